This is an optimization exercise on Yosys and OpenROAD, whose aim is small area, not a production implementation.
In this exercise RTL edits were held to simulation tests only and were not proved equivalent to the original.
The runs stand in the order in which they began. Some may have run side by side, so a run need not build on the results above it, and the first need not be the original design.
The series may have gaps, and a smaller design here may also do less where the tests do not look.
Power is estimated from default activity; no workload was simulated.

<file path="flow/run.sh">
#!/bin/bash
# synth_recipe.tcl (not shown) runs the flow's synth.tcl, then flattens the netlist and writes it again
# the make line also repeats each setting of config.mk as NAME=value (left out here)
make -C /OpenROAD-flow-scripts/flow DESIGN_CONFIG=/design/flow/config.mk WORK_HOME=/design/flow/orfs CLKGATE_MAP_FILE= SYNTH_SCRIPT=/design/flow/synth_recipe.tcl finish
</file>
<file path="flow/design.v">
module cpu (
    input           clk,
    input           rst,
    output          imem_en,
    output          imem_wen,
    output  [31:0]  imem_addr,
    output  [31:0]  imem_wdata,
    input   [31:0]  imem_rdata,
    output          dmem_en,
    output          dmem_wen,
    output  [31:0]  dmem_addr,
    output  [31:0]  dmem_wdata,
    input   [31:0]  dmem_rdata
);
    wire    [31:0]  pc;
    wire    [31:0]  inst;
    wire            branch_en;
    wire    [31:0]  branch_addr;
    wire    [31:0]  imm;
    wire            mem_read;
    wire            mem_write;
    wire            mem2reg;
    wire    [ 3:0]  aluop;
    wire    [ 1:0]  alu_src_a;
    wire    [ 1:0]  alu_src_b;
    wire    [31:0]  rf_qa;
    wire    [31:0]  rf_qb;
    wire    [31:0]  rf_di;
    wire    [31:0]  alu_do;
    wire    [31:0]  mem_do;
    PC u_PC (clk, rst, 32'h00001000, branch_en, branch_addr, pc);
    IF u_IF (pc, inst, imem_en, imem_wen, imem_addr, imem_wdata, imem_rdata);
    ID u_ID (clk, rst, pc, inst, imm, branch_en, branch_addr, mem_read, mem_write, mem2reg, aluop, alu_src_a, alu_src_b, rf_qa, rf_qb, rf_di);
    EX u_EX (pc, imm, rf_qa, rf_qb, aluop, alu_src_a, alu_src_b, alu_do);
    MA u_MA (alu_do, mem_read, mem_do, mem_write, rf_qb, dmem_en, dmem_wen, dmem_addr, dmem_wdata, dmem_rdata);
    WB u_WB (alu_do, mem_do, mem2reg, rf_di);
endmodule
module regfile (
    input           clk,
    input           rst,
    input   [ 4:0]  ra,
    input   [ 4:0]  rb,
    input           we,
    input   [ 4:0]  rd,
    input   [31:0]  di,
    output  [31:0]  qa,
    output  [31:0]  qb
);
    reg [31:0] rf [0:31];
    assign qa = ra == 0 ? 'h0 : rf[ra];
    assign qb = rb == 0 ? 'h0 : rf[rb];
    always @(posedge clk) begin
        if (!rst && we && rd != 0)
            rf[rd] <= di;
    end
endmodule
module PC (
    input           clk,
    input           rst_en,
    input   [31:0]  rst_addr,
    input           branch_en,
    input   [31:0]  branch_addr,
    output  [31:0]  pc
);
    reg [31:0] pcr;
    always @(posedge clk) begin
        if (rst_en)
            pcr <= rst_addr;
        else if (branch_en)
            pcr <= branch_addr;
        else
            pcr <= pcr + 'h4;
    end
    assign pc = pcr;
endmodule
module IF (
    input   [31:0]  pc,
    output  [31:0]  inst,
    output          imem_en,
    output          imem_wen,
    output  [31:0]  imem_addr,
    output  [31:0]  imem_wdata,
    input   [31:0]  imem_rdata
);
    assign  imem_en     = 1;
    assign  imem_wen    = 0;
    assign  imem_addr   = pc;
    assign  imem_wdata  = 'h0;
    assign  inst = { imem_rdata[7:0], imem_rdata[15:8], imem_rdata[23:16], imem_rdata[31:24] };
endmodule
module ID (
    input           clk,
    input           rst,
    input   [31:0]  pc,
    input   [31:0]  inst,
    output  [31:0]  imm,
    output          branch_en,
    output  [31:0]  branch_addr,
    output          mem_read,
    output          mem_write,
    output          mem2reg,
    output  [ 3:0]  aluop,
    output  [ 1:0]  alu_src_a,
    output  [ 1:0]  alu_src_b,
    output  [31:0]  rf_qa,
    output  [31:0]  rf_qb,
    input   [31:0]  rf_di
);
    wire [6:0] opcode = inst[6:0];
    wire [2:0] funct3 = inst[14:12];
    wire [6:0] funct7 = inst[31:25];
    wire lui    = opcode == 7'b0110111;
    wire auipc  = opcode == 7'b0010111;
    wire jal    = opcode == 7'b1101111;
    wire jalr   = opcode == 7'b1100111;
    wire beq    = opcode == 7'b1100011 && funct3 == 3'b000;
    wire bne    = opcode == 7'b1100011 && funct3 == 3'b001;
    wire blt    = opcode == 7'b1100011 && funct3 == 3'b100;
    wire bge    = opcode == 7'b1100011 && funct3 == 3'b101;
    wire bltu   = opcode == 7'b1100011 && funct3 == 3'b110;
    wire bgeu   = opcode == 7'b1100011 && funct3 == 3'b111;
    wire lw     = opcode == 7'b0000011 && funct3 == 3'b010;
    wire sw     = opcode == 7'b0100011 && funct3 == 3'b010;
    wire i_type = opcode == 7'b0010011;
    wire r_type = opcode == 7'b0110011;
    wire       rf_we = lui | auipc | jal | jalr | lw | i_type | r_type;
    wire [4:0] rf_ra = inst[19:15];
    wire [4:0] rf_rb = inst[24:20];
    wire [4:0] rf_rd = inst[11:7];
    regfile u_regfile (clk, rst, rf_ra, rf_rb, rf_we, rf_rd, rf_di, rf_qa, rf_qb);
    assign imm          =   lui | auipc                            ? { inst[31:12], 12'b0 }                                             :
                            jal                                    ? { {12{inst[31]}}, inst[31], inst[19:12], inst[20], inst[30:21] }   :
                            jalr | lw | i_type                     ? { {20{inst[31]}}, inst[31:20] }                                    :
                            beq | bne | blt | bge | bltu | bgeu    ? { {20{inst[31]}}, inst[31], inst[7], inst[30:25], inst[11:8] }     :
                            sw                                     ? { {20{inst[31]}}, inst[31:25], inst[11:7] }                        :
                            'h0;
    assign branch_en    =   jal | jalr |
                            (beq && rf_qa == rf_qb) |
                            (bne && rf_qa != rf_qb) |
                            (blt && $signed(rf_qa) <  $signed(rf_qb)) |
                            (bge && $signed(rf_qa) >= $signed(rf_qb)) |
                            (bltu && $unsigned(rf_qa) <  $unsigned(rf_qb)) |
                            (bgeu && $unsigned(rf_qa) >= $unsigned(rf_qb)) ;
    assign branch_addr  =   jal | beq | bne | blt | bge | bltu | bgeu   ? pc + (imm << 1)               :
                            jalr                                        ? (rf_qa + imm) & 32'hfffffffe  :
                            'h0;
    assign mem_read     =   lw;
    assign mem_write    =   sw;
    assign mem2reg      =   mem_read;
    assign aluop        =   lui | auipc | jal | jalr | lw | sw  ? 4'b0000                                   :
                            i_type                              ? { funct3 == 3'b101 & funct7[5] , funct3 } :
                            r_type                              ? { funct7[5], funct3 }                     :
                            4'b1111;
    assign alu_src_a    =   lw | sw | i_type | r_type        ? 2'b00 :    
                            lui                              ? 2'b10 :    
                            auipc | jal | jalr               ? 2'b01 :    
                            2'b11;
    assign alu_src_b    =   r_type                           ? 2'b00 :    
                            lui | auipc | lw | sw | i_type   ? 2'b01 :    
                            jal | jalr                       ? 2'b10 :    
                            2'b11;
endmodule
module EX (
    input   [31:0]  pc,
    input   [31:0]  imm,
    input   [31:0]  rf_qa,
    input   [31:0]  rf_qb,
    input   [ 3:0]  aluop,
    input   [ 1:0]  alu_src_a,
    input   [ 1:0]  alu_src_b,
    output  [31:0]  alu_do
);
    reg [31:0] at;
    reg [31:0] bt;
    reg [31:0] rt;
    always @(alu_src_a, pc, rf_qa) begin
        case (alu_src_a)
            2'b00: at = rf_qa; 
            2'b01: at = pc; 
            2'b10: at = 'h0; 
            default: at = 'h0;
        endcase
    end
    always @(alu_src_b, imm, rf_qb) begin
        case (alu_src_b)
            2'b00: bt = rf_qb;
            2'b01: bt = imm;
            2'b10: bt = 'h4; 
            default: bt = 'h0;
        endcase
    end
    always @(aluop, at, bt) begin
        case (aluop)
            4'b0000: rt = at + bt;
            4'b1000: rt = at - bt;
            4'b0001: rt = at << bt[4:0];
            4'b0010: rt = $signed(at) < $signed(bt) ? 'h1 : 'h0;
            4'b0011: rt = $unsigned(at) < $unsigned(bt) ? 'h1 : 'h0;
            4'b0100: rt = at ^ bt;
            4'b0101: rt = at >> bt[4:0];
            4'b1101: rt = $signed(at) >>> bt[4:0];
            4'b0110: rt = at | bt;
            4'b0111: rt = at & bt;
            default: rt = 'h0;
        endcase
    end
    assign alu_do = rt;
endmodule
module MA (
    input   [31:0]  alu_do,
    input           mem_read,
    output  [31:0]  mem_do,
    input           mem_write,
    input   [31:0]  rf_qb,
    output          dmem_en,
    output          dmem_wen,
    output  [31:0]  dmem_addr,
    output  [31:0]  dmem_wdata,
    input   [31:0]  dmem_rdata
);
    assign  dmem_en     = mem_read | mem_write;
    assign  dmem_wen    = mem_write;
    assign  dmem_addr   = dmem_en ? alu_do : 'h0;
    assign  dmem_wdata  = dmem_wen ? { rf_qb[7:0], rf_qb[15:8], rf_qb[23:16], rf_qb[31:24] } : 'h0;
    assign  mem_do = { dmem_rdata[7:0], dmem_rdata[15:8], dmem_rdata[23:16], dmem_rdata[31:24] };
endmodule
module WB (
    input   [31:0]  alu_do,
    input   [31:0]  mem_do,
    input           mem2reg,
    output  [31:0]  rf_di
);
    assign rf_di = mem2reg ? mem_do : alu_do;
endmodule
</file>
<file path="flow/constraint.sdc">
create_clock -name core_clock -period 13.0 [get_ports {clk}]
set_input_delay 2.6000 -clock core_clock [delete_from_list [all_inputs] [get_ports {clk}]]
set_output_delay 2.6000 -clock core_clock [all_outputs]
set_load 0.01 [all_outputs]
</file>
<file path="flow/config.mk">
export PLATFORM = sky130hd
export DESIGN_NAME = cpu
export DESIGN_NICKNAME = cpu
export VERILOG_FILES = /design/flow/design.v
export SDC_FILE = /design/flow/constraint.sdc
export NUM_CORES = 4
export LEC_CHECK = 0
export CAP_MARGIN = 20
export CORE_MARGIN = 2
export CORE_UTILIZATION = 40
export SLEW_MARGIN = 20
</file>
==> impl_metrics.yaml, run 1 <==
pwr:
  p_comb_frac: 0.109
  power.switching_mw: 1.96
  pwr-share-clk: 0.414
  cellLeakagePower_nw: 27.1
  seq_power_share: 0.476
  post-layout-total-power_mw: 7.77
  cell_internal_pwr_mw: 5.81
  power.density_cell_area_nw_per_um2: 106
  netSwitchingFraction: 0.252
  power.ir.vdd_worst_uv: 114
floorplanning:
  initial_utilization: 0.403
  ios: 198
  die-area_sq_um: 165000
  number_of_placement_rows: 147
  placeableCoreArea_sq_um: 160000
  die_x_um: 406
  floorplan.die.height_um: 406
hold_path:
  holdCritPathClass: "reg2reg"
  timing.hold.worst.start: "u_PC.pcr[1]$_SDFFE_PP0N_"
  holdPathStages: 2
  whs_endpoint: "u_PC.pcr[1]$_SDFFE_PP0N_"
worst_setup_path:
  critical_path_peak_fanout: 12
  worstSetupStartpointType: "input pin"
  timing.reg2reg.worst_path_depth: 17
  arrival_ns: 10.14
  r2r_start: "u_ID.u_regfile.rf[6][10]$_DFFE_PP_"
  r2r_slack_ns: 6.09
  timing_worst_setup_path_type: "in2out"
  crit-reg2reg-capture: "u_ID.u_regfile.rf[23][19]$_DFFE_PP_"
  cp-end-kind: "primary output"
  timing.critical_path.required_ns: 10.40
clock_tree:
  clock_sink_count: 1055
  postCtsHoldBufs: 0
  postCtsResizedCells: 0
  cts_tree: "built"
  clock_tree.root_cell: "sky130_fd_sc_hd__clkbuf_16"
  clock_insertion_delay_worst_skew_ns: 0.78
  cts_post_setup_buffers_inserted: 0
  ctsHtreeMaxLevel: 3
  clk_path_buf_depth: 3
  number_of_buffers_inserted_during_clock_tree_synthesis: 111
  worst_setup_hold_path_clk_slew_ns: 0.07
placed_design:
  dp_hpwl_mm: 176
  gpl_wtd_cong: 1.02
  number_of_port_buffers: 162
  placedCellCount: 7149
  post-place-ws_ns: 0.329
  placement.cell_area_sq_um: 69700
final_layout:
  post_route_cells_drive_above_1_share: 0.205
  non_filler_cells_in_the_finished_layout: 7361
  final_design_area_no_fill_sq_um: 73400
  area.growth.synth_to_final_pct: 13.6
  num-nets-final: 5365
  post-route-util: 0.457
synthesis:
  postSynth.asyncResetShare: 0
  dominantRegCellSynth: "sky130_fd_sc_hd__edfxtp_1"
  yosys_warnings: 3
  synth.top_cells.by_count: "1,024 x sky130_fd_sc_hd__edfxtp_1, 434 x sky130_fd_sc_hd__mux4_2, 411 x sky130_fd_sc_hd__mux2i_1"
  library_cell_occupying_the_most_area_in_the_post_synthesis_netlist: "sky130_fd_sc_hd__edfxtp_1"
  synth.avg_cell_area_sq_um: 13.2
  synthTopCellsByArea: "sky130_fd_sc_hd__edfxtp_1 48%, sky130_fd_sc_hd__mux4_2 15%, sky130_fd_sc_hd__mux2i_1 6.4%, sky130_fd_sc_hd__ha_1 3.7%, sky130_fd_sc_hd__a22oi_1 2.5%"
  most_frequently_used_cell_type_in_the_post_synthesis_netlist: "sky130_fd_sc_hd__edfxtp_1"
  post_synth_instance_area_sq_um: 64600
  netlist-cell-type-count: 117
  post-synth-top-area-fraction: 0.476
  syn_inst: 4887
  seq_area_frac_synth: 0.486
  synth_enable_flop_cells: 1024
  ys_ff_latch: 1055
global_route:
  number_of_antenna_violations_at_the_first_check_in_global_routing: 5
  first_pass_grt_wire_length_mm: 364
  grt_max_degree: 67
  groute.usage.overall: 0.314
  first_global_vias: 47100
  grt_overflow_total: 0
timing:
  max_slew_margin: 0.189
  finalSetupViolations: 0
  timing.final.ws_setup_ns: 0.256
  post-route-min-period_ns: 12.74
  drv_slew: 0
  timing.final.crit_share: 0.980
  hold_slack_ns: 0.692
  rsz0062_at_grt: "false"
  finalHoldViolations: 0
  achievable-frequency_mhz: 78.5
  setup_tns_ns: 0
  worst_slew_pin_slew_ns: 1.21
  fin_skew_ns: 0.0779
drt:
  dr.first_iter.drc_count: 6981
  post-route-drc-count: 0
  drt_wl_total_mm: 263
  detailroute.via_count: 48900
  detail_route.first_pass.iterations: 6
  drt.antenna.violating_nets: 0
  routedWlPerCell_um: 35.7
  vias_per_cell: 6.65
outcome:
  status: "no timing/DRC/antenna violations"
job:
  timing.max_cap.violations: 0
==> per-layer routing <==
metal | vias up | track usage | routed length, um
met2 | 3170 | 0.477 | 117000
met4 | 2 | 0.153 | 14900
met5 | - | 0 | 18
li1 | 20100 | - | -
met1 | 25100 | 0.432 | 104000
met3 | 619 | 0.0608 | 27000
==> final cells by class <==
cell class                      instances  area, sq um
Antenna cell                            1         2.50
Clock buffer                          126         2830
Clock inverter                         84          820
Fill cell                           14200        87000
Inverter                              138          526
Multi-Input combinational cell       3378        31400
Sequential cell                      1055        31400
Tap cell                             2160         2700
Timing Repair Buffer                  419         3730
==> critical path, cell delays in order <==
cell                              delay [ns]
sky130_fd_sc_hd__clkdlybuf4s50_1        0.65
sky130_fd_sc_hd__or2_2                  0.63
sky130_fd_sc_hd__buf_4                  0.34
sky130_fd_sc_hd__nor4_2                 0.12
sky130_fd_sc_hd__or3_1                  0.49
sky130_fd_sc_hd__nor3_1                 0.80
sky130_fd_sc_hd__inv_1                  0.17
sky130_fd_sc_hd__ha_1                   0.31
sky130_fd_sc_hd__fa_1                   0.49
sky130_fd_sc_hd__o21bai_1               0.17
sky130_fd_sc_hd__a21oi_1                0.17
sky130_fd_sc_hd__o211ai_1               0.38
sky130_fd_sc_hd__a31oi_1                0.29
sky130_fd_sc_hd__o31ai_1                0.40
sky130_fd_sc_hd__xnor2_1                0.20
sky130_fd_sc_hd__o221ai_1               0.17
sky130_fd_sc_hd__a211oi_1               0.31
sky130_fd_sc_hd__buf_4                  0.25
sky130_fd_sc_hd__o211ai_1               0.11
sky130_fd_sc_hd__o32ai_1                0.46
sky130_fd_sc_hd__nor2_1                 0.08
sky130_fd_sc_hd__clkdlybuf4s50_1        0.50
==> flip-flops by register name, indices dropped and copies added (netlist names) <==
| register | flops |
|---|---|
| u_PC.pcr | 31 |
| u_ID.u_regfile.rf | 1024 |
==> cell usage in the layout (no fill, tap or decap), types with 38 or more instances in the layout <==
cell	Yosys	layout
sky130_fd_sc_hd__a211oi_1	49	48
sky130_fd_sc_hd__a21o_1	73	73
sky130_fd_sc_hd__a21oi_1	219	207
sky130_fd_sc_hd__a22oi_1	219	219
sky130_fd_sc_hd__and2_1	47	45
sky130_fd_sc_hd__buf_4	62	244
sky130_fd_sc_hd__clkbuf_16	0	111
sky130_fd_sc_hd__clkdlybuf4s50_1	0	156
sky130_fd_sc_hd__conb_1	2	67
sky130_fd_sc_hd__edfxtp_1	1024	1024
sky130_fd_sc_hd__ha_1	192	192
sky130_fd_sc_hd__inv_1	130	130
sky130_fd_sc_hd__mux2_2	60	60
sky130_fd_sc_hd__mux2i_1	411	411
sky130_fd_sc_hd__mux4_2	434	434
sky130_fd_sc_hd__nand2_1	210	209
sky130_fd_sc_hd__nand3_1	85	85
sky130_fd_sc_hd__nor2_1	340	304
sky130_fd_sc_hd__nor3_1	63	62
sky130_fd_sc_hd__o21a_1	39	38
sky130_fd_sc_hd__o21ai_0	118	117
sky130_fd_sc_hd__o22ai_1	40	40
sky130_fd_sc_hd__xnor2_1	59	59
==> worst max path at each step <==
stage                               from       endpoint  slack [ns]  cells past startpoint
final                     imem_rdata[11]  dmem_addr[10]        0.26                     22
after global routing      imem_rdata[23]  dmem_addr[31]        0.06                     19
after CTS                 imem_rdata[11]  dmem_addr[10]        0.32                     22
after detailed placement  imem_rdata[11]  dmem_addr[10]        0.33                     22
after global placement    imem_rdata[11]  dmem_addr[10]        0.30                     22
after floorplan           imem_rdata[12]  dmem_addr[27]        1.79                     25
==> power by group through the flow <==
stage / Clock, mW / Combinational [mW] / Sequential [mW]
after floorplan: 0 / 0.524 / 3.77
after CTS: 3.25 / 0.829 / 3.70
after global placement: 0 / 0.824 / 3.77
after global routing: 3.38 / 0.886 / 3.70
after detailed placement: 0 / 0.826 / 3.77
final: 3.22 / 0.850 / 3.70
==> cells by family (layout without fill, tap and decap cells) <==
logic type | count (synthesis) | in the layout | share of synthesized area
AO/OA/AOI/OAI | 1136 | 1136 | 0.125
multiplexers | 911 | 911 | 0.227
buffers and inverters | 519 | 767 | 0.0394
AND/OR/NAND/NOR | 978 | 978 | 0.0729
XOR/XNOR | 90 | 90 | 0.0122
other | 2 | 68 | 0.000116
adder cells (fa/ha/maj) | 196 | 196 | 0.0384
flip-flops | 1055 | 1055 | 0.486
==> run 2, diff against run 1 <==
==> flow/design.v (replaced) <==
module cpu (
    input           clk,
    input           rst,
    output          imem_en,
    output          imem_wen,
    output  [31:0]  imem_addr,
    output  [31:0]  imem_wdata,
    input   [31:0]  imem_rdata,
    output          dmem_en,
    output          dmem_wen,
    output  [31:0]  dmem_addr,
    output  [31:0]  dmem_wdata,
    input   [31:0]  dmem_rdata
);
    reg  [2:0]  ph;          
    reg         r2;          
    reg  [31:2] pc;
    reg  [31:0] T;           
    reg  [31:0] D;           
    reg         c;           
    reg         ic;          
    reg         nz;          
    reg         flag;        
    reg  [4:0]  s;           
    reg         sgn;         
    wire [31:0] inst = { imem_rdata[7:0], imem_rdata[15:8], imem_rdata[23:16], imem_rdata[31:24] };
    wire [4:0]  opc  = inst[6:2];
    wire [2:0]  f3   = inst[14:12];
    wire i_lui   = opc == 5'b01101;
    wire i_auipc = opc == 5'b00101;
    wire i_jal   = opc == 5'b11011;
    wire i_jalr  = opc == 5'b11001;
    wire i_br    = opc == 5'b11000;
    wire i_ld    = opc == 5'b00000;
    wire i_st    = opc == 5'b01000;
    wire i_opi   = opc == 5'b00100;
    wire i_op    = opc == 5'b01100;
    wire i_alu   = i_op | i_opi;
    wire i_sh    = i_alu & (f3[1:0] == 2'b01);
    wire i_slt   = i_alu & (f3[2:1] == 2'b01);
    wire [4:0] rs1 = inst[19:15];
    wire [4:0] rs2 = inst[24:20];
    wire [4:0] rd  = inst[11:7];
    wire [31:0] immI = { {20{inst[31]}}, inst[31:20] };
    wire [31:0] immS = { {20{inst[31]}}, inst[31:25], inst[11:7] };
    wire [31:0] immB = { {19{inst[31]}}, inst[31], inst[7], inst[30:25], inst[11:8], 1'b0 };
    wire [31:0] immU = { inst[31:12], 12'b0 };
    wire [31:0] immJ = { {11{inst[31]}}, inst[31], inst[19:12], inst[20], inst[30:21], 1'b0 };
    wire [31:0] imm  = (i_lui | i_auipc) ? immU :
                       i_jal             ? immJ :
                       i_br              ? immB :
                       i_st              ? immS : immI;
    wire [3:0]  imm_n = imm[4*ph +: 4];
    wire [31:0] pcw  = { pc, 2'b00 };
    wire [3:0]  pc_n = pcw[4*ph +: 4];
    wire [3:0] tail [0:31];
    wire [3:0] wd;
    wire       rf_we;
    assign tail[0] = 4'b0;
    genvar g;
    generate
        for (g = 1; g < 32; g = g + 1) begin : R
            reg [31:0] q;
            always @(posedge clk)
                q <= { (rf_we && rd == g) ? wd : q[3:0], q[31:4] };
            assign tail[g] = q[3:0];
        end
    endgenerate
    reg [3:0] ra, rb;
    integer i;
    always @* begin
        ra = 4'b0;
        rb = 4'b0;
        for (i = 1; i < 32; i = i + 1) begin
            ra = ra | (tail[i] & {4{rs1 == i}});
            rb = rb | (tail[i] & {4{rs2 == i}});
        end
    end
    wire first = ph == 3'd0;
    wire last  = ph == 3'd7;
    wire       use_pc = i_auipc | i_jal | (i_br & r2);
    wire [3:0] a      = i_lui ? 4'b0 : use_pc ? pc_n : ra;
    wire [3:0] b      = (i_op | (i_br & ~r2)) ? rb : imm_n;
    wire       sub    = (i_op & inst[30] & (f3 == 3'b000)) | i_slt | (i_br & ~r2);
    wire       cin    = first ? sub : c;
    wire [4:0] sum    = {1'b0, a} + {1'b0, b ^ {4{sub}}} + {4'b0, cin};
    wire [3:0] res    = ~i_alu          ? sum[3:0] :
                        f3 == 3'b100    ? a ^ b :
                        f3 == 3'b110    ? a | b :
                        f3 == 3'b111    ? a & b : sum[3:0];
    wire ltu = ~sum[4];
    wire lt  = (a[3] ^ b[3]) ? a[3] : ltu;
    wire eq  = ~nz & (a == b);
    wire taken = (f3[2] ? (f3[1] ? ltu : lt) : eq) ^ f3[0];
    wire [4:0] inc = {1'b0, pc_n} + {2'b0, first, 2'b0} + {4'b0, ~first & ic};
    wire       left = ~f3[2];
    wire [4:0] t    = left ? (~s + 5'd1) : s;
    wire [63:0] DD  = { D, D };
    wire [7:0] win  = DD[4*t[4:2] +: 8];
    wire [3:0] rot  = win[t[1:0] +: 4];
    wire       fill = ~left & inst[30] & sgn;
    reg  [3:0] sh_n;
    integer j;
    always @* begin
        for (j = 0; j < 4; j = j + 1) begin
            if ((left ? {ph, j[1:0]} : ~{ph, j[1:0]}) < s)
                sh_n[j] = left ? 1'b0 : fill;
            else
                sh_n[j] = rot[j];
        end
    end
    wire [31:0] ldv = { dmem_rdata[7:0], dmem_rdata[15:8], dmem_rdata[23:16], dmem_rdata[31:24] };
    assign wd = ~r2             ? ((i_jal | i_jalr) ? inc[3:0] : res) :
                i_ld            ? (first ? ldv[3:0] : D[3:0]) :
                i_slt           ? {3'b0, first & flag} :
                                  sh_n;
    assign rf_we = r2 ? (i_ld | i_sh | i_slt)
                      : ((i_alu & ~i_sh & ~i_slt) | i_lui | i_auipc | i_jal | i_jalr);
    wire t_main = r2 ? i_br : (i_jal | i_jalr | i_ld | i_st);
    wire [3:0] t_in = t_main ? sum[3:0] : inc[3:0];
    wire [31:0] tn = { t_in, T[31:4] };
    wire done = r2 | ~(i_ld | i_st | i_sh | i_slt | (i_br & taken));
    always @(posedge clk) begin
        T  <= tn;
        c  <= sum[4];
        ic <= inc[4];
        nz <= (~first & nz) | (a != b);
        if (last & ~r2) flag <= f3[0] ? ltu : lt;
        if (~r2 & first) s[3:0] <= b;
        if (~r2 & (ph == 3'd1)) s[4] <= b[0];
        if (~r2 & last) sgn <= ra[3];
        if (r2 & i_ld & first)
            D <= { ldv[3:0], ldv[31:4] };
        else
            D <= { r2 ? D[3:0] : i_st ? rb : ra, D[31:4] };
        if (rst) begin
            ph <= 3'd0;
            r2 <= 1'b0;
            pc <= 30'h400;
        end else begin
            ph <= ph + 3'd1;
            if (last) begin
                r2 <= ~done;
                if (done) pc <= tn[31:2];
            end
        end
    end
    assign imem_en    = 1'b1;
    assign imem_wen   = 1'b0;
    assign imem_addr  = pcw;
    assign imem_wdata = 32'h0;
    wire mem = r2 & first & (i_ld | i_st);
    assign dmem_en    = mem;
    assign dmem_wen   = mem & i_st;
    assign dmem_addr  = { T[31:2], 2'b00 };
    assign dmem_wdata = { D[7:0], D[15:8], D[23:16], D[31:24] };
endmodule
--- a/flow/config.mk
+++ b/flow/config.mk
@@ -5,7 +5,8 @@
 export SDC_FILE = /design/flow/constraint.sdc
 export NUM_CORES = 4
 export LEC_CHECK = 0
+export ABC_AREA = 1
 export CAP_MARGIN = 20
 export CORE_MARGIN = 2
-export CORE_UTILIZATION = 40
+export CORE_UTILIZATION = 65
 export SLEW_MARGIN = 20
==> impl_metrics.yaml, run 2 <==
outcome:
  status: "no timing/DRC/antenna violations"
placed_design:
  placement.cell_area_sq_um: 33000
  placedCellCount: 3748
  dp_hpwl_mm: 66.6
  gpl_wtd_cong: 1.01
  number_of_port_buffers: 157
drt:
  detailroute.via_count: 23000
  routedWlPerCell_um: 26.3
  drt.antenna.violating_nets: 0
  drt_wl_total_mm: 103
  dr.first_iter.drc_count: 3210
  post-route-drc-count: 0
  vias_per_cell: 5.85
  detail_route.first_pass.iterations: 8
floorplanning:
  number_of_placement_rows: 80
  ios: 198
  initial_utilization: 0.655
  die_x_um: 223
  die-area_sq_um: 49700
  placeableCoreArea_sq_um: 47500
  floorplan.die.height_um: 223
timing:
  worst_slew_pin_slew_ns: 1.16
  drv_slew: 0
  post-route-min-period_ns: 8.73
  max_slew_margin: 0.225
  timing.final.crit_share: 0.671
  rsz0062_at_grt: "false"
  fin_skew_ns: 0.0337
  finalSetupViolations: 0
  finalHoldViolations: 0
  setup_tns_ns: 0
  achievable-frequency_mhz: 115
clock_tree:
  cts_post_setup_buffers_inserted: 0
  number_of_buffers_inserted_during_clock_tree_synthesis: 94
  ctsHtreeMaxLevel: 3
  cts_tree: "built"
  clock_insertion_delay_worst_skew_ns: 0.68
  worst_setup_hold_path_clk_slew_ns: 0.07
  clock_tree.root_cell: "sky130_fd_sc_hd__clkbuf_16"
  postCtsResizedCells: 0
  clock_sink_count: 1098
  clk_path_buf_depth: 3
  postCtsHoldBufs: 0
final_layout:
  largest_register: "R.q"
  top_flop_regs: "R.q x992, D x32"
  multi_input_area_sq_um: 7420
  non_filler_cells_in_the_finished_layout: 3925
  area.growth.synth_to_final_pct: 16.4
  num-nets-final: 3321
  post_route_cells_drive_above_1_share: 0.0695
  final-seq-area_sq_um: 22100
  final_design_area_no_fill_sq_um: 36300
  layout.cells.most_common: "sky130_fd_sc_hd__dfxtp_1"
  largest_register_ffs: 992
  most_frequent_cells_in_the_layout: "1,091 x sky130_fd_sc_hd__dfxtp_1, 689 x sky130_fd_sc_hd__nand2_1, 285 x sky130_fd_sc_hd__inv_1"
  fillerInstances: 2722
synthesis:
  netlist-cell-type-count: 56
  synth.avg_cell_area_sq_um: 10.2
  library_cell_occupying_the_most_area_in_the_post_synthesis_netlist: "sky130_fd_sc_hd__dfxtp_1"
  postSynth.asyncResetShare: 0
  ys_ff_latch: 1098
  synthTopCellsByArea: "sky130_fd_sc_hd__dfxtp_1 70%, sky130_fd_sc_hd__nand2_1 8.4%, sky130_fd_sc_hd__inv_1 3.4%, sky130_fd_sc_hd__nand3_1 3.3%, sky130_fd_sc_hd__nor2_1 2.6%"
  dominantRegCellSynth: "sky130_fd_sc_hd__dfxtp_1"
  most_frequently_used_cell_type_in_the_post_synthesis_netlist: "sky130_fd_sc_hd__dfxtp_1"
  post_synth_instance_area_sq_um: 31100
  synth.top_cells.by_count: "1,091 x sky130_fd_sc_hd__dfxtp_1, 695 x sky130_fd_sc_hd__nand2_1, 285 x sky130_fd_sc_hd__inv_1"
  post-synth-top-area-fraction: 0.701
  syn_inst: 3042
  seq_area_frac_synth: 0.708
  yosys_warnings: 1
  synth_enable_flop_cells: 7
pwr:
  seq_power_share: 0.508
  p_comb_frac: 0.070
  post-layout-total-power_mw: 7.00
  power.density_cell_area_nw_per_um2: 193
  power.switching_mw: 1.74
  power.ir.vdd_worst_uv: 193
  cell_internal_pwr_mw: 5.26
  cellLeakagePower_nw: 15.3
  netSwitchingFraction: 0.249
  pwr-share-clk: 0.422
worst_setup_path:
  timing_worst_setup_path_type: "in2reg"
  slowest_cell_on_crit_path: "sky130_fd_sc_hd__clkdlybuf4s50_1"
  worstSetupStartpointType: "input pin"
  critical-path-top-cell-by-count: "sky130_fd_sc_hd__nand2_1"
  critical_path_peak_fanout: 61
  worst_path_largest_cell_delay_ns: 1.14
  arrival_ns: 9.26
  timing.critical_path.required_ns: 13.53
  cp-end-kind: "flip-flop"
global_route:
  grt_overflow_total: 0
  first_pass_grt_wire_length_mm: 149
  groute.usage.overall: 0.412
  grt_max_degree: 62
  number_of_antenna_violations_at_the_first_check_in_global_routing: 3
  grt_use_met3: 0.104
  top_usage_layer: "met2"
  first_global_vias: 23400
  groute.layer.met1.usage: 0.481
  gr-usage-met2: 0.669
job:
  timing.max_cap.violations: 0
hold_path:
  holdCritPathClass: "reg2reg"
==> run 2: power groups by stage <==
stage	sequential [mW]	clock, mW	combinational (mW)
final	3.55	2.95	0.492
after global routing	3.56	3.05	0.518
after CTS	3.55	2.93	0.475
after detailed placement	3.62	0	0.468
after global placement	3.61	0	0.458
after floorplan	3.60	0	0.270
==> run 2: final timing paths <==
kind	startpoint	slack [ns]	cells after the start	endpoint
worst min-delay path	R[5].q[27]$_DFF_P_	0.31	0	R[5].q[23]$_DFF_P_
worst max register to register	ph[0]$_SDFF_PP0_	7.51	22	pc[13]$_SDFFE_PP0P_
worst max-delay path	imem_rdata[0]	4.27	26	pc[13]$_SDFFE_PP0P_
worst min register to register	R[5].q[27]$_DFF_P_	0.31	0	R[5].q[23]$_DFF_P_
==> run 2: kinds of logic after synthesis <==
logic type,synth area share
and+or+nand+nor,0.163
DFF,0.708
buffers and inverters,0.0587
AOI/OAI and AO/OA,0.0548
adders and majority gates,0.0109
xor gates and xnor gates,0.00362
other,0.000241
muxes,0.000321
==> run 2: per-layer routing <==
metal | up-vias | part of all wire
li1 | 9921 | -
met1 | 10800 | 0.35
met2 | 1707 | 0.46
met3 | 567 | 0.10
met4 | 2 | 0.083
met5 | - | 0.00014
==> run 2: final cells by class <==
class | count | area share
flip-flops and latches | 1098 | 0.608
clock buffers | 137 | 0.0760
well taps | 615 | 0.0212
clock inverters | 37 | 0.0129
multi-input cells | 1565 | 0.205
diodes | 3 | 0.000207
inverters | 302 | 0.0313
repair buffers | 168 | 0.0456
==> run 2: critical path: cells and delay by family <==
kind | cells | cell delay [ns]
adders and majority gates | 2 | 0.65
and+or+nand+nor | 13 | 2.57
buffers and inverters | 5 | 1.92
xor gates and xnor gates | 1 | 0.12
AOI/OAI and AO/OA | 5 | 1.32
==> run 2: stage by stage <==
stage,setup WS (ns),utilization,hold WS [ns]
after floorplan,6.85,-,0.310
after global placement,4.30,0.695,0.310
after detailed placement,4.09,0.695,0.312
after CTS,4.66,0.762,0.319
after global routing,4.15,0.763,0.320
final,4.27,0.763,0.310
==> run 3, diff against run 2 <==
--- a/flow/design.v
+++ b/flow/design.v
@@ -23,18 +23,19 @@
     reg         flag;        
     reg  [4:0]  s;           
     reg         sgn;         
+    reg  [3:0]  pv1, pv2;    
     wire [31:0] inst = { imem_rdata[7:0], imem_rdata[15:8], imem_rdata[23:16], imem_rdata[31:24] };
-    wire [4:0]  opc  = inst[6:2];
     wire [2:0]  f3   = inst[14:12];
-    wire i_lui   = opc == 5'b01101;
-    wire i_auipc = opc == 5'b00101;
-    wire i_jal   = opc == 5'b11011;
-    wire i_jalr  = opc == 5'b11001;
-    wire i_br    = opc == 5'b11000;
-    wire i_ld    = opc == 5'b00000;
-    wire i_st    = opc == 5'b01000;
-    wire i_opi   = opc == 5'b00100;
-    wire i_op    = opc == 5'b01100;
+    wire o6 = inst[6], o5 = inst[5], o4 = inst[4], o3 = inst[3], o2 = inst[2];
+    wire i_br    =  o6 & ~o2;
+    wire i_jalr  =  o6 &  o2 & ~o3;
+    wire i_jal   =  o6 &  o3;
+    wire i_ld    = ~o6 & ~o5 & ~o4;
+    wire i_st    = ~o6 &  o5 & ~o4;
+    wire i_opi   = ~o6 & ~o5 &  o4 & ~o2;
+    wire i_auipc = ~o6 & ~o5 &  o4 &  o2;
+    wire i_op    = ~o6 &  o5 &  o4 & ~o2;
+    wire i_lui   = ~o6 &  o5 &  o4 &  o2;
     wire i_alu   = i_op | i_opi;
     wire i_sh    = i_alu & (f3[1:0] == 2'b01);
     wire i_slt   = i_alu & (f3[2:1] == 2'b01);
@@ -93,33 +94,39 @@
     wire eq  = ~nz & (a == b);
     wire taken = (f3[2] ? (f3[1] ? ltu : lt) : eq) ^ f3[0];
     wire [4:0] inc = {1'b0, pc_n} + {2'b0, first, 2'b0} + {4'b0, ~first & ic};
-    wire       left = ~f3[2];
-    wire [4:0] t    = left ? (~s + 5'd1) : s;
-    wire [63:0] DD  = { D, D };
-    wire [7:0] win  = DD[4*t[4:2] +: 8];
-    wire [3:0] rot  = win[t[1:0] +: 4];
-    wire       fill = ~left & inst[30] & sgn;
+    wire       left    = ~f3[2];
+    wire       fill    = inst[30] & sgn;
+    wire       big     = |s[4:3];
+    wire       sh_last = ~big | (s == 5'd8);
+    wire [11:0] win    = left ? { D[3:0], first ? 4'b0 : pv1, (ph[2:1] == 2'b00) ? 4'b0 : pv2 }
+                              : { (ph[2:1] == 2'b11) ? {4{fill}} : D[11:8], last ? {4{fill}} : D[7:4], D[3:0] };
+    wire [3:0] o       = left ? (big ? 4'd0 : 4'd8 - {1'b0, s[2:0]})
+                              : (big ? 4'd8 : {1'b0, s[2:0]});
     reg  [3:0] sh_n;
-    integer j;
     always @* begin
-        for (j = 0; j < 4; j = j + 1) begin
-            if ((left ? {ph, j[1:0]} : ~{ph, j[1:0]}) < s)
-                sh_n[j] = left ? 1'b0 : fill;
-            else
-                sh_n[j] = rot[j];
-        end
+        case (o)
+            4'd0: sh_n = win[3:0];
+            4'd1: sh_n = win[4:1];
+            4'd2: sh_n = win[5:2];
+            4'd3: sh_n = win[6:3];
+            4'd4: sh_n = win[7:4];
+            4'd5: sh_n = win[8:5];
+            4'd6: sh_n = win[9:6];
+            4'd7: sh_n = win[10:7];
+            default: sh_n = win[11:8];
+        endcase
     end
     wire [31:0] ldv = { dmem_rdata[7:0], dmem_rdata[15:8], dmem_rdata[23:16], dmem_rdata[31:24] };
     assign wd = ~r2             ? ((i_jal | i_jalr) ? inc[3:0] : res) :
                 i_ld            ? (first ? ldv[3:0] : D[3:0]) :
                 i_slt           ? {3'b0, first & flag} :
                                   sh_n;
-    assign rf_we = r2 ? (i_ld | i_sh | i_slt)
+    assign rf_we = r2 ? (i_ld | (i_sh & sh_last) | i_slt)
                       : ((i_alu & ~i_sh & ~i_slt) | i_lui | i_auipc | i_jal | i_jalr);
     wire t_main = r2 ? i_br : (i_jal | i_jalr | i_ld | i_st);
     wire [3:0] t_in = t_main ? sum[3:0] : inc[3:0];
     wire [31:0] tn = { t_in, T[31:4] };
-    wire done = r2 | ~(i_ld | i_st | i_sh | i_slt | (i_br & taken));
+    wire done = r2 ? ~(i_sh & ~sh_last) : ~(i_ld | i_st | i_sh | i_slt | (i_br & taken));
     always @(posedge clk) begin
         T  <= tn;
         c  <= sum[4];
@@ -129,10 +136,13 @@
         if (~r2 & first) s[3:0] <= b;
         if (~r2 & (ph == 3'd1)) s[4] <= b[0];
         if (~r2 & last) sgn <= ra[3];
+        if (r2 & last & ~sh_last) s[4:3] <= s[4:3] - 2'd1;
+        pv1 <= D[3:0];
+        pv2 <= pv1;
         if (r2 & i_ld & first)
             D <= { ldv[3:0], ldv[31:4] };
         else
-            D <= { r2 ? D[3:0] : i_st ? rb : ra, D[31:4] };
+            D <= { r2 ? sh_n : i_st ? rb : ra, D[31:4] };
         if (rst) begin
             ph <= 3'd0;
             r2 <= 1'b0;
==> flow/flow/run.sh (new file) <==
#!/bin/bash
# The standard layout (standard.sh: ORFS with the standard synthesis),
# with two changes:
#  - ports are buffered with buf_1 instead of the default buffer cell;
#  - clock tree: sink clusters of up to 30 flops within 60 um, no dummy loads.
set -euo pipefail
cd "$(dirname "$0")/.."
export BUFFER_PORTS_ARGS="-buffer_cell sky130_fd_sc_hd__buf_1"
export CTS_ARGS="-sink_clustering_enable -repair_clock_nets -sink_clustering_size 30 -sink_clustering_max_diameter 60 -dont_use_dummy_load"
bash standard.sh finish > flow_standard.log 2>&1
==> flow/standard.sh (new file) <==
#!/bin/bash
# synth_recipe.tcl (not shown) runs the flow's synth.tcl, then flattens the netlist and writes it again
# the make line also repeats each setting of config.mk as NAME=value (left out here)
make -C /OpenROAD-flow-scripts/flow DESIGN_CONFIG=/design/flow/config.mk WORK_HOME=/design/flow/orfs CLKGATE_MAP_FILE= SYNTH_SCRIPT=/design/flow/synth_recipe.tcl "${@:-finish}"
removed: flow/run.sh
==> impl_metrics.yaml, run 3 <==
synthesis:
  seq_area_frac_synth: 0.728
  ys_ff_latch: 1106
  synth.top_cells.by_count: "1,099 x sky130_fd_sc_hd__dfxtp_1, 536 x sky130_fd_sc_hd__nand2_1, 263 x sky130_fd_sc_hd__inv_1"
  netlist-cell-type-count: 55
  syn_inst: 2859
  postSynth.asyncResetShare: 0
  post_synth_instance_area_sq_um: 30500
  library_cell_occupying_the_most_area_in_the_post_synthesis_netlist: "sky130_fd_sc_hd__dfxtp_1"
  dominantRegCellSynth: "sky130_fd_sc_hd__dfxtp_1"
  post-synth-top-area-fraction: 0.722
  most_frequently_used_cell_type_in_the_post_synthesis_netlist: "sky130_fd_sc_hd__dfxtp_1"
  synthTopCellsByArea: "sky130_fd_sc_hd__dfxtp_1 72%, sky130_fd_sc_hd__nand2_1 6.6%, sky130_fd_sc_hd__inv_1 3.2%, sky130_fd_sc_hd__nor2_1 2.7%, sky130_fd_sc_hd__nand3_1 2.5%"
  yosys_warnings: 1
  synth_enable_flop_cells: 7
  synth.avg_cell_area_sq_um: 10.7
global_route:
  grt_use_met3: 0.0625
  grt_max_degree: 62
  number_of_antenna_violations_at_the_first_check_in_global_routing: 4
  first_pass_grt_wire_length_mm: 125
  groute.usage.overall: 0.354
  gr-usage-met2: 0.573
  groute.layer.met1.usage: 0.467
  grt_overflow_total: 0
  first_global_vias: 20200
  top_usage_layer: "met2"
drt:
  post-route-drc-count: 0
  dr.first_iter.drc_count: 2403
  routedWlPerCell_um: 24.1
  drt_wl_total_mm: 87.1
  drt.antenna.violating_nets: 0
  vias_per_cell: 5.72
  detail_route.first_pass.iterations: 8
  detailroute.via_count: 20700
pwr:
  cellLeakagePower_nw: 14.3
  power.ir.vdd_worst_uv: 264
  power.density_cell_area_nw_per_um2: 186
final_layout:
  most_frequent_cells_in_the_layout: "1,099 x sky130_fd_sc_hd__dfxtp_1, 534 x sky130_fd_sc_hd__nand2_1, 263 x sky130_fd_sc_hd__inv_1"
  largest_register: "R.q"
  top_flop_regs: "R.q x992, D x32"
  post_route_cells_drive_above_1_share: 0.0372
  fillerInstances: 3054
  largest_register_ffs: 992
  area.growth.synth_to_final_pct: 7.18
  layout.cells.most_common: "sky130_fd_sc_hd__dfxtp_1"
  non_filler_cells_in_the_finished_layout: 3619
  num-nets-final: 3098
  final_design_area_no_fill_sq_um: 32700
worst_setup_path:
  worstSetupStartpointType: "input pin"
  critical_path_peak_fanout: 61
  setup.worst_path.start: "imem_rdata[11]"
  r2r_start: "ph[0]$_SDFF_PP0_"
  cp-end-kind: "flip-flop"
  arrival_ns: 8.53
  timing.critical_path.required_ns: 13.52
  timing_worst_setup_path_type: "in2reg"
timing:
  post-route-min-period_ns: 8.01
  timing.final.crit_share: 0.616
  achievable-frequency_mhz: 125
  drv_slew: 0
  max_slew_margin: 0.295
  setup_tns_ns: 0
  rsz0062_at_grt: "false"
  worst_slew_pin_slew_ns: 1.05
  finalHoldViolations: 0
  fin_skew_ns: 0.0971
  finalSetupViolations: 0
clock_tree:
  number_of_buffers_inserted_during_clock_tree_synthesis: 49
  clock_sink_count: 1106
  postCtsResizedCells: 0
  clock_tree.root_cell: "sky130_fd_sc_hd__clkbuf_16"
  clock_insertion_delay_worst_skew_ns: 0.64
  postCtsHoldBufs: 0
  ctsHtreeMaxLevel: 2
  worst_setup_hold_path_clk_slew_ns: 0.10
  clk_path_buf_depth: 3
  cts_post_setup_buffers_inserted: 0
  cts_tree: "built"
outcome:
  status: "no timing/DRC/antenna violations"
floorplanning:
  floorplan.die.height_um: 221
  number_of_placement_rows: 79
  die_x_um: 221
  ios: 198
  die-area_sq_um: 48700
  placeableCoreArea_sq_um: 46500
  initial_utilization: 0.656
placed_design:
  dp_hpwl_mm: 61.3
  placement.cell_area_sq_um: 31400
  number_of_port_buffers: 157
  gpl_wtd_cong: 1.00
  placedCellCount: 3566
hold_path:
  holdCritPathClass: "reg2reg"
  timing.hold.worst.start: "R[1].q[26]$_DFF_P_"
job:
  timing.max_cap.violations: 0
## run 3: cell count changes after synthesis, moves of 8 or more
| cell | change |
|---|---|
| sky130_fd_sc_hd__a21oi_1 | -22 |
| sky130_fd_sc_hd__o22ai_1 | +18 |
| sky130_fd_sc_hd__o21ai_1 | +14 |
| sky130_fd_sc_hd__nand2_1 | -159 |
| sky130_fd_sc_hd__o21ai_0 | +48 |
| sky130_fd_sc_hd__dfxtp_1 | +8 |
| sky130_fd_sc_hd__buf_2 | +8 |
| sky130_fd_sc_hd__nor3_2 | -9 |
| sky130_fd_sc_hd__nor2_2 | +10 |
| sky130_fd_sc_hd__nand3_1 | -57 |
| sky130_fd_sc_hd__inv_1 | -22 |
## run 3: path summary, 6_finish.rpt
| kind | cells past startpoint | end | slack (ns) |
|---|---|---|---|
| worst min-delay path | 0 | R[1].q[22]$_DFF_P_ | 0.25 |
| worst max-delay path | 28 | pc[4]$_SDFFE_PP0P_ | 4.99 |
| worst min register to register | 0 | R[1].q[22]$_DFF_P_ | 0.25 |
| worst max register to register | 20 | pc[4]$_SDFFE_PP0P_ | 7.23 |
## run 3: kinds of logic after synthesis
| logic type | Yosys count | share of synthesized area |
|---|---|---|
| buf+inv | 378 | 0.0544 |
| other cells | 2 | 0.000246 |
| fa+ha+maj | 22 | 0.00952 |
| xor+xnor | 8 | 0.00230 |
| simple gates | 982 | 0.135 |
| flops | 1106 | 0.728 |
| compound gates | 361 | 0.0701 |
## run 3: layout make-up
cell class / count / area (sq um) / share of cell area
tap: 607 / 759 / 0.0232
clock buffer: 49 / 1230 / 0.0375
multi-input combinational: 1411 / 6770 / 0.207
antenna: 4 / 10.0 / 0.000306
timing repair buffer: 168 / 672 / 0.0206
inverter: 274 / 1030 / 0.0315
sequential: 1106 / 22200 / 0.680
## run 3: report_power, final
group	switching, mW	internal [mW]
clock network	0.963	0.676
logic	0.451	0.148
registers	0.144	3.69
## run 3: routing by layer
layer / wire length, um / up-vias / part of all wire
met5: 0 / - / 0
met4: 4420 / 0 / 0.051
met3: 7100 / 313 / 0.082
met2: 40200 / 1163 / 0.46
met1: 35400 / 9906 / 0.41
li1: - / 9309 / -
## run 3: critical path, stage by stage
cell and delay, ns:
sky130_fd_sc_hd__buf_1 0.07, sky130_fd_sc_hd__buf_4 0.25, sky130_fd_sc_hd__inv_2 0.52, sky130_fd_sc_hd__nor2_2 0.26, sky130_fd_sc_hd__nand2_1 0.12, sky130_fd_sc_hd__inv_1 0.07, sky130_fd_sc_hd__nand2_1 0.10, sky130_fd_sc_hd__o21ai_0 0.09
sky130_fd_sc_hd__nor2_1 0.21, sky130_fd_sc_hd__nand2_1 0.15, sky130_fd_sc_hd__nor4_1 0.66, sky130_fd_sc_hd__nand3_1 0.15, sky130_fd_sc_hd__nand2_1 0.15, sky130_fd_sc_hd__inv_1 0.08, sky130_fd_sc_hd__fa_1 0.42, sky130_fd_sc_hd__fa_1 0.47
sky130_fd_sc_hd__nand2_1 0.08, sky130_fd_sc_hd__nand2_1 0.06, sky130_fd_sc_hd__a21oi_1 0.26, sky130_fd_sc_hd__inv_1 0.10, sky130_fd_sc_hd__or2_2 0.30, sky130_fd_sc_hd__nand3_2 0.09, sky130_fd_sc_hd__nand2_1 0.06, sky130_fd_sc_hd__nand2_1 0.09
sky130_fd_sc_hd__nand3_4 0.52, sky130_fd_sc_hd__nand3_1 0.34, sky130_fd_sc_hd__nand2_1 0.09, sky130_fd_sc_hd__nor2_1 0.12
## run 3: through the flow
step	hold slack, ns	power, mW	setup slack (ns)	utilization
after floorplan	0.310	4.19	6.68	-
after global placement	0.310	4.43	4.63	0.677
after detailed placement	0.312	4.47	4.50	0.677
after CTS	0.253	6.06	5.08	0.703
after global routing	0.251	6.25	4.71	0.703
final	0.254	6.07	4.99	0.703
==> run 4, diff against run 3 <==
--- a/flow/design.v
+++ b/flow/design.v
@@ -20,7 +20,6 @@
     reg         c;           
     reg         ic;          
     reg         nz;          
-    reg         flag;        
     reg  [4:0]  s;           
     reg         sgn;         
     reg  [3:0]  pv1, pv2;    
@@ -84,15 +83,17 @@
     wire [3:0] b      = (i_op | (i_br & ~r2)) ? rb : imm_n;
     wire       sub    = (i_op & inst[30] & (f3 == 3'b000)) | i_slt | (i_br & ~r2);
     wire       cin    = first ? sub : c;
-    wire [4:0] sum    = {1'b0, a} + {1'b0, b ^ {4{sub}}} + {4'b0, cin};
+    wire       sgnd   = (i_slt | (i_br & ~r2)) & (f3[2] ? ~f3[1] : ~f3[0]) & last;
+    wire [3:0] ac     = { a[3] ^ sgnd, a[2:0] };
+    wire [3:0] bc     = { b[3] ^ sgnd, b[2:0] } ^ {4{sub}};
+    wire [4:0] sum    = {1'b0, ac} + {1'b0, bc} + {4'b0, cin};
     wire [3:0] res    = ~i_alu          ? sum[3:0] :
                         f3 == 3'b100    ? a ^ b :
                         f3 == 3'b110    ? a | b :
                         f3 == 3'b111    ? a & b : sum[3:0];
-    wire ltu = ~sum[4];
-    wire lt  = (a[3] ^ b[3]) ? a[3] : ltu;
+    wire lt  = ~sum[4];
     wire eq  = ~nz & (a == b);
-    wire taken = (f3[2] ? (f3[1] ? ltu : lt) : eq) ^ f3[0];
+    wire taken = (f3[2] ? lt : eq) ^ f3[0];
     wire [4:0] inc = {1'b0, pc_n} + {2'b0, first, 2'b0} + {4'b0, ~first & ic};
     wire       left    = ~f3[2];
     wire       fill    = inst[30] & sgn;
@@ -119,7 +120,7 @@
     wire [31:0] ldv = { dmem_rdata[7:0], dmem_rdata[15:8], dmem_rdata[23:16], dmem_rdata[31:24] };
     assign wd = ~r2             ? ((i_jal | i_jalr) ? inc[3:0] : res) :
                 i_ld            ? (first ? ldv[3:0] : D[3:0]) :
-                i_slt           ? {3'b0, first & flag} :
+                i_slt           ? {3'b0, first & ~c} :
                                   sh_n;
     assign rf_we = r2 ? (i_ld | (i_sh & sh_last) | i_slt)
                       : ((i_alu & ~i_sh & ~i_slt) | i_lui | i_auipc | i_jal | i_jalr);
@@ -132,7 +133,6 @@
         c  <= sum[4];
         ic <= inc[4];
         nz <= (~first & nz) | (a != b);
-        if (last & ~r2) flag <= f3[0] ? ltu : lt;
         if (~r2 & first) s[3:0] <= b;
         if (~r2 & (ph == 3'd1)) s[4] <= b[0];
         if (~r2 & last) sgn <= ra[3];
==> flow/flow/run.sh (replaced) <==
#!/bin/bash
# The standard layout (standard.sh) with these changes:
#  - after the standard synthesis, its combinational logic is mapped again
#    by ABC with an area-oriented script (flow/resyn.ys.in); flip-flops keep
#    their cells and names;
#  - ports are buffered with buf_1 instead of the default buffer cell;
#  - clock tree: sink clusters of up to 30 flops within 60 um, no dummy loads.
set -euo pipefail
cd "$(dirname "$0")/.."
W=$(pwd)
R=$W/orfs/results/sky130hd/cpu/base
LIB=$FLOW_HOME/platforms/sky130hd/lib/sky130_fd_sc_hd__tt_025C_1v80.lib
YOSYS=$FLOW_HOME/../tools/install/yosys/bin/yosys
[ -x "$YOSYS" ] || YOSYS=yosys
export BUFFER_PORTS_ARGS="-buffer_cell sky130_fd_sc_hd__buf_1"
export CTS_ARGS="-sink_clustering_enable -repair_clock_nets -sink_clustering_size 30 -sink_clustering_max_diameter 60 -dont_use_dummy_load"

bash standard.sh synth > flow_synth.log 2>&1
cp $R/1_2_yosys.v $W/std_synth.v
sed -e "s#@LIB@#$LIB#g" -e "s#@IN@#$W/std_synth.v#g" -e "s#@OUT@#$W/resyn.v#g" flow/resyn.ys.in > resyn.ys
$YOSYS -l resyn.log -s resyn.ys > /dev/null 2>&1
# same flip-flops, same names
diff <(grep -E '^ *sky130_fd_sc_hd__[a-z]*df[a-z]*_[0-9] ' std_synth.v | sort) \
     <(grep -E '^ *sky130_fd_sc_hd__[a-z]*df[a-z]*_[0-9] ' resyn.v | sort) > resyn_flops.diff
sleep 1
cp resyn.v $R/1_2_yosys.v
bash standard.sh finish > flow_standard.log 2>&1
==> flow/flow/resyn.ys.in (new file) <==
# Re-map the combinational logic of the standard synthesis netlist with a
# stronger ABC script. Flip-flops (and their instance names) are kept as
# they are: their cell modules are kept as hierarchy while the rest is
# flattened into logic and mapped again.
read_liberty -ignore_miss_func @LIB@
read_verilog @IN@
hierarchy -top cpu
setattr -mod -set keep_hierarchy 1 sky130_fd_sc_hd__dfxtp_1 sky130_fd_sc_hd__edfxtp_1 sky130_fd_sc_hd__dfrtp_1 sky130_fd_sc_hd__dfstp_1 sky130_fd_sc_hd__dfxtp_2 sky130_fd_sc_hd__dfxtp_4
flatten
opt_clean
abc -liberty @LIB@ -dont_use sky130_fd_sc_hd__lpflow_bleeder_1 -dont_use sky130_fd_sc_hd__lpflow_clkbufkapwr_1 -dont_use sky130_fd_sc_hd__lpflow_clkbufkapwr_16 -dont_use sky130_fd_sc_hd__lpflow_clkbufkapwr_2 -dont_use sky130_fd_sc_hd__lpflow_clkbufkapwr_4 -dont_use sky130_fd_sc_hd__lpflow_clkbufkapwr_8 -dont_use sky130_fd_sc_hd__lpflow_clkinvkapwr_1 -dont_use sky130_fd_sc_hd__lpflow_clkinvkapwr_16 -dont_use sky130_fd_sc_hd__lpflow_clkinvkapwr_2 -dont_use sky130_fd_sc_hd__lpflow_clkinvkapwr_4 -dont_use sky130_fd_sc_hd__lpflow_clkinvkapwr_8 -dont_use sky130_fd_sc_hd__lpflow_decapkapwr_12 -dont_use sky130_fd_sc_hd__lpflow_decapkapwr_3 -dont_use sky130_fd_sc_hd__lpflow_decapkapwr_4 -dont_use sky130_fd_sc_hd__lpflow_decapkapwr_6 -dont_use sky130_fd_sc_hd__lpflow_decapkapwr_8 -dont_use sky130_fd_sc_hd__lpflow_inputiso0n_1 -dont_use sky130_fd_sc_hd__lpflow_inputiso0p_1 -dont_use sky130_fd_sc_hd__lpflow_inputiso1n_1 -dont_use sky130_fd_sc_hd__lpflow_inputiso1p_1 -dont_use sky130_fd_sc_hd__lpflow_inputisolatch_1 -dont_use sky130_fd_sc_hd__lpflow_isobufsrc_1 -dont_use sky130_fd_sc_hd__lpflow_isobufsrc_16 -dont_use sky130_fd_sc_hd__lpflow_isobufsrc_2 -dont_use sky130_fd_sc_hd__lpflow_isobufsrc_4 -dont_use sky130_fd_sc_hd__lpflow_isobufsrc_8 -dont_use sky130_fd_sc_hd__lpflow_isobufsrckapwr_16 -dont_use sky130_fd_sc_hd__lpflow_lsbuf_lh_hl_isowell_tap_1 -dont_use sky130_fd_sc_hd__lpflow_lsbuf_lh_hl_isowell_tap_2 -dont_use sky130_fd_sc_hd__lpflow_lsbuf_lh_hl_isowell_tap_4 -dont_use sky130_fd_sc_hd__lpflow_lsbuf_lh_isowell_4 -dont_use sky130_fd_sc_hd__lpflow_lsbuf_lh_isowell_tap_1 -dont_use sky130_fd_sc_hd__lpflow_lsbuf_lh_isowell_tap_2 -dont_use sky130_fd_sc_hd__lpflow_lsbuf_lh_isowell_tap_4 -dont_use sky130_fd_sc_hd__probe_p_8 -dont_use sky130_fd_sc_hd__probec_p_8  -script "+strash; &get -n; &dch -f; &nf -R 1000; &put"
opt_clean -purge
hilomap -singleton -hicell sky130_fd_sc_hd__conb_1 HI -locell sky130_fd_sc_hd__conb_1 LO
insbuf -buf sky130_fd_sc_hd__buf_4 A X
splitnets
opt_clean -purge
stat -liberty @LIB@
select cpu
write_verilog -noattr -noexpr -nohex -nodec -selected @OUT@
==> impl_metrics.yaml, run 4 <==
global_route:
  first_pass_grt_wire_length_mm: 111
  grt_use_met3: 0.0493
  grt_overflow_total: 0
  groute.layer.met1.usage: 0.418
  groute.usage.overall: 0.326
  gr-usage-met2: 0.544
  grt_max_degree: 35
  number_of_antenna_violations_at_the_first_check_in_global_routing: 3
  top_usage_layer: "met2"
  first_global_vias: 17400
worst_setup_path:
  cell_family_with_most_cp_delay: "compound AO/OA/AOI/OAI gates"
  worst_path_largest_cell_delay_ns: 0.90
  worstSetupStartpointType: "input pin"
  cp-end-kind: "flip-flop"
  slowest_cell_on_crit_path: "sky130_fd_sc_hd__o221a_2"
  critical_path_peak_fanout: 32
  crit_chain: "buf_1 > buf_4 > clkinv_1 > nand2_1 > nor2_1 > a222oi_1 > nand4_1 > or3_1 > a32oi_1 > xnor2_1 > maj3_1 > o22ai_1 > a221oi_1 > nor2_1 > a21o_1 > xnor2_1 > a21oi_1 > o221a_2 > mux2i_1 > nor2_1"
  arrival_ns: 8.88
  timing_worst_setup_path_type: "in2reg"
  timing.critical_path.required_ns: 13.48
  critPathBufInv: 3
  critical-path-top-cell-by-count: "sky130_fd_sc_hd__nor2_1"
synthesis:
  post_synth_instance_area_sq_um: 29200
  synth.avg_cell_area_sq_um: 12.7
  syn_inst: 2306
  yosys_warnings: 1
drt:
  detail_route.first_pass.iterations: 8
  routedWlPerCell_um: 25.3
  detailroute.via_count: 17800
  drt_wl_total_mm: 76.7
  drt.antenna.violating_nets: 0
  vias_per_cell: 5.88
  post-route-drc-count: 0
  dr.first_iter.drc_count: 2257
timing:
  timing.final.ws_setup_ns: 4.60
  fin_skew_ns: 0.0746
  finalHoldViolations: 0
  drv_slew: 0
  setup_tns_ns: 0
  hold_slack_ns: 0.289
  rsz0062_at_grt: "false"
  timing.final.crit_share: 0.646
  worst_slew_pin_slew_ns: 1.20
  post-route-min-period_ns: 8.40
  finalSetupViolations: 0
  max_slew_margin: 0.200
  achievable-frequency_mhz: 119
final_layout:
  antenna-diode-count: 0
  largest_register: "R.q"
  most_frequent_cells_in_the_layout: "1,099 x sky130_fd_sc_hd__dfxtp_1, 228 x sky130_fd_sc_hd__nor2_1, 160 x sky130_fd_sc_hd__nand2_1"
  post_route_cells_drive_above_1_share: 0.0295
  layout.cells.most_common: "sky130_fd_sc_hd__dfxtp_1"
  area.growth.synth_to_final_pct: 6.30
  non_filler_cells_in_the_finished_layout: 3029
  num-nets-final: 2505
  largest_register_ffs: 992
  top_flop_regs: "R.q x992, D x32"
placed_design:
  post-place-ws_ns: 4.31
  dp_hpwl_mm: 53.9
  placedCellCount: 2983
  gpl_wtd_cong: 0.993
  number_of_port_buffers: 157
clock_tree:
  postCtsHoldBufs: 0
  clock_tree.root_cell: "sky130_fd_sc_hd__clkbuf_16"
  cts_tree: "built"
  ctsHtreeMaxLevel: 2
  cts_post_setup_buffers_inserted: 0
  clock_sink_count: 1105
  clock_insertion_delay_worst_skew_ns: 0.62
  worst_setup_hold_path_clk_slew_ns: 0.10
  postCtsResizedCells: 0
  number_of_buffers_inserted_during_clock_tree_synthesis: 46
  clk_path_buf_depth: 3
hold_path:
  holdCritPathClass: "reg2reg"
floorplanning:
  number_of_placement_rows: 77
  ios: 198
  floorplan.die.height_um: 216
  die_x_um: 216
  die-area_sq_um: 46600
  initial_utilization: 0.659
  placeableCoreArea_sq_um: 44300
job:
  timing.max_cap.violations: 0
outcome:
  status: "no timing/DRC/antenna violations"
pwr:
  post-layout-total-power_mw: 5.78
  cellLeakagePower_nw: 12.0
  power.density_cell_area_nw_per_um2: 186
  power.ir.vdd_worst_uv: 174
==> run 4: routing by layer <==
layer	routed length [um]	vias up
met1	30700	8676
met4	4090	2
met5	14	-
li1	-	7959
met2	36300	948
met3	5510	238
==> run 4: final timing paths <==
kind / slack (ns) / start / to / cells after the start
min: 0.29 / R[24].q[8]$_DFF_P_ / R[24].q[4]$_DFF_P_ / 0
max reg2reg: 7.29 / ph[0]$_SDFF_PP0_ / pc[9]$_SDFFE_PP0P_ / 16
max: 4.60 / imem_rdata[0] / pc[9]$_SDFFE_PP0P_ / 20
min reg2reg: 0.29 / R[24].q[8]$_DFF_P_ / R[24].q[4]$_DFF_P_ / 0
==> run 4: worst register-to-register path: stages (launching register included) <==
cell and delay, ns:
sky130_fd_sc_hd__dfxtp_1 1.02, sky130_fd_sc_hd__and2_0 0.58, sky130_fd_sc_hd__a222oi_1 0.21, sky130_fd_sc_hd__nand3_1 0.12
sky130_fd_sc_hd__nand2_1 0.17, sky130_fd_sc_hd__a22oi_1 0.21, sky130_fd_sc_hd__o21ai_0 0.38, sky130_fd_sc_hd__maj3_1 0.55
sky130_fd_sc_hd__o22ai_1 0.31, sky130_fd_sc_hd__a221oi_1 0.14, sky130_fd_sc_hd__nor2_1 0.19, sky130_fd_sc_hd__a21o_1 0.17
sky130_fd_sc_hd__xnor2_1 0.07, sky130_fd_sc_hd__a21oi_1 0.16, sky130_fd_sc_hd__o221a_2 0.90, sky130_fd_sc_hd__mux2i_1 0.34
sky130_fd_sc_hd__nor2_1 0.07
==> run 4: area by class of cell <==
type	instances	area (sq um)
Clock buffer	46	1150
Multi-Input combinational cell	1099	6190
Inverter	12	45.0
Timing Repair Buffer	175	722
Sequential cell	1105	22200
Tap cell	592	741
Fill cell	2863	13300
==> run 4: through the flow <==
stage,util,instance area [sq um]
2_1_floorplan,-,29300
5_1_grt,0.700,31000
3_5_place_dp,0.674,29900
3_3_place_gp,0.674,29900
4_1_cts,0.700,31000
6_report,0.700,31000
==> run 4: where the power goes <==
| group | internal (mW) | switching, mW |
|---|---|---|
| Clock | 0.638 | 0.954 |
| Combinational | 0.104 | 0.283 |
| Sequential | 3.66 | 0.148 |
==> run 5, diff against run 4 <==
--- a/flow/design.v
+++ b/flow/design.v
@@ -41,16 +41,29 @@
     wire [4:0] rs1 = inst[19:15];
     wire [4:0] rs2 = inst[24:20];
     wire [4:0] rd  = inst[11:7];
-    wire [31:0] immI = { {20{inst[31]}}, inst[31:20] };
-    wire [31:0] immS = { {20{inst[31]}}, inst[31:25], inst[11:7] };
-    wire [31:0] immB = { {19{inst[31]}}, inst[31], inst[7], inst[30:25], inst[11:8], 1'b0 };
-    wire [31:0] immU = { inst[31:12], 12'b0 };
-    wire [31:0] immJ = { {11{inst[31]}}, inst[31], inst[19:12], inst[20], inst[30:21], 1'b0 };
-    wire [31:0] imm  = (i_lui | i_auipc) ? immU :
-                       i_jal             ? immJ :
-                       i_br              ? immB :
-                       i_st              ? immS : immI;
-    wire [3:0]  imm_n = imm[4*ph +: 4];
+    wire fU  = i_lui | i_auipc;
+    wire fSB = i_st | i_br;
+    wire sx  = inst[31];
+    wire [3:0] n0 = { fSB ? inst[10:8] : fU ? 3'b0 : inst[23:21],
+                      i_st ? inst[7] : (fU | i_br | i_jal) ? 1'b0 : inst[20] };
+    wire [3:0] n1 = { fU ? 3'b0 : inst[27:25],
+                      fSB ? inst[11] : fU ? 1'b0 : inst[24] };
+    wire [3:0] n2 = { i_br ? inst[7] : i_jal ? inst[20] : fU ? 1'b0 : sx,
+                      fU ? 3'b0 : inst[30:28] };
+    wire       uj = fU | i_jal;
+    reg  [3:0] imm_n;
+    always @* begin
+        case (ph)
+            3'd0: imm_n = n0;
+            3'd1: imm_n = n1;
+            3'd2: imm_n = n2;
+            3'd3: imm_n = uj ? inst[15:12] : {4{sx}};
+            3'd4: imm_n = uj ? inst[19:16] : {4{sx}};
+            3'd5: imm_n = fU ? inst[23:20] : {4{sx}};
+            3'd6: imm_n = fU ? inst[27:24] : {4{sx}};
+            default: imm_n = fU ? inst[31:28] : {4{sx}};
+        endcase
+    end
     wire [31:0] pcw  = { pc, 2'b00 };
     wire [3:0]  pc_n = pcw[4*ph +: 4];
     wire [3:0] tail [0:31];
--- a/flow/flow/run.sh
+++ b/flow/flow/run.sh
@@ -4,7 +4,8 @@
 #    by ABC with an area-oriented script (flow/resyn.ys.in); flip-flops keep
 #    their cells and names;
 #  - ports are buffered with buf_1 instead of the default buffer cell;
-#  - clock tree: sink clusters of up to 30 flops within 60 um, no dummy loads.
+#  - clock tree: clkbuf_8 only, sink clusters of up to 18 flops within 80 um,
+#    no dummy loads.
 set -euo pipefail
 cd "$(dirname "$0")/.."
 W=$(pwd)
@@ -13,7 +14,7 @@
 YOSYS=$FLOW_HOME/../tools/install/yosys/bin/yosys
 [ -x "$YOSYS" ] || YOSYS=yosys
 export BUFFER_PORTS_ARGS="-buffer_cell sky130_fd_sc_hd__buf_1"
-export CTS_ARGS="-sink_clustering_enable -repair_clock_nets -sink_clustering_size 30 -sink_clustering_max_diameter 60 -dont_use_dummy_load"
+export CTS_ARGS="-sink_clustering_enable -repair_clock_nets -sink_clustering_size 18 -sink_clustering_max_diameter 80 -buf_list sky130_fd_sc_hd__clkbuf_8 -dont_use_dummy_load"
 
 bash standard.sh synth > flow_synth.log 2>&1
 cp $R/1_2_yosys.v $W/std_synth.v
==> flow/flow/resyn.ys.in (replaced) <==
# Re-map the combinational logic of the standard synthesis netlist with a
# stronger ABC script. Flip-flops (and their instance names) are kept as
# they are: their cell modules are kept as hierarchy while the rest is
# flattened into logic and mapped again.
read_liberty -ignore_miss_func @LIB@
read_verilog @IN@
hierarchy -top cpu
setattr -mod -set keep_hierarchy 1 sky130_fd_sc_hd__dfxtp_1 sky130_fd_sc_hd__edfxtp_1 sky130_fd_sc_hd__dfrtp_1 sky130_fd_sc_hd__dfstp_1 sky130_fd_sc_hd__dfxtp_2 sky130_fd_sc_hd__dfxtp_4
flatten
opt_clean
abc -liberty @LIB@ -dont_use sky130_fd_sc_hd__lpflow_bleeder_1 -dont_use sky130_fd_sc_hd__lpflow_clkbufkapwr_1 -dont_use sky130_fd_sc_hd__lpflow_clkbufkapwr_16 -dont_use sky130_fd_sc_hd__lpflow_clkbufkapwr_2 -dont_use sky130_fd_sc_hd__lpflow_clkbufkapwr_4 -dont_use sky130_fd_sc_hd__lpflow_clkbufkapwr_8 -dont_use sky130_fd_sc_hd__lpflow_clkinvkapwr_1 -dont_use sky130_fd_sc_hd__lpflow_clkinvkapwr_16 -dont_use sky130_fd_sc_hd__lpflow_clkinvkapwr_2 -dont_use sky130_fd_sc_hd__lpflow_clkinvkapwr_4 -dont_use sky130_fd_sc_hd__lpflow_clkinvkapwr_8 -dont_use sky130_fd_sc_hd__lpflow_decapkapwr_12 -dont_use sky130_fd_sc_hd__lpflow_decapkapwr_3 -dont_use sky130_fd_sc_hd__lpflow_decapkapwr_4 -dont_use sky130_fd_sc_hd__lpflow_decapkapwr_6 -dont_use sky130_fd_sc_hd__lpflow_decapkapwr_8 -dont_use sky130_fd_sc_hd__lpflow_inputiso0n_1 -dont_use sky130_fd_sc_hd__lpflow_inputiso0p_1 -dont_use sky130_fd_sc_hd__lpflow_inputiso1n_1 -dont_use sky130_fd_sc_hd__lpflow_inputiso1p_1 -dont_use sky130_fd_sc_hd__lpflow_inputisolatch_1 -dont_use sky130_fd_sc_hd__lpflow_isobufsrc_1 -dont_use sky130_fd_sc_hd__lpflow_isobufsrc_16 -dont_use sky130_fd_sc_hd__lpflow_isobufsrc_2 -dont_use sky130_fd_sc_hd__lpflow_isobufsrc_4 -dont_use sky130_fd_sc_hd__lpflow_isobufsrc_8 -dont_use sky130_fd_sc_hd__lpflow_isobufsrckapwr_16 -dont_use sky130_fd_sc_hd__lpflow_lsbuf_lh_hl_isowell_tap_1 -dont_use sky130_fd_sc_hd__lpflow_lsbuf_lh_hl_isowell_tap_2 -dont_use sky130_fd_sc_hd__lpflow_lsbuf_lh_hl_isowell_tap_4 -dont_use sky130_fd_sc_hd__lpflow_lsbuf_lh_isowell_4 -dont_use sky130_fd_sc_hd__lpflow_lsbuf_lh_isowell_tap_1 -dont_use sky130_fd_sc_hd__lpflow_lsbuf_lh_isowell_tap_2 -dont_use sky130_fd_sc_hd__lpflow_lsbuf_lh_isowell_tap_4 -dont_use sky130_fd_sc_hd__probe_p_8 -dont_use sky130_fd_sc_hd__probec_p_8  -script "+strash; &get -n; &deepsyn -T 60; &put; strash; &get -n; &deepsyn -T 60; &dch -f; &nf -R 1000; &put"
opt_clean -purge
hilomap -singleton -hicell sky130_fd_sc_hd__conb_1 HI -locell sky130_fd_sc_hd__conb_1 LO
insbuf -buf sky130_fd_sc_hd__buf_4 A X
splitnets
opt_clean -purge
stat -liberty @LIB@
select cpu
write_verilog -noattr -noexpr -nohex -nodec -selected @OUT@
==> impl_metrics.yaml, run 5 <==
final_layout:
  fillerInstances: 2945
  layout.cells.most_common: "sky130_fd_sc_hd__dfxtp_1"
  num-nets-final: 2385
  largest_register: "R.q"
  antenna-diode-count: 0
  top_flop_regs: "R.q x992, D x32"
  area.growth.synth_to_final_pct: 6.12
  most_frequent_cells_in_the_layout: "1,099 x sky130_fd_sc_hd__dfxtp_1, 180 x sky130_fd_sc_hd__nor2_1, 157 x sky130_fd_sc_hd__buf_1"
  post_route_cells_drive_above_1_share: 0.0488
  largest_register_ffs: 992
drt:
  drt_wl_total_mm: 66.7
  routedWlPerCell_um: 22.9
  vias_per_cell: 5.58
  post-route-drc-count: 0
  detailroute.via_count: 16200
  drt.antenna.violating_nets: 0
  detail_route.first_pass.iterations: 7
  dr.first_iter.drc_count: 1665
hold_path:
  timing.hold.worst.start: "R[13].q[7]$_DFF_P_"
  holdPathStages: 0
  holdCritPathClass: "reg2reg"
worst_setup_path:
  timing.reg2reg.worst_path_depth: 17
  timing_worst_setup_path_type: "in2reg"
  critical-path-top-cell-by-count: "sky130_fd_sc_hd__a21oi_1"
  r2r_start: "ph[1]$_SDFF_PP0_"
  cp-end-kind: "flip-flop"
  worst_path_largest_cell_delay_ns: 0.88
  worstSetupStartpointType: "input pin"
  critical_path_peak_fanout: 31
  arrival_ns: 9.05
  crit_chain: "buf_1 > and3b_1 > a222oi_1 > a21oi_1 > a21oi_1 > nand2_1 > nor4_1 > a221oi_1 > xnor2_1 > maj3_1 > maj3_1 > nor3_1 > o31ai_1 > a21oi_1 > xnor2_1 > o31ai_1 > nor2b_4 > a22oi_1"
  setup.worst_path.start: "imem_rdata[12]"
  slowest_cell_on_crit_path: "sky130_fd_sc_hd__a221oi_1"
  timing.critical_path.required_ns: 13.52
clock_tree:
  number_of_buffers_inserted_during_clock_tree_synthesis: 71
  worst_setup_hold_path_clk_slew_ns: 0.11
  clock_sink_count: 1105
  clock_insertion_delay_worst_skew_ns: 0.67
  ctsHtreeMaxLevel: 3
  clock_tree.root_cell: "sky130_fd_sc_hd__clkbuf_8"
  cts_post_setup_buffers_inserted: 0
  cts_tree: "built"
  clk_path_buf_depth: 3
  postCtsResizedCells: 0
  postCtsHoldBufs: 0
floorplanning:
  die_x_um: 214
  die-area_sq_um: 45900
  initial_utilization: 0.654
  ios: 198
  floorplan.die.height_um: 214
  number_of_placement_rows: 77
  placeableCoreArea_sq_um: 43900
timing:
  finalHoldViolations: 0
  worst_slew_pin_slew_ns: 1.11
  max_slew_margin: 0.263
  post-route-min-period_ns: 8.53
  drv_slew: 0
  rsz0062_at_grt: "false"
  achievable-frequency_mhz: 117
  setup_tns_ns: 0
  finalSetupViolations: 0
  fin_skew_ns: 0.0415
  timing.final.crit_share: 0.656
synthesis:
  yosys_warnings: 1
  post_synth_instance_area_sq_um: 28700
  syn_inst: 2151
  synth.avg_cell_area_sq_um: 13.4
global_route:
  number_of_antenna_violations_at_the_first_check_in_global_routing: 0
  first_pass_grt_wire_length_mm: 98.4
  first_global_vias: 15900
  gr-usage-met2: 0.464
  top_usage_layer: "met2"
  grt_overflow_total: 0
  groute.layer.met1.usage: 0.382
  grt_use_met3: 0.0590
  grt_max_degree: 36
  groute.usage.overall: 0.290
pwr:
  power.density_cell_area_nw_per_um2: 184
  post-layout-total-power_mw: 5.60
  power.ir.vdd_worst_uv: 178
  cellLeakagePower_nw: 11.9
job:
  timing.max_cap.violations: 0
outcome:
  status: "no timing/DRC/antenna violations"
placed_design:
  gpl_wtd_cong: 0.966
  dp_hpwl_mm: 47.4
  number_of_port_buffers: 157
## run 5: cell count changes in the layout (fill, tap and decap cells not counted), moves of 26 or more
cell and change:
sky130_fd_sc_hd__clkbuf_16 -46, sky130_fd_sc_hd__nor3_1 -26, sky130_fd_sc_hd__nor2_1 -48, sky130_fd_sc_hd__clkbuf_8 +71, sky130_fd_sc_hd__o21ai_0 -48, sky130_fd_sc_hd__mux2_1 +34
sky130_fd_sc_hd__nand2_1 -29, sky130_fd_sc_hd__mux2i_1 -35
## run 5: metal layers
layer	vias to the layer above	routed length, um
li1	7519	-
met1	7814	27900
met2	748	30700
met3	164	5110
met4	0	2980
met5	-	0
## run 5: worst paths after layout
path | endpoint | slack (ns)
hold / removal | R[13].q[3]$_DFF_P_ | 0.30
setup / recovery | pc[12]$_SDFFE_PP1P_ | 4.47
hold reg to reg | R[13].q[3]$_DFF_P_ | 0.30
setup reg to reg | pc[12]$_SDFFE_PP1P_ | 6.40
## run 5: layout make-up
| class | instances | area, sq um | share of cell area |
|---|---|---|---|
| multi-input combinational | 937 | 5720 | 0.188 |
| clock buffer | 71 | 977 | 0.0320 |
| timing repair buffer | 185 | 797 | 0.0261 |
| tap | 592 | 741 | 0.0243 |
| sequential | 1105 | 22200 | 0.727 |
| inverter | 19 | 71.3 | 0.00234 |
## run 5: worst max-delay path, delay by kind of cell
kind	cells	cell delay [ns]
AO/OA/AOI/OAI	8	2.78
AND/OR/NAND/NOR	5	2.02
adder cells (fa/ha/maj)	2	0.84
buffers and inverters	1	0.42
XOR/XNOR	2	0.36
## run 5: through the flow
step           instance area [sq um]  setup slack, ns  utilization  std cells  hold slack (ns)
2_1_floorplan                  28900             5.00            -       2187            0.310
3_3_place_gp                   29500             3.73        0.671       2837            0.310
3_5_place_dp                   29500             3.66        0.671       2837            0.312
4_1_cts                        30500             4.40        0.694       2908            0.301
5_1_grt                        30500             4.26        0.694       2909            0.306
6_report                       30500             4.47        0.694       2909            0.298
## run 5: where the power goes
part	total [mW]	switching, mW	internal (mW)	leakage [nW]
logic	0.384	0.273	0.112	2.41
clock network	1.41	0.913	0.495	0.510
registers	3.81	0.142	3.67	9.01
total	5.60	1.33	4.28	11.9
==> run 6, diff against run 5 <==
--- a/flow/design.v
+++ b/flow/design.v
@@ -14,6 +14,7 @@
 );
     reg  [2:0]  ph;          
     reg         r2;          
+    reg         boot;        
     reg  [31:2] pc;
     reg  [31:0] T;           
     reg  [31:0] D;           
@@ -135,12 +136,12 @@
                 i_ld            ? (first ? ldv[3:0] : D[3:0]) :
                 i_slt           ? {3'b0, first & ~c} :
                                   sh_n;
-    assign rf_we = r2 ? (i_ld | (i_sh & sh_last) | i_slt)
-                      : ((i_alu & ~i_sh & ~i_slt) | i_lui | i_auipc | i_jal | i_jalr);
+    assign rf_we = ~boot & (r2 ? (i_ld | (i_sh & sh_last) | i_slt)
+                               : ((i_alu & ~i_sh & ~i_slt) | i_lui | i_auipc | i_jal | i_jalr));
     wire t_main = r2 ? i_br : (i_jal | i_jalr | i_ld | i_st);
-    wire [3:0] t_in = t_main ? sum[3:0] : inc[3:0];
+    wire [3:0] t_in = boot ? {3'b0, ph == 3'd3} : t_main ? sum[3:0] : inc[3:0];
     wire [31:0] tn = { t_in, T[31:4] };
-    wire done = r2 ? ~(i_sh & ~sh_last) : ~(i_ld | i_st | i_sh | i_slt | (i_br & taken));
+    wire done = boot | (r2 ? ~(i_sh & ~sh_last) : ~(i_ld | i_st | i_sh | i_slt | (i_br & taken)));
     always @(posedge clk) begin
         T  <= tn;
         c  <= sum[4];
@@ -159,10 +160,11 @@
         if (rst) begin
             ph <= 3'd0;
             r2 <= 1'b0;
-            pc <= 30'h400;
+            boot <= 1'b1;
         end else begin
             ph <= ph + 3'd1;
             if (last) begin
+                boot <= 1'b0;
                 r2 <= ~done;
                 if (done) pc <= tn[31:2];
             end
@@ -172,7 +174,7 @@
     assign imem_wen   = 1'b0;
     assign imem_addr  = pcw;
     assign imem_wdata = 32'h0;
-    wire mem = r2 & first & (i_ld | i_st);
+    wire mem = ~boot & r2 & first & (i_ld | i_st);
     assign dmem_en    = mem;
     assign dmem_wen   = mem & i_st;
     assign dmem_addr  = { T[31:2], 2'b00 };
==> flow/flow/run.sh (replaced) <==
#!/bin/bash
# The standard layout (standard.sh) with these changes:
#  - after the standard synthesis, its combinational logic is mapped again
#    by ABC (flow/resyn.ys.in) with four area-oriented scripts, and the
#    smallest result is kept; flip-flops keep their cells and names;
#  - ports are buffered with buf_1 instead of the default buffer cell;
#  - clock tree: clkbuf_8 only, sink clusters of up to 18 flops within 80 um,
#    no dummy loads.
set -euo pipefail
cd "$(dirname "$0")/.."
W=$(pwd)
R=$W/orfs/results/sky130hd/cpu/base
LIB=$FLOW_HOME/platforms/sky130hd/lib/sky130_fd_sc_hd__tt_025C_1v80.lib
YOSYS=$FLOW_HOME/../tools/install/yosys/bin/yosys
[ -x "$YOSYS" ] || YOSYS=yosys
export BUFFER_PORTS_ARGS="-buffer_cell sky130_fd_sc_hd__buf_1"
export CTS_ARGS="-sink_clustering_enable -repair_clock_nets -sink_clustering_size 18 -sink_clustering_max_diameter 80 -buf_list sky130_fd_sc_hd__clkbuf_8 -dont_use_dummy_load"

bash standard.sh synth > flow_synth.log 2>&1
cp $R/1_2_yosys.v $W/std_synth.v

SCRIPTS=(
  "+strash; &get -n; &dch -f; &nf -R 1000; &put"
  "+strash; &get -n; &deepsyn -T 60 -S 1; &put; strash; &get -n; &deepsyn -T 60 -S 2; &dch -f; &nf -R 1000; &put"
  "+strash; &get -n; &deepsyn -T 60 -S 7; &put; strash; &get -n; &deepsyn -T 60 -S 3; &dch -f; &nf -R 1000; &put"
  "+strash; &get -n; &deepsyn -T 60 -S 5; &put; strash; &get -n; &deepsyn -T 60 -S 11; &dch -f; &nf -R 1000; &put"
)
flops() { grep -E '^ *sky130_fd_sc_hd__[a-z]*df[a-z]*_[0-9] ' "$1" | sort; }
flops std_synth.v > std_flops.txt
for i in "${!SCRIPTS[@]}"; do
  sed -e "s#@LIB@#$LIB#g" -e "s#@IN@#$W/std_synth.v#g" -e "s#@OUT@#$W/resyn_$i.v#g" \
      -e "s#@SCRIPT@#${SCRIPTS[$i]//&/\\&}#g" flow/resyn.ys.in > resyn_$i.ys
  ( $YOSYS -l resyn_$i.log -s resyn_$i.ys > /dev/null 2>&1 || true ) &
done
wait
best=""; best_area=""
for i in "${!SCRIPTS[@]}"; do
  [ -s resyn_$i.v ] || continue
  flops resyn_$i.v | cmp -s - std_flops.txt || continue
  a=$(grep 'Chip area for top module' resyn_$i.log | awk '{print $NF}')
  [ -n "$a" ] || continue
  echo "candidate $i area $a" >> resyn_choice.log
  if [ -z "$best" ] || awk "BEGIN{exit !($a < $best_area)}"; then best=$i; best_area=$a; fi
done
echo "chosen ${best:-none} $best_area" >> resyn_choice.log
if [ -n "$best" ]; then
  sleep 1
  cp resyn_$best.v $R/1_2_yosys.v
fi
bash standard.sh finish > flow_standard.log 2>&1
==> flow/flow/resyn.ys.in (replaced) <==
# Re-map the combinational logic of the standard synthesis netlist with a
# stronger ABC script (@SCRIPT@, filled in by run.sh). Flip-flops (and their instance names) are kept as
# they are: their cell modules are kept as hierarchy while the rest is
# flattened into logic and mapped again.
read_liberty -ignore_miss_func @LIB@
read_verilog @IN@
hierarchy -top cpu
setattr -mod -set keep_hierarchy 1 sky130_fd_sc_hd__dfxtp_1 sky130_fd_sc_hd__edfxtp_1 sky130_fd_sc_hd__dfrtp_1 sky130_fd_sc_hd__dfstp_1 sky130_fd_sc_hd__dfxtp_2 sky130_fd_sc_hd__dfxtp_4
flatten
opt_clean
abc -liberty @LIB@ -dont_use sky130_fd_sc_hd__lpflow_bleeder_1 -dont_use sky130_fd_sc_hd__lpflow_clkbufkapwr_1 -dont_use sky130_fd_sc_hd__lpflow_clkbufkapwr_16 -dont_use sky130_fd_sc_hd__lpflow_clkbufkapwr_2 -dont_use sky130_fd_sc_hd__lpflow_clkbufkapwr_4 -dont_use sky130_fd_sc_hd__lpflow_clkbufkapwr_8 -dont_use sky130_fd_sc_hd__lpflow_clkinvkapwr_1 -dont_use sky130_fd_sc_hd__lpflow_clkinvkapwr_16 -dont_use sky130_fd_sc_hd__lpflow_clkinvkapwr_2 -dont_use sky130_fd_sc_hd__lpflow_clkinvkapwr_4 -dont_use sky130_fd_sc_hd__lpflow_clkinvkapwr_8 -dont_use sky130_fd_sc_hd__lpflow_decapkapwr_12 -dont_use sky130_fd_sc_hd__lpflow_decapkapwr_3 -dont_use sky130_fd_sc_hd__lpflow_decapkapwr_4 -dont_use sky130_fd_sc_hd__lpflow_decapkapwr_6 -dont_use sky130_fd_sc_hd__lpflow_decapkapwr_8 -dont_use sky130_fd_sc_hd__lpflow_inputiso0n_1 -dont_use sky130_fd_sc_hd__lpflow_inputiso0p_1 -dont_use sky130_fd_sc_hd__lpflow_inputiso1n_1 -dont_use sky130_fd_sc_hd__lpflow_inputiso1p_1 -dont_use sky130_fd_sc_hd__lpflow_inputisolatch_1 -dont_use sky130_fd_sc_hd__lpflow_isobufsrc_1 -dont_use sky130_fd_sc_hd__lpflow_isobufsrc_16 -dont_use sky130_fd_sc_hd__lpflow_isobufsrc_2 -dont_use sky130_fd_sc_hd__lpflow_isobufsrc_4 -dont_use sky130_fd_sc_hd__lpflow_isobufsrc_8 -dont_use sky130_fd_sc_hd__lpflow_isobufsrckapwr_16 -dont_use sky130_fd_sc_hd__lpflow_lsbuf_lh_hl_isowell_tap_1 -dont_use sky130_fd_sc_hd__lpflow_lsbuf_lh_hl_isowell_tap_2 -dont_use sky130_fd_sc_hd__lpflow_lsbuf_lh_hl_isowell_tap_4 -dont_use sky130_fd_sc_hd__lpflow_lsbuf_lh_isowell_4 -dont_use sky130_fd_sc_hd__lpflow_lsbuf_lh_isowell_tap_1 -dont_use sky130_fd_sc_hd__lpflow_lsbuf_lh_isowell_tap_2 -dont_use sky130_fd_sc_hd__lpflow_lsbuf_lh_isowell_tap_4 -dont_use sky130_fd_sc_hd__probe_p_8 -dont_use sky130_fd_sc_hd__probec_p_8  -script "@SCRIPT@"
opt_clean -purge
hilomap -singleton -hicell sky130_fd_sc_hd__conb_1 HI -locell sky130_fd_sc_hd__conb_1 LO
insbuf -buf sky130_fd_sc_hd__buf_1 A X
splitnets
opt_clean -purge
stat -liberty @LIB@
select cpu
write_verilog -noattr -noexpr -nohex -nodec -selected @OUT@
==> impl_metrics.yaml, run 6 <==
placed_design:
  placedCellCount: 2817
  gpl_wtd_cong: 0.938
  placement.cell_area_sq_um: 29500
  number_of_port_buffers: 157
  dp_hpwl_mm: 44.7
outcome:
  status: "no timing/DRC/antenna violations"
final_layout:
  final_design_area_no_fill_sq_um: 30500
  multi_input_area_sq_um: 5460
  fillerInstances: 2871
  final-seq-area_sq_um: 22500
  largest_register: "R.q"
  post_route_cells_drive_above_1_share: 0.0421
  num-nets-final: 2372
  antenna-diode-count: 0
  layout.cells.most_common: "sky130_fd_sc_hd__dfxtp_1"
  largest_register_ffs: 992
  post-route-util: 0.709
  non_filler_cells_in_the_finished_layout: 2889
  most_frequent_cells_in_the_layout: "1,070 x sky130_fd_sc_hd__dfxtp_1, 168 x sky130_fd_sc_hd__nand2_1, 157 x sky130_fd_sc_hd__buf_1"
  area.growth.synth_to_final_pct: 8.03
  top_flop_regs: "R.q x992, D x32"
timing:
  finalSetupViolations: 0
  finalHoldViolations: 0
  worst_slew_pin_slew_ns: 1.07
  timing.final.crit_share: 0.660
  drv_slew: 0
  post-route-min-period_ns: 8.58
  rsz0062_at_grt: "false"
  fin_skew_ns: 0.0465
  max_slew_margin: 0.280
  achievable-frequency_mhz: 117
  setup_tns_ns: 0
worst_setup_path:
  critPathBufInv: 2
  slowest_cell_on_crit_path: "sky130_fd_sc_hd__a21oi_1"
  cell_family_with_most_cp_delay: "compound AO/OA/AOI/OAI gates"
  crit_chain: "buf_1 > nor2b_1 > and2_0 > a22oi_1 > a21oi_1 > nor4_1 > o21ai_0 > a21oi_1 > xnor2_1 > maj3_1 > maj3_1 > maj3_1 > mux2_1 > mux2i_1 > xor2_1 > a221oi_1 > o21ai_0 > nor2_2 > buf_4"
  timing.critical_path.required_ns: 13.30
  setup.worst_path.start: "imem_rdata[13]"
  worstSetupStartpointType: "input pin"
  critical_path_peak_fanout: 30
  critical-path-top-cell-by-count: "sky130_fd_sc_hd__maj3_1"
  cp-end-kind: "flip-flop"
  r2r_start: "ph[1]$_SDFF_PP0_"
  timing_worst_setup_path_type: "in2reg"
  arrival_ns: 8.88
  worst_path_largest_cell_delay_ns: 0.59
clock_tree:
  cts_tree: "built"
  number_of_buffers_inserted_during_clock_tree_synthesis: 71
  ctsHtreeMaxLevel: 3
  postCtsResizedCells: 0
  clk_path_buf_depth: 3
  cts_post_setup_buffers_inserted: 0
  clock_insertion_delay_worst_skew_ns: 0.65
  clock_sink_count: 1106
  postCtsHoldBufs: 0
  clock_tree.root_cell: "sky130_fd_sc_hd__clkbuf_8"
  worst_setup_hold_path_clk_slew_ns: 0.10
floorplanning:
  ios: 198
  die-area_sq_um: 45100
  number_of_placement_rows: 76
  die_x_um: 212
  initial_utilization: 0.657
  floorplan.die.height_um: 212
  placeableCoreArea_sq_um: 43000
drt:
  route.top_layer_used: "met4"
  routedWlPerCell_um: 22.2
  detailroute.via_count: 16000
  wl_met3_mm: 4.43
  wl_met1_mm: 28.2
  dr.first_iter.drc_count: 1641
  vias_per_cell: 5.54
  met2_wirelength_mm: 28.6
  post-route-drc-count: 0
  detail_route.first_pass.iterations: 9
  drt_wl_total_mm: 64.1
  drt.antenna.violating_nets: 0
global_route:
  groute.usage.overall: 0.284
  number_of_antenna_violations_at_the_first_check_in_global_routing: 0
  grt_max_degree: 37
  grt_overflow_total: 0
  first_pass_grt_wire_length_mm: 93.3
  first_global_vias: 15600
pwr:
  cellLeakagePower_nw: 11.7
  power.ir.vdd_worst_uv: 147
  power.density_cell_area_nw_per_um2: 169
synthesis:
  post_synth_instance_area_sq_um: 28200
  syn_inst: 2120
  synth.avg_cell_area_sq_um: 13.3
  yosys_warnings: 1
job:
  timing.max_cap.violations: 0
hold_path:
  timing.hold.worst.start: "R[1].q[17]$_DFF_P_"
  holdCritPathClass: "reg2reg"
run 6: worst paths after layout:
kind | end | slack [ns] | cells after the start
worst max-delay path | pc[3]$_DFFE_PP_ | 4.42 | 19
worst min-delay path | R[1].q[13]$_DFF_P_ | 0.31 | 0
worst max register to register | pc[3]$_DFFE_PP_ | 6.43 | 19
worst min register to register | R[1].q[13]$_DFF_P_ | 0.31 | 0
run 6: final cells by class:
| class | count | area share |
|---|---|---|
| Clock buffer | 71 | 0.0321 |
| Inverter | 15 | 0.00185 |
| Tap cell | 585 | 0.0240 |
| Sequential cell | 1106 | 0.738 |
| Multi-Input combinational cell | 935 | 0.179 |
| Timing Repair Buffer | 177 | 0.0249 |
run 6: worst register-to-register path, stage by stage, from the launching register on:
cell                       delay [ns]
sky130_fd_sc_hd__dfxtp_1         0.77
sky130_fd_sc_hd__and2_0          0.51
sky130_fd_sc_hd__nand2_1         0.43
sky130_fd_sc_hd__a221oi_1        0.74
sky130_fd_sc_hd__a221oi_1        0.12
sky130_fd_sc_hd__nand3_1         0.13
sky130_fd_sc_hd__a31oi_1         0.05
sky130_fd_sc_hd__nor2_1          0.22
sky130_fd_sc_hd__a21oi_1         0.18
sky130_fd_sc_hd__xnor2_1         0.24
sky130_fd_sc_hd__maj3_1          0.43
sky130_fd_sc_hd__maj3_1          0.43
sky130_fd_sc_hd__maj3_1          0.40
sky130_fd_sc_hd__mux2_1          0.32
sky130_fd_sc_hd__mux2i_1         0.18
sky130_fd_sc_hd__xor2_1          0.11
sky130_fd_sc_hd__a221oi_1        0.33
sky130_fd_sc_hd__o21ai_0         0.18
sky130_fd_sc_hd__nor2_2          0.11
sky130_fd_sc_hd__buf_4           0.35
run 6: per-layer routing:
| layer | global-route usage | up-vias |
|---|---|---|
| met5 | 0 | - |
| met4 | 0.130 | 0 |
| met3 | 0.0510 | 171 |
| met2 | 0.450 | 737 |
| met1 | 0.385 | 7638 |
| li1 | - | 7452 |
run 6: metrics by stage:
| step | power (mW) | worst slack [ns] | hold WS, ns |
|---|---|---|---|
| floorplan | 3.66 | 4.88 | 0.310 |
| global placement | 3.79 | 3.91 | 0.310 |
| detailed placement | 3.80 | 3.94 | 0.312 |
| CTS | 5.17 | 4.59 | 0.300 |
| global route | 5.31 | 4.14 | 0.305 |
| finish | 5.15 | 4.42 | 0.307 |
run 6: report_power, final:
part	internal, mW	switching (mW)
Sequential	3.43	0.0219
Combinational	0.0756	0.208
Clock	0.495	0.923
Total	4.00	1.15
==> run 7, diff against run 6 <==
--- a/flow/flow/run.sh
+++ b/flow/flow/run.sh
@@ -4,6 +4,8 @@
 #    by ABC (flow/resyn.ys.in) with four area-oriented scripts, and the
 #    smallest result is kept; flip-flops keep their cells and names;
 #  - ports are buffered with buf_1 instead of the default buffer cell;
+#  - constant outputs share the synthesis's single tie cell (no tie fanout
+#    repair);
 #  - clock tree: clkbuf_8 only, sink clusters of up to 18 flops within 80 um,
 #    no dummy loads.
 set -euo pipefail
@@ -14,6 +16,7 @@
 YOSYS=$FLOW_HOME/../tools/install/yosys/bin/yosys
 [ -x "$YOSYS" ] || YOSYS=yosys
 export BUFFER_PORTS_ARGS="-buffer_cell sky130_fd_sc_hd__buf_1"
+export SKIP_REPAIR_TIE_FANOUT=1
 export CTS_ARGS="-sink_clustering_enable -repair_clock_nets -sink_clustering_size 18 -sink_clustering_max_diameter 80 -buf_list sky130_fd_sc_hd__clkbuf_8 -dont_use_dummy_load"
 
 bash standard.sh synth > flow_synth.log 2>&1
==> impl_metrics.yaml, run 7 <==
final_layout:
  most_frequent_cells_in_the_layout: "1,070 x sky130_fd_sc_hd__dfxtp_1, 168 x sky130_fd_sc_hd__nand2_1, 157 x sky130_fd_sc_hd__buf_1"
  final_design_area_no_fill_sq_um: 30400
  post_route_cells_drive_above_1_share: 0.0428
  top_flop_regs: "R.q x992, D x32"
  fillerInstances: 2815
  final-seq-area_sq_um: 22500
  area.growth.synth_to_final_pct: 7.56
  largest_register: "R.q"
  largest_register_ffs: 992
  layout.cells.most_common: "sky130_fd_sc_hd__dfxtp_1"
  num-nets-final: 2335
  multi_input_area_sq_um: 5330
timing:
  rsz0062_at_grt: "false"
  worst_slew_pin_slew_ns: 1.14
  fin_skew_ns: 0.0359
  post-route-min-period_ns: 8.89
  finalHoldViolations: 0
  max_slew_margin: 0.236
  finalSetupViolations: 0
  achievable-frequency_mhz: 113
  setup_tns_ns: 0
  drv_slew: 0
  timing.final.crit_share: 0.684
drt:
  drt_wl_total_mm: 66.5
  detailroute.via_count: 16200
  dr.first_iter.drc_count: 1767
  vias_per_cell: 5.66
  detail_route.first_pass.iterations: 8
  drt.antenna.violating_nets: 0
  routedWlPerCell_um: 23.3
  post-route-drc-count: 0
pwr:
  power.switching_mw: 1.16
  post-layout-total-power_mw: 5.16
  pwr-share-clk: 0.276
  power.density_cell_area_nw_per_um2: 170
  cell_internal_pwr_mw: 4.00
  power.ir.vdd_worst_uv: 139
  seq_power_share: 0.669
  p_comb_frac: 0.055
  netSwitchingFraction: 0.225
  cellLeakagePower_nw: 11.6
synthesis:
  synth.avg_cell_area_sq_um: 13.3
  post_synth_instance_area_sq_um: 28200
  syn_inst: 2120
  yosys_warnings: 1
placed_design:
  gpl_wtd_cong: 0.966
  dp_hpwl_mm: 45.9
  placement.cell_area_sq_um: 29300
  number_of_port_buffers: 157
worst_setup_path:
  critical_path_peak_fanout: 30
  r2r_start: "ph[0]$_SDFF_PP0_"
  cp-end-kind: "flip-flop"
  setup.worst_path.start: "imem_rdata[13]"
  timing_worst_setup_path_type: "in2reg"
  worstSetupStartpointType: "input pin"
  timing.critical_path.required_ns: 13.29
  arrival_ns: 9.18
hold_path:
  holdCritPathClass: "reg2reg"
  timing.hold.worst.start: "R[14].q[10]$_DFF_P_"
clock_tree:
  clock_tree.root_cell: "sky130_fd_sc_hd__clkbuf_8"
  cts_tree: "built"
  postCtsResizedCells: 0
  worst_setup_hold_path_clk_slew_ns: 0.10
  cts_post_setup_buffers_inserted: 0
  clock_sink_count: 1106
  number_of_buffers_inserted_during_clock_tree_synthesis: 71
  postCtsHoldBufs: 0
  clk_path_buf_depth: 3
  clock_insertion_delay_worst_skew_ns: 0.65
  ctsHtreeMaxLevel: 3
global_route:
  groute.usage.overall: 0.297
  first_global_vias: 15800
  grt_max_degree: 38
  grt_overflow_total: 0
  number_of_antenna_violations_at_the_first_check_in_global_routing: 0
  first_pass_grt_wire_length_mm: 97.1
job:
  timing.max_cap.violations: 0
floorplanning:
  die-area_sq_um: 45100
  floorplan.die.height_um: 212
  number_of_placement_rows: 76
  placeableCoreArea_sq_um: 43000
  die_x_um: 212
  ios: 198
  initial_utilization: 0.657
outcome:
  status: "no timing/DRC/antenna violations"
run 7: per-layer routing:
layer  GRT usage  share of wire  up-vias  wire length, um
li1            -              -     7420                -
met4       0.140          0.048        0             3180
met1       0.388           0.42     7825            28100
met2       0.482           0.46      734            30500
met5           0              0        -                0
met3      0.0542          0.071      171             4730
run 7: per-stage QoR:
stage / util / hold slack [ns] / std cells / worst slack (ns)
3_3_place_gp: 0.682 / 0.310 / 2779 / 3.68
3_5_place_dp: 0.682 / 0.312 / 2779 / 3.70
2_1_floorplan: - / 0.310 / 2120 / 4.88
5_1_grt: 0.706 / 0.307 / 2852 / 3.99
6_report: 0.706 / 0.312 / 2853 / 4.11
4_1_cts: 0.705 / 0.312 / 2850 / 4.38
run 7: cell type report:
cell class                 count  area share
antenna                        1   0.0000824
clock buffer                  71      0.0322
inverter                      15     0.00186
multi-input combinational    899       0.176
sequential                  1106       0.741
tap                          585      0.0241
timing repair buffer         176      0.0248
run 7: worst max-delay path, stage by stage:
cell	delay [ns]
sky130_fd_sc_hd__buf_1	0.61
sky130_fd_sc_hd__nor2b_1	0.27
sky130_fd_sc_hd__and2_0	0.56
sky130_fd_sc_hd__a22oi_1	0.31
sky130_fd_sc_hd__a21oi_1	0.11
sky130_fd_sc_hd__nor4_1	0.54
sky130_fd_sc_hd__o21ai_0	0.32
sky130_fd_sc_hd__a21oi_1	0.59
sky130_fd_sc_hd__xnor2_1	0.20
sky130_fd_sc_hd__maj3_1	0.43
sky130_fd_sc_hd__maj3_1	0.41
sky130_fd_sc_hd__maj3_1	0.41
sky130_fd_sc_hd__mux2_1	0.34
sky130_fd_sc_hd__mux2i_1	0.19
sky130_fd_sc_hd__xor2_1	0.11
sky130_fd_sc_hd__a221oi_1	0.46
sky130_fd_sc_hd__o21ai_0	0.20
sky130_fd_sc_hd__nor2_2	0.12
sky130_fd_sc_hd__buf_4	0.37
run 7: path summary, 6_finish.rpt:
kind | to | slack, ns | cells past startpoint
worst max-delay path | pc[18]$_DFFE_PP_ | 4.11 | 19
worst min-delay path | R[14].q[6]$_DFF_P_ | 0.31 | 0
worst max register to register | pc[18]$_DFFE_PP_ | 6.38 | 19
worst min register to register | R[14].q[6]$_DFF_P_ | 0.31 | 0
run 7: power by group through the flow:
stage / logic [mW] / registers [mW] / clock network (mW)
finish: 0.284 / 3.45 / 1.42
detailed placement: 0.266 / 3.53 / 0
global placement: 0.264 / 3.53 / 0
global route: 0.299 / 3.46 / 1.56
CTS: 0.268 / 3.45 / 1.45
floorplan: 0.143 / 3.52 / 0

afterwards: timing with drivers on the ports:
The flow's constraints put no driver on any port. The routed layouts listed below were extracted and timed again, unchanged, in two steps. Step 1: set_driving_cell puts a clkbuf_16 on clk and a buf_2 on each other input, an assumption about the parent block. Step 2 moves the port delays by t, midway between the first and last clock arrival at a register: inputs arrive t later, outputs are due t later. That takes back most of the time a late clock gives input paths. a / b / c = ideal ports / drivers / drivers and shift; a / b = the first two.
run	t, ns	setup WS [ns]	worst hold slack (ns)	worst slew at a driven data input, ns	cell pins on the clock port's net
run 1	0.820	0.256 / 0.227 / 0.227	0.692 / 0.692 / 0.692	0.15	1
run 2	0.722	4.272 / 4.269 / 3.546	0.310 / 0.310 / 0.310	0.06	1
run 3	0.651	4.986 / 5.029 / 4.377	0.254 / 0.254 / 0.254	0.11	1
run 4	0.639	4.602 / 4.633 / 3.994	0.289 / 0.289 / 0.289	0.06	1
run 5	0.705	4.467 / 4.497 / 3.792	0.298 / 0.298 / 0.298	0.05	1
run 6	0.684	4.421 / 4.447 / 3.763	0.307 / 0.307 / 0.307	0.04	1
run 7	0.688	4.113 / 4.126 / 3.438	0.312 / 0.312 / 0.312	0.06	1
After both steps setup and hold are still met in every run listed. The setup slack of run 2, which loses most, moves by -0.003 ns with the drivers and by -0.726 ns with both steps.
